What follows belongs to an exercise in optimizing a design on an open flow for a short achievable clock period and few clock cycles; a production flow would make more cautious choices. At most, simulation tests tie the RTL to the original design; equivalence was not proved. The runs stand in the order in which they began. Some may have run side by side, so a run need not build on the results above it, and the first need not be the original design. The series may have gaps, and a smaller design here may also do less where the tests do not look. Only the layout flow was run in runs 3 and 4; the RTL was not checked for function there.

**flow/run.sh**
```bash
#!/bin/bash
# synth_recipe.tcl (not shown) runs the flow's synth.tcl, then flattens the netlist and writes it again
# the make line also repeats each setting of config.mk as NAME=value (left out here)
make -C /OpenROAD-flow-scripts/flow DESIGN_CONFIG=/design/flow/config.mk WORK_HOME=/design/flow/orfs CLKGATE_MAP_FILE= SYNTH_SCRIPT=/design/flow/synth_recipe.tcl finish
```
**flow/design.v**
```verilog
`timescale 1ns / 1ps
module RegFile (
    input         clk,
    input         rst,
    input  [4:0]  ra_a,
    input  [4:0]  ra_b,
    output [31:0] rd_a,
    output [31:0] rd_b,
    input         we_x,
    input  [4:0]  wa_x,
    input  [31:0] wd_x,
    input         we_w,
    input  [4:0]  wa_w,
    input  [31:0] wd_w
);
reg [31:0] r [0:31];
integer i;
always @(posedge clk) begin
    if (rst) begin
        for (i = 0; i < 32; i = i + 1) r[i] <= 32'b0;
    end else begin
        if (we_w) r[wa_w] <= wd_w;
        if (we_x) r[wa_x] <= wd_x;
    end
end
assign rd_a = r[ra_a];
assign rd_b = r[ra_b];
endmodule
`timescale 1ns / 1ps
module MultDiv #(
    parameter S  = 8,    
    parameter LS = 3     
) (
    input             clk,
    input             rst,
    input             start,     
    input      [31:0] a,         
    input      [31:0] b,         
    output            busy,
    output            done,      
    output     [31:0] hi,
    output     [31:0] lo
);
function [5:0] lzc;
    input [31:0] x;
    integer j;
    begin
        lzc = 6'd32;
        for (j = 0; j < 32; j = j + 1)
            if (x[j]) lzc = 6'd31 - j[5:0];
    end
endfunction
wire        sa = a[31];
wire        sb = b[31];
wire [31:0] ua = sa ? (32'd0 - a) : a;
wire [31:0] ub = sb ? (32'd0 - b) : b;
wire [5:0]  lza = lzc(ua);
wire [5:0]  lzb = lzc(ub);
wire        qzero = (lza > lzb);
wire [4:0]  k = lzb[4:0] - lza[4:0];             
wire [5-LS-1:0] ncm1 = k[4:LS];                  
wire [5:0]  steps = ({1'b0, ncm1} + 6'd1) << LS;  
wire [31:0] rem0 = (steps == 6'd32) ? 32'd0 : (ua >> steps);
wire [31:0] qd0  = ua << (6'd32 - steps);
reg         r_busy;
reg  [31:0] r_rem, r_qd, r_b;
reg  [5-LS-1:0] r_cnt;                           
reg         r_sq, r_sr;                          
reg  [31:0] rem [0:S];
reg  [31:0] qd  [0:S];
reg  [32:0] t;
reg  [33:0] d;
integer s;
always @(*) begin
    rem[0] = r_rem;
    qd[0]  = r_qd;
    for (s = 0; s < S; s = s + 1) begin
        t = {rem[s], qd[s][31]};
        d = {1'b0, t} - {2'b0, r_b};
        if (!d[33]) begin
            rem[s+1] = d[31:0];
            qd[s+1]  = {qd[s][30:0], 1'b1};
        end else begin
            rem[s+1] = t[31:0];
            qd[s+1]  = {qd[s][30:0], 1'b0};
        end
    end
end
wire last = r_busy && (r_cnt == 0);
assign busy = r_busy;
assign done = (start && qzero) || last;
assign hi   = r_busy ? (r_sr ? (32'd0 - rem[S]) : rem[S]) : a;
assign lo   = r_busy ? (r_sq ? (32'd0 - qd[S])  : qd[S])  : 32'd0;
always @(posedge clk) begin
    if (rst) begin
        r_busy <= 1'b0;
    end else if (r_busy) begin
        r_rem <= rem[S];
        r_qd  <= qd[S];
        r_cnt <= r_cnt - 1'b1;
        if (last) r_busy <= 1'b0;
    end else if (start && !qzero) begin
        r_busy <= 1'b1;
        r_rem  <= rem0;
        r_qd   <= qd0;
        r_b    <= ub;
        r_cnt  <= ncm1;
        r_sq   <= sa ^ sb;
        r_sr   <= sa;
    end
end
endmodule
`timescale 1ns / 1ps
module CPU (
    input         clk,
    input         reset,
    output [31:0] imem_addr,
    input  [31:0] imem_data,
    output [31:0] dmem_addr,
    output [31:0] dmem_wdata,
    output        dmem_we,
    input  [31:0] dmem_rdata
);
reg rst;
always @(posedge clk) rst <= reset;
reg  [31:0] pc_f;
reg  [31:0] ir, ir_pc;
reg         ir_v;
assign imem_addr = pc_f;
wire [5:0]  op   = ir[31:26];
wire [5:0]  fn   = ir[5:0];
wire [4:0]  ra   = ir[25:21];
wire [4:0]  rb   = ir[20:16];
wire [4:0]  rc   = ir[15:11];
wire [4:0]  sh   = ir[10:6];
wire [15:0] imm  = ir[15:0];
wire [31:0] sext = {{16{imm[15]}}, imm};
wire [31:0] zext = {16'b0, imm};
wire is_r    = (op == 6'h00);
wire f_add   = is_r && (fn == 6'h20);
wire f_sub   = is_r && (fn == 6'h22);
wire f_and   = is_r && (fn == 6'h24);
wire f_or    = is_r && (fn == 6'h25);
wire f_xor   = is_r && (fn == 6'h26);
wire f_slt   = is_r && (fn == 6'h2a);
wire f_sll   = is_r && (fn == 6'h00);
wire f_srl   = is_r && (fn == 6'h02);
wire f_sra   = is_r && (fn == 6'h03);
wire f_sllv  = is_r && (fn == 6'h04);
wire f_srlv  = is_r && (fn == 6'h06);
wire f_srav  = is_r && (fn == 6'h07);
wire f_jr    = is_r && (fn == 6'h08);
wire f_mult  = is_r && (fn == 6'h18);
wire f_div   = is_r && (fn == 6'h1a);
wire f_mfhi  = is_r && (fn == 6'h10);
wire f_mflo  = is_r && (fn == 6'h12);
wire o_j     = (op == 6'h02);
wire o_jal   = (op == 6'h03);
wire o_beq   = (op == 6'h04);
wire o_bne   = (op == 6'h05);
wire o_addi  = (op == 6'h08);
wire o_slti  = (op == 6'h0a);
wire o_andi  = (op == 6'h0c);
wire o_ori   = (op == 6'h0d);
wire o_xori  = (op == 6'h0e);
wire o_lui   = (op == 6'h0f);
wire o_lw    = (op == 6'h23);
wire o_sw    = (op == 6'h2b);
wire r_known = f_add | f_sub | f_and | f_or | f_xor | f_slt | f_sll | f_srl | f_sra |
               f_sllv | f_srlv | f_srav | f_jr | f_mult | f_div | f_mfhi | f_mflo;
wire i_alu   = o_addi | o_slti | o_andi | o_ori | o_xori | o_lui;
wire uses_a  = ~(o_j | o_jal | o_lui | f_sll | f_srl | f_sra | f_mfhi | f_mflo);
wire uses_b  = is_r | o_beq | o_bne | o_sw;
wire [31:0] rf_a, rf_b;
reg         ld_we;
reg  [4:0]  ld_rd;
reg  [31:0] ld_data;
wire [31:0] va = (ld_we && ld_rd == ra) ? ld_data : rf_a;
wire [31:0] vb = (ld_we && ld_rd == rb) ? ld_data : rf_b;
reg         m_we, m_ld;
reg  [4:0]  m_rd;
reg  [31:0] m_addr, m_wdata;
wire lu_stall = ir_v && m_ld && ((uses_a && m_rd == ra) || (uses_b && m_rd == rb));
wire dv_start, dv_busy, dv_done;
wire [31:0] dv_hi, dv_lo;
wire dv_stall = ir_v && f_div && !lu_stall && !dv_done;
wire x_fire   = ir_v && !lu_stall && !dv_stall;
assign dv_start = ir_v && f_div && !lu_stall && !dv_busy;
wire [31:0] opb   = is_r ? vb : ((o_xori | o_andi | o_ori) ? zext : sext);
wire [31:0] sum   = va + opb;
wire [31:0] diff  = va - opb;
wire        lt    = (va[31] != opb[31]) ? va[31] : diff[31];
wire        varsh = f_sllv | f_srlv | f_srav;
wire [4:0]  amt   = varsh ? va[4:0] : sh;
wire        big   = varsh && (|va[31:5]);
wire [31:0] shl   = big ? 32'd0 : (vb << amt);
wire [31:0] shr   = big ? 32'd0 : (vb >> amt);
wire [31:0] sar0  = $signed(vb) >>> amt;
wire [31:0] sar   = big ? {32{vb[31]}} : sar0;
reg  [31:0] hi, lo;
wire [31:0] pc4 = ir_pc + 32'd4;
reg  [31:0] res;
always @(*) begin
    res = 32'd0;
    case (1'b1)
        f_add | o_addi | o_xori: res = sum;
        f_sub:                   res = diff;
        f_and | o_andi:          res = va & opb;
        f_or  | o_ori:           res = va | opb;
        f_xor:                   res = va ^ vb;
        f_slt | o_slti:          res = {31'd0, lt};
        f_sll | f_sllv:          res = shl;
        f_srl | f_srlv:          res = shr;
        f_sra | f_srav:          res = sar;
        f_mfhi:                  res = hi;
        f_mflo:                  res = lo;
        o_lui:                   res = {imm, 16'd0};
        o_jal:                   res = pc4;
        default:                 res = 32'd0;
    endcase
end
wire       x_wen = r_known | i_alu | o_jal;
wire [4:0] x_wa  = o_jal ? 5'd31 : (is_r ? rc : rb);
wire        eq      = (va == vb);
wire        taken   = (o_beq && eq) || (o_bne && !eq);
wire [31:0] btarget = pc4 + {sext[29:0], 2'b00};
wire [31:0] jtarget = {pc4[31:28], ir[25:0], 2'b00};
wire [31:0] npc     = f_jr ? va : ((o_j | o_jal) ? jtarget : (taken ? btarget : pc4));
wire        redirect = x_fire && (npc != pc_f);
RegFile u_rf (
    .clk(clk), .rst(rst),
    .ra_a(ra), .ra_b(rb), .rd_a(rf_a), .rd_b(rf_b),
    .we_x(x_fire && x_wen), .wa_x(x_wa), .wd_x(res),
    .we_w(ld_we), .wa_w(ld_rd), .wd_w(ld_data)
);
MultDiv u_div (
    .clk(clk), .rst(rst), .start(dv_start), .a(va), .b(vb),
    .busy(dv_busy), .done(dv_done), .hi(dv_hi), .lo(dv_lo)
);
wire [63:0] prod = $signed(va) * $signed(vb);
always @(posedge clk) begin
    if (rst) begin
        hi <= 32'd0;
        lo <= 32'd0;
    end else if (x_fire && f_mult) begin
        hi <= prod[63:32];
        lo <= prod[31:0];
    end else if (x_fire && f_div) begin
        hi <= dv_hi;
        lo <= dv_lo;
    end
end
always @(posedge clk) begin
    if (rst) begin
        pc_f <= 32'd0;
        ir_v <= 1'b0;
    end else if (redirect) begin
        pc_f <= npc;
        ir_v <= 1'b0;
    end else if (!(ir_v && !x_fire)) begin
        pc_f  <= pc_f + 32'd4;
        ir    <= imem_data;
        ir_pc <= pc_f;
        ir_v  <= 1'b1;
    end
end
always @(posedge clk) begin
    m_we    <= !reset && !rst && x_fire && o_sw;
    m_ld    <= !rst && x_fire && o_lw;
    m_rd    <= rb;
    m_addr  <= sum;
    m_wdata <= vb;
end
assign dmem_addr  = m_addr;
assign dmem_wdata = m_wdata;
assign dmem_we    = m_we;
always @(posedge clk) begin
    ld_we   <= !rst && m_ld && !(x_fire && x_wen && x_wa == m_rd);
    ld_rd   <= m_rd;
    ld_data <= dmem_rdata;
end
endmodule
```
**flow/constraint.sdc**
```tcl
create_clock -name core_clock -period 100.0 [get_ports {clk}]
set_input_delay 20.0000 -clock core_clock [delete_from_list [all_inputs] [get_ports {clk}]]
set_output_delay 20.0000 -clock core_clock [all_outputs]
set_load 0.01 [all_outputs]
```
**flow/config.mk**
```make
export PLATFORM = sky130hd
export DESIGN_NAME = CPU
export DESIGN_NICKNAME = CPU
export VERILOG_FILES = /design/flow/design.v
export SDC_FILE = /design/flow/constraint.sdc
export NUM_CORES = 4
export LEC_CHECK = 0
export CAP_MARGIN = 20
export CORE_MARGIN = 2
export CORE_UTILIZATION = 40
export SLEW_MARGIN = 20
```
==> results of run 1 <==
==> final cells by class <==
cell class              count  area [um^2]
flip-flops and latches   1406        40100
inverters                1474         5530
clock buffers             233         4800
multi-input cells       10800        93100
repair buffers            607         5070
fillers                 33700       197000
diodes                     79          198
clock inverters            86          940
well taps                4730         5920
==> synth_stat cells (358+ instances only) <==
master / instances / area [um^2]
xnor2_1: 358 / 3140
nand3_1: 1163 / 5820
edfxtp_1: 1188 / 35700
inv_1: 1446 / 5430
clkbuf_1: 996 / 3740
nand2_1: 1462 / 5490
ha_1: 614 / 7680
a21oi_1: 589 / 2950
fa_1: 1094 / 21900
o21ai_0: 1523 / 7620
mux4_2: 641 / 14400
nor2_1: 877 / 3290
==> kinds of logic (layout without fill, tap and decap cells) <==
kind of cell / count (synthesis) / in the layout / synth area share (%)
AOI/OAI and AO/OA: 3220 / 3220 / 13.6
xor gates and xnor gates: 510 / 510 / 3.15
buffers and inverters: 2701 / 2400 / 7.27
adders and majority gates: 1708 / 1708 / 20.9
and+or+nand+nor: 4319 / 4319 / 13.9
other: 0 / 79 / 0
DFF: 1406 / 1406 / 28.2
muxes: 1005 / 1005 / 12.9
==> sequential cells by signal, indices dropped and copies added, names as in the netlist, 2 cells and up, named ones only <==
name / cells
hi: 32
ir: 32
ir_pc: 32
ld_data: 32
ld_rd: 5
lo: 32
m_addr: 32
m_rd: 5
m_wdata: 32
pc_f: 32
u_div.r_b: 32
u_div.r_cnt: 2
u_div.r_qd: 32
u_div.r_rem: 32
u_rf.r: 1024
==> path summary, 6_finish.rpt <==
check             slack (ns)          from  endpoint
hold / removal          0.44       m_rd[1]  ld_rd[1]
hold reg to reg         0.44       m_rd[1]  ld_rd[1]
setup / recovery       65.57  u_div.r_b[1]    hi[14]
setup reg to reg       65.57  u_div.r_b[1]    hi[14]
==> critical path: cells and delay by family (launching register included) <==
family                   cells  cell delay (ns)
XOR/XNOR                     1             0.16
AO/OA/AOI/OAI               73            21.69
AND/OR/NAND/NOR             23             5.16
flip-flops                   1             0.56
multiplexers                 4             1.05
adder cells (fa/ha/maj)      9             2.46
buffers and inverters       12             3.06
==> through the flow <==
stage / hold WS [ns] / setup slack (ns) / instance area (um^2)
floorplan: 0.396 / 72.39 / 142000
global placement: 0.430 / 66.92 / 150000
detailed placement: 0.431 / 66.56 / 150000
CTS: 0.442 / 66.39 / 155000
global route: 0.457 / 63.24 / 156000
finish: 0.441 / 65.57 / 156000
==> metal layers <==
layer | part of all wire (%) | vias up
met5 | 0.040 | -
met4 | 8.4 | 32
met3 | 11 | 2198
met2 | 44 | 8405
met1 | 36 | 61900
li1 | - | 51800
==> run summary, run 1 <==
Post-CTS Resized -> 0
Worst Skew -> 0.0727 ns
Maxcap violations -> 0
I/O pin count -> 163
Via density -> 6.42
DRT Wirelength -> 641 mm
CP Capture Type -> register
Seq/Total Area, Yosys -> 28.2%
Post-synth EDFFs -> 1188
Placed Cells -> 19000
Pin count of the biggest net entering global routing -> 112
Iter 0 DRT Violations -> 17100
Post-route ant nets -> 0
Root Driver -> clkbuf_16
Hold Vio Cnt, Final -> 0
GRT overflow -> 0
Num rows -> 218
Syn Area/Cell -> 9.53 um^2
Most frequent CP cell -> o21ai_0
Synth Warn # -> 5
Final setup TNS -> 0 ns
Setup CP Type -> reg2reg
Number of global-route vias before repair -> 120000
DR WL/cell -> 33.1 um
Die X -> 599 um
Final Wtd Congestion -> 1.07
Max transition margin -> 13.1%
Final count of pins violating max slew -> 0
Initial antenna violation count -> 59
Final nets -> 16200
Type of the most critical hold path -> reg2reg
Worst path slowest cell -> o41ai_1
Via count -> 124000
DRC violations left -> 0
First-pass DRT Iterations -> 8
Finished Layout Cells -> 19400
Gr usage total -> 35.2%
Clock sinks -> 1406
Layout cell share with drive strength beyond 1 -> 12.9%
Outcome -> no timing/DRC/antenna violations
Met2 Track Usage GR -> 54.3%
Syn Nets -> 16600
Vert. Die Dim -> 599 um
Yosys cell types -> 112
Worst Path Required -> 100.77 ns
Crit path largest cell delay -> 0.82 ns
Die footprint -> 359000 um^2
RSZ-0062 raised after global routing -> no
Port bufs -> 162
Yosys reg bits -> 1406
GR peak layer -> met2
Post-Syn Instances -> 14900
GR Util met3 -> 9.08%
Worst slew pin tran -> 1.29 ns
Fmax -> 0.0290 GHz
Hold depth -> 0
Grt met1 use -> 43.0%
Worst setup SP type -> register
Hpwl dp -> 445 mm
Commonest non-fill, non-tap cell in the layout -> o21ai_0
Final Core Density -> 44.1%
Crit-path max FO -> 75
Setup Fix Bufs, Post-CTS -> 0
Core Region -> 353000 um^2
Worst skew pair latency -> 0.93 ns
# hold bufs at CTS -> 0
Mapped cell area -> 142000 um^2
Min cycle time layout -> 34.43 ns
# H-tree levels -> 4
Leading cell types in the layout, fill and taps excluded -> o21ai_0, inv_1, nand2_1, edfxtp_1, nand3_1
Area Growth Syn to Fin -> 9.76%
CTS tree -> yes
Reg2Reg Depth -> 122
Prevailing post-synth register cell -> edfxtp_1
Num CTS Buffers -> 175
First-pass GRT wire length -> 901 mm
FFs w/ async S/R, synth -> 0%
CP arrival -> 35.20 ns
Initial Utilization -> 40.2%
Clock transition at the registers of the reported paths -> 0.07 ns
Final period util -> 34.4%
Final setup violation count -> 0
Max Root-Sink Buffers -> 4
Testbench counts, summed over its fixed seeds: cycles 83,279.
Power of run 1 is left out: the tool's default activity adds up to more than one toggle a clock period on the data nets, which glitch-free logic cannot reach.
==> inputs of run 2 (changes only) <==
--- a/flow/design.v
+++ b/flow/design.v
@@ -30,4 +30,4 @@
 module MultDiv #(
-    parameter S  = 8,    
-    parameter LS = 3     
+    parameter S  = 4,    
+    parameter LS = 2     
 ) (
@@ -40,4 +40,6 @@
     output            done,      
-    output     [31:0] hi,
-    output     [31:0] lo
+    output     [31:0] hi,        
+    output     [31:0] lo,
+    output            hi_neg,
+    output            lo_neg
 );
@@ -91,4 +93,6 @@
 assign done = (start && qzero) || last;
-assign hi   = r_busy ? (r_sr ? (32'd0 - rem[S]) : rem[S]) : a;
-assign lo   = r_busy ? (r_sq ? (32'd0 - qd[S])  : qd[S])  : 32'd0;
+assign hi     = r_busy ? rem[S] : a;
+assign lo     = r_busy ? qd[S]  : 32'd0;
+assign hi_neg = r_busy & r_sr;
+assign lo_neg = r_busy & r_sq;
 always @(posedge clk) begin
@@ -185,2 +189,3 @@
 wire [31:0] dv_hi, dv_lo;
+wire        dv_hi_neg, dv_lo_neg;
 wire dv_stall = ir_v && f_div && !lu_stall && !dv_done;
@@ -200,2 +205,5 @@
 reg  [31:0] hi, lo;
+reg         hi_n, lo_n;
+wire [31:0] hi_v = hi_n ? (32'd0 - hi) : hi;
+wire [31:0] lo_v = lo_n ? (32'd0 - lo) : lo;
 wire [31:0] pc4 = ir_pc + 32'd4;
@@ -214,4 +222,4 @@
         f_sra | f_srav:          res = sar;
-        f_mfhi:                  res = hi;
-        f_mflo:                  res = lo;
+        f_mfhi:                  res = hi_v;
+        f_mflo:                  res = lo_v;
         o_lui:                   res = {imm, 16'd0};
@@ -237,3 +245,4 @@
     .clk(clk), .rst(rst), .start(dv_start), .a(va), .b(vb),
-    .busy(dv_busy), .done(dv_done), .hi(dv_hi), .lo(dv_lo)
+    .busy(dv_busy), .done(dv_done), .hi(dv_hi), .lo(dv_lo),
+    .hi_neg(dv_hi_neg), .lo_neg(dv_lo_neg)
 );
@@ -242,12 +251,55 @@
     if (rst) begin
-        hi <= 32'd0;
-        lo <= 32'd0;
+        hi   <= 32'd0;
+        lo   <= 32'd0;
+        hi_n <= 1'b0;
+        lo_n <= 1'b0;
     end else if (x_fire && f_mult) begin
-        hi <= prod[63:32];
-        lo <= prod[31:0];
+        hi   <= prod[63:32];
+        lo   <= prod[31:0];
+        hi_n <= 1'b0;
+        lo_n <= 1'b0;
     end else if (x_fire && f_div) begin
-        hi <= dv_hi;
-        lo <= dv_lo;
+        hi   <= dv_hi;
+        lo   <= dv_lo;
+        hi_n <= dv_hi_neg;
+        lo_n <= dv_lo_neg;
     end
 end
+localparam BB    = 4;    
+localparam PD_J  = 1;    
+localparam PD_JR = 1;    
+localparam PD_BB = 1;    
+reg  [31:0] ras;
+wire [31:0] pcf4 = pc_f + 32'd4;
+wire [31:0] seq_next;
+generate if (BB > 0) begin : g_btb
+    reg  [31:0] bt_tgt [0:(1<<BB)-1];
+    reg  [31-BB-2:0] bt_tag [0:(1<<BB)-1];
+    reg  [(1<<BB)-1:0] bt_v;
+    wire [BB-1:0] fi = pc_f[BB+1:2];
+    wire [BB-1:0] xi = ir_pc[BB+1:2];
+    wire hit = bt_v[fi] && (bt_tag[fi] == pc_f[31:BB+2]);
+    assign seq_next = hit ? bt_tgt[fi] : pcf4;
+    always @(posedge clk) begin
+        if (rst) bt_v <= 0;
+        else if (redirect) begin
+            bt_v[xi]   <= 1'b1;
+            bt_tag[xi] <= ir_pc[31:BB+2];
+            bt_tgt[xi] <= npc;
+        end
+    end
+end else begin : g_nobtb
+    assign seq_next = pcf4;
+end endgenerate
+wire [5:0]  d_op  = imem_data[31:26];
+wire        d_jmp = PD_J && (d_op[5:1] == 5'b00001);
+wire        d_jr  = PD_JR && (d_op == 6'd0) && (imem_data[5:0] == 6'h08);
+wire        d_bb  = PD_BB && (d_op[5:1] == 5'b00010) && imem_data[15];
+wire [31:0] d_jt  = {pcf4[31:28], imem_data[25:0], 2'b00};
+wire [31:0] d_bt  = pcf4 + {{14{imem_data[15]}}, imem_data[15:0], 2'b00};
+wire [31:0] f_next = d_jmp ? d_jt : (d_jr ? ras : (d_bb ? d_bt : seq_next));
+always @(posedge clk) begin
+    if (rst) ras <= 32'd0;
+    else if (x_fire && o_jal) ras <= pc4;
+end
 always @(posedge clk) begin
@@ -260,3 +312,3 @@
     end else if (!(ir_v && !x_fire)) begin
-        pc_f  <= pc_f + 32'd4;
+        pc_f  <= f_next;
         ir    <= imem_data;
==> run summary, run 2 <==
Core Region -> 438000 um^2 (was 353000 um^2)
Syn Area/Cell -> 10.9 um^2 (was 9.53 um^2)
I/O pin count -> 163 (unchanged)
Reg2Reg Depth -> 56 (was 122)
Num rows -> 243 (was 218)
Mapped cell area -> 176000 um^2 (was 142000 um^2)
GR peak layer -> met2 (unchanged)
Post-route setup slack -> 76.25 ns (was 65.57 ns)
Worst setup SP type -> input pin (was register)
Crit path from -> imem_data[10] (was u_div.r_b[1])
Yosys reg bits -> 2389 (was 1406)
Most flops, register -> u_rf.r (unchanged)
Worst path slowest cell -> a2111oi_0 (was o41ai_1)
# hold bufs at CTS -> 0 (unchanged)
Critical R2R Launch -> u_div.r_b[1] (unchanged)
Gr usage total -> 31.6% (was 35.2%)
Hold Path Origin -> m_rd[4] (was m_rd[1])
GR Util met3 -> 8.74% (was 9.08%)
Synth Warn # -> 5 (unchanged)
Layout fillers -> 40500 (was 33700)
Initial Utilization -> 40.1% (was 40.2%)
Hpwl dp -> 486 mm (was 445 mm)
First-pass GRT wire length -> 1010 mm (was 901 mm)
Final Wtd Congestion -> 1.03 (was 1.07)
R2R setup slack -> 83.24 ns (was 65.57 ns)
Prevailing post-synth register cell -> edfxtp_1 (unchanged)
Max Root-Sink Buffers -> 4 (unchanged)
Hold Vio Cnt, Final -> 0 (unchanged)
Clock sinks -> 2389 (was 1406)
Met2 Track Usage GR -> 47.7% (was 54.3%)
Commonest non-fill, non-tap cell in the layout -> edfxtp_1 (was o21ai_0)
Synth area leader -> edfxtp_1 (unchanged)
Final setup TNS -> 0 ns (unchanged)
Register area -> 69100 um^2 (was 40100 um^2)
Post-synth EDFFs -> 2117 (was 1188)
Syn Nets -> 17800 (was 16600)
Largest family of logic cells by synthesized area -> adder cells (unchanged)
Area share of the largest cell type after synthesis -> 36.2% (was 25.2%)
Post-synthesis compound-gate area fraction -> 11.5% (was 13.6%)
CP arrival -> 24.62 ns (was 35.20 ns)
Final nets -> 17400 (was 16200)
Crit path largest cell delay -> 0.77 ns (was 0.82 ns)
Final instance area -> 194000 um^2 (was 156000 um^2)
Mux contribution to synthesized area -> 13.2% (was 12.9%)
Vert. Die Dim -> 667 um (was 599 um)
Worst r2r dst -> hi[31] (was hi[14])
Outcome -> no timing/DRC/antenna violations (unchanged)
Type of the most critical hold path -> reg2reg (unchanged)
Final Hold Slack -> 0.448 ns (was 0.441 ns)
Yosys cell types -> 115 (was 112)
Pin count of the biggest net entering global routing -> 104 (was 112)
Worst Skew -> 0.0906 ns (was 0.0727 ns)
CP cell instances -> clkdlybuf4s50_1, ha_1, or3_1, or3_1, a211oi_1, nor3_1, o31a_1, o31a_1, a31oi_1, a211o_1, o21ai_0, xor2_1, nor2_1, a2111oi_0, a221oi_1, nor3_1, a311o_1
Max transition margin -> 10.0% (was 13.1%)
Post-Place Worst Slack -> 75.52 ns (was 66.56 ns)
Root Driver -> clkbuf_16 (unchanged)
Post-synthesis simple-gate area fraction -> 11.0% (was 13.9%)
RSZ-0062 raised after global routing -> no (unchanged)
Worst Path Required -> 100.87 ns (was 100.77 ns)
Final period util -> 23.7% (was 34.4%)
Number of global-route vias before repair -> 134000 (was 120000)
Post-synthesis xor/xnor area fraction -> 2.52% (was 3.15%)
Adder-Cell Fraction of Synth Area -> 16.1% (was 20.9%)
Initial antenna violation count -> 61 (was 59)
Registers with the most flip-flops -> u_rf.r x1024, g_btb.bt_tgt x512, g_btb.bt_tag x416
Worst Hold Path EP -> ld_rd[4] (was ld_rd[1])
Final count of pins violating max slew -> 0 (unchanged)
Min cycle time layout -> 23.75 ns (was 34.43 ns)
Worst path buffer plus inverter count -> 1 (was 12)
GRT overflow -> 0 (unchanged)
DRT Wirelength -> 717 mm (was 641 mm)
Crit-path max FO -> 6 (was 75)
Area Growth Syn to Fin -> 10.1% (was 9.76%)
Top post-synthesis cells by area -> edfxtp_1, fa_1, mux4_2 (unchanged)
Fmax -> 0.0421 GHz (was 0.0290 GHz)
Leading cell types in the layout, fill and taps excluded -> edfxtp_1, o21ai_0, inv_1, nand2_1, nand3_1 (was o21ai_0, inv_1, nand2_1, edfxtp_1, nand3_1)
Post-Syn Instances -> 16100 (was 14900)
Num CTS Buffers -> 276 (was 175)
Via count -> 139000 (was 124000)
# H-tree levels -> 5 (was 4)
First-pass DRT Iterations -> 10 (was 8)
Iter 0 DRT Violations -> 19800 (was 17100)
Multi-input gate area -> 97200 um^2 (was 93100 um^2)
Most common cell in the netlist -> edfxtp_1 (was o21ai_0)
Post-CTS Resized -> 0 (unchanged)
Layout cell share with drive strength beyond 1 -> 13.8% (was 12.9%)
DRC violations left -> 0 (unchanged)
Worst skew pair latency -> 0.98 ns (was 0.93 ns)
Top post-synthesis cells by count -> edfxtp_1, o21ai_0, inv_1 (was o21ai_0, nand2_1, inv_1)
DR WL/cell -> 33.1 um (about the same)
Via density -> 6.39 (was 6.42)
Die footprint -> 445000 um^2 (was 359000 um^2)
Setup Fix Bufs, Post-CTS -> 0 (unchanged)
Maxcap violations -> 0 (unchanged)
FFs w/ async S/R, synth -> 0% (unchanged)
Clock transition at the registers of the reported paths -> 0.06 ns (was 0.07 ns)
Grt met1 use -> 40.6% (was 43.0%)
Post-route ant nets -> 0 (unchanged)
Die X -> 667 um (was 599 um)
Port bufs -> 162 (unchanged)
Max reg flops -> 1024 (unchanged)
Final setup violation count -> 0 (unchanged)
Setup CP Type -> in2reg (was reg2reg)
CP Capture Type -> register (unchanged)
Worst slew pin tran -> 1.34 ns (was 1.29 ns)
CTS tree -> yes (unchanged)
Seq/Total Area, Yosys -> 39.3% (was 28.2%)
Placed cell areas -> 184000 um^2 (was 150000 um^2)
Top Family by Delay on Critical Path -> compound AO/OA/AOI/OAI gates (unchanged)
Hold depth -> 0 (unchanged)
-- run 2: logic make-up (layout without fill, tap and decap cells) --
kind of cell,count (synthesis),after routing
AO/OA/AOI/OAI,3331,3331
XOR/XNOR,505,505
adder cells (fa/ha/maj),1612,1612
buffers and inverters,2799,2611
flip-flops,2389,2389
multiplexers,1237,1237
other,0,42
AND/OR/NAND/NOR,4215,4215
-- run 2: cell type report --
type,count,share of cell area [%]
Antenna cell,42,0.0543
Clock buffer,345,3.80
Clock inverter,146,0.828
Inverter,1431,2.78
Multi-Input combinational cell,10900,50.2
Sequential cell,2389,35.7
Tap cell,5757,3.72
Timing Repair Buffer,689,2.92
-- run 2: how the worst max path moves through the flow --
| stage | end | slack (ns) | cells after the start |
|---|---|---|---|
| floorplan | pc_f[29] | 76.86 | 16 |
| global placement | pc_f[29] | 75.16 | 15 |
| detailed placement | pc_f[29] | 75.52 | 17 |
| CTS | pc_f[29] | 76.49 | 17 |
| global route | pc_f[29] | 76.03 | 17 |
| finish | pc_f[29] | 76.25 | 17 |
-- run 2: routing by layer --
| layer | wire (um) | vias to the layer above |
|---|---|---|
| met2 | 313000 | 9430 |
| met1 | 264000 | 69700 |
| met3 | 88300 | 2122 |
| met4 | 51700 | 22 |
| met5 | 184 | - |
| li1 | - | 57300 |
-- run 2: through the flow --
step / util, % / instances
CTS: 44.1 / 21700
global route: 44.2 / 21700
detailed placement: 42.1 / 21200
floorplan: - / 16100
finish: 44.2 / 21700
global placement: 42.1 / 21200
Testbench counts for the RTL of run 2, summed over its fixed seeds: cycles 75,526.
Power of run 2 is left out for the same reason.
==> inputs of run 3 (changes only) <==
--- a/flow/design.v
+++ b/flow/design.v
@@ -30,4 +30,4 @@
 module MultDiv #(
-    parameter S  = 4,    
-    parameter LS = 2     
+    parameter S  = 8,    
+    parameter LS = 3     
 ) (
@@ -68,8 +68,10 @@
 reg  [31:0] r_rem, r_qd, r_b;
+reg  [32:0] r_b2;
+reg  [33:0] r_b3;
 reg  [5-LS-1:0] r_cnt;                           
 reg         r_sq, r_sr;                          
-reg  [31:0] rem [0:S];
-reg  [31:0] qd  [0:S];
-reg  [32:0] t;
-reg  [33:0] d;
+reg  [31:0] rem [0:S/2];
+reg  [31:0] qd  [0:S/2];
+reg  [33:0] t;
+reg  [34:0] d1, d2, d3;
 integer s;
@@ -78,11 +80,19 @@
     qd[0]  = r_qd;
-    for (s = 0; s < S; s = s + 1) begin
-        t = {rem[s], qd[s][31]};
-        d = {1'b0, t} - {2'b0, r_b};
-        if (!d[33]) begin
-            rem[s+1] = d[31:0];
-            qd[s+1]  = {qd[s][30:0], 1'b1};
+    for (s = 0; s < S/2; s = s + 1) begin
+        t  = {rem[s], qd[s][31:30]};
+        d1 = {1'b0, t} - {3'b0, r_b};
+        d2 = {1'b0, t} - {2'b0, r_b2};
+        d3 = {1'b0, t} - {1'b0, r_b3};
+        if (!d3[34]) begin
+            rem[s+1] = d3[31:0];
+            qd[s+1]  = {qd[s][29:0], 2'd3};
+        end else if (!d2[34]) begin
+            rem[s+1] = d2[31:0];
+            qd[s+1]  = {qd[s][29:0], 2'd2};
+        end else if (!d1[34]) begin
+            rem[s+1] = d1[31:0];
+            qd[s+1]  = {qd[s][29:0], 2'd1};
         end else begin
             rem[s+1] = t[31:0];
-            qd[s+1]  = {qd[s][30:0], 1'b0};
+            qd[s+1]  = {qd[s][29:0], 2'd0};
         end
@@ -93,4 +103,4 @@
 assign done = (start && qzero) || last;
-assign hi     = r_busy ? rem[S] : a;
-assign lo     = r_busy ? qd[S]  : 32'd0;
+assign hi     = r_busy ? rem[S/2] : a;
+assign lo     = r_busy ? qd[S/2]  : 32'd0;
 assign hi_neg = r_busy & r_sr;
@@ -101,4 +111,4 @@
     end else if (r_busy) begin
-        r_rem <= rem[S];
-        r_qd  <= qd[S];
+        r_rem <= rem[S/2];
+        r_qd  <= qd[S/2];
         r_cnt <= r_cnt - 1'b1;
@@ -110,2 +120,4 @@
         r_b    <= ub;
+        r_b2   <= {ub, 1'b0};
+        r_b3   <= {1'b0, ub, 1'b0} + {2'b0, ub};
         r_cnt  <= ncm1;
@@ -270,3 +282,3 @@
 localparam PD_JR = 1;    
-localparam PD_BB = 1;    
+localparam PD_BB = 0;    
 reg  [31:0] ras;
==> flow/flow/run.sh (new file) <==
#!/bin/bash
# Standard ORFS layout, with ORFS's own repair_timing (after CTS and after
# global routing) asked to keep a setup-slack margin, so that the cells on
# the paths to and from the ports get sized for speed. The SDC is unchanged.
set -euo pipefail
MARGIN=$(cat flow/margin.txt)
bash standard.sh SETUP_SLACK_MARGIN=$MARGIN finish > flow_standard.log 2>&1
==> flow/flow/margin.txt (new file) <==
79.5
==> flow/standard.sh (new file) <==
#!/bin/bash
# synth_recipe.tcl (not shown) runs the flow's synth.tcl, then flattens the netlist and writes it again
# the make line also repeats each setting of config.mk as NAME=value (left out here)
make -C /OpenROAD-flow-scripts/flow DESIGN_CONFIG=/design/flow/config.mk WORK_HOME=/design/flow/orfs CLKGATE_MAP_FILE= SYNTH_SCRIPT=/design/flow/synth_recipe.tcl "${@:-finish}"
--- a/flow/config.mk
+++ b/flow/config.mk
@@ -7,2 +7,3 @@
 export LEC_CHECK = 0
+export ABC_CLOCK_PERIOD_IN_PS = 15000
 export CAP_MARGIN = 20
removed: flow/run.sh
==> run summary, run 3 <==
Outcome -> no timing/DRC/antenna violations (unchanged)
Num rows -> 252 (was 243)
Maxcap violations -> 0 (unchanged)
Yosys cell types -> 102 (was 115)
Worst Hold Path EP -> ld_rd[0] (was ld_rd[4])
Reg2Reg Depth -> 66 (was 56)
Leading cell types in the layout, fill and taps excluded -> edfxtp_1, o21ai_0, nand2_1, inv_1, nand3_1 (was edfxtp_1, o21ai_0, inv_1, nand2_1, nand3_1)
Critical R2R Launch -> u_div.r_b3[0] (was u_div.r_b[1])
Setup CP Type -> reg2out (was in2reg)
Area Growth Syn to Fin -> 10.8% (was 10.1%)
Via density -> 6.45 (was 6.39)
Final setup TNS -> 0 ns (unchanged)
Registers with the most flip-flops -> u_rf.r x1024, g_btb.bt_tgt x512, g_btb.bt_tag x416 (unchanged)
Final count of pins violating max slew -> 0 (unchanged)
Area share of the largest cell type after synthesis -> 34.2% (was 36.2%)
Via count -> 155000 (was 139000)
Mapped cell area -> 188000 um^2 (was 176000 um^2)
GRT overflow -> 0 (unchanged)
Core Region -> 470000 um^2 (was 438000 um^2)
Final period util -> 21.6% (was 23.7%)
Initial Utilization -> 40.1% (about the same)
First-pass GRT wire length -> 1130 mm (was 1010 mm)
First-pass DRT Iterations -> 9 (was 10)
Layout fillers -> 43500 (was 40500)
Hold Vio Cnt, Final -> 0 (unchanged)
Most common cell in the netlist -> edfxtp_1 (unchanged)
# H-tree levels -> 5 (unchanged)
Crit path from -> pc_f[29] (was imem_data[10])
Pin count of the biggest net entering global routing -> 103 (was 104)
Num CTS Buffers -> 268 (was 276)
Prevailing post-synth register cell -> edfxtp_1 (unchanged)
Worst slew pin tran -> 1.26 ns (was 1.34 ns)
Crit-path max FO -> 2 (was 6)
CP Capture Type -> output pin (was register)
Post-synth EDFFs -> 2149 (was 2117)
Type of the most critical hold path -> reg2reg (unchanged)
Synth Warn # -> 5 (unchanged)
Commonest non-fill, non-tap cell in the layout -> edfxtp_1 (unchanged)
Final setup violation count -> 0 (unchanged)
Worst skew pair latency -> 1.02 ns (was 0.98 ns)
Top post-synthesis cells by area -> edfxtp_1, fa_1, mux4_2 (unchanged)
Min cycle time layout -> 21.63 ns (was 23.75 ns)
Max Root-Sink Buffers -> 4 (unchanged)
Seq/Total Area, Yosys -> 37.1% (was 39.3%)
Iter 0 DRT Violations -> 22100 (was 19800)
Final Wtd Congestion -> 1.07 (was 1.03)
Post-Syn Instances -> 17800 (was 16100)
Number of global-route vias before repair -> 151000 (was 134000)
CTS tree -> yes (unchanged)
Top Family by Delay on Critical Path -> flip-flops (was compound AO/OA/AOI/OAI gates)
Most flops, register -> u_rf.r (unchanged)
Die footprint -> 477000 um^2 (was 445000 um^2)
Multi-input gate area -> 109000 um^2 (was 97200 um^2)
Clock sinks -> 2421 (was 2389)
Die X -> 690 um (was 667 um)
Worst setup SP type -> register (was input pin)
Root Driver -> clkbuf_16 (unchanged)
Worst Path Required -> 80.00 ns (was 100.87 ns)
Crit path largest cell delay -> 0.35 ns (was 0.77 ns)
Layout cell share with drive strength beyond 1 -> 15.1% (was 13.8%)
Worst r2r dst -> u_div.r_rem[23] (was hi[31])
Final nets -> 19500 (was 17400)
Fmax -> 0.0462 GHz (was 0.0421 GHz)
Syn Nets -> 19700 (was 17800)
Vert. Die Dim -> 690 um (was 667 um)
Hpwl dp -> 556 mm (was 486 mm)
Gr usage total -> 33.1% (was 31.6%)
Post-route ant nets -> 0 (unchanged)
Worst path buffer plus inverter count -> 2 (was 1)
Initial antenna violation count -> 68 (was 61)
CP arrival -> 1.63 ns (was 24.62 ns)
Top post-synthesis cells by count -> edfxtp_1, o21ai_0, nand2_1 (was edfxtp_1, o21ai_0, inv_1)
Port bufs -> 162 (unchanged)
Max reg flops -> 1024 (unchanged)
R2R setup slack -> 80.25 ns (was 83.24 ns)
Yosys reg bits -> 2421 (was 2389)
Hold depth -> 0 (unchanged)
Syn Area/Cell -> 10.6 um^2 (was 10.9 um^2)
DR WL/cell -> 33.7 um (was 33.1 um)
Max transition margin -> 16.0% (was 10.0%)
Register area -> 70100 um^2 (was 69100 um^2)
Worst Skew -> 0.132 ns (was 0.0906 ns)
Clock transition at the registers of the reported paths -> 0.06 ns (about the same)
Synth area leader -> edfxtp_1 (unchanged)
CP cell instances -> buf_12, buf_6 (was clkdlybuf4s50_1, ha_1, or3_1, or3_1, a211oi_1, nor3_1, o31a_1, o31a_1, a31oi_1, a211o_1, o21ai_0, xor2_1, nor2_1, a2111oi_0, a221oi_1, nor3_1, a311o_1)
Worst path slowest cell -> dfxtp_4 (was a2111oi_0)
I/O pin count -> 163 (unchanged)
FFs w/ async S/R, synth -> 0% (unchanged)
Hold Path Origin -> m_rd[0] (was m_rd[4])
DRT Wirelength -> 810 mm (was 717 mm)
DRC violations left -> 0 (unchanged)
RSZ-0062 raised after global routing -> yes (was no)
# hold bufs at CTS -> 0 (unchanged)
## run 3: worst max path at each step
stage / to / slack [ns] / depth (start not counted)
6_report: imem_addr[29] / 78.37 / 2
5_1_grt: imem_addr[29] / 78.37 / 2
4_1_cts: imem_addr[29] / 78.35 / 2
3_5_place_dp: pc_f[31] / 77.45 / 8
3_3_place_gp: pc_f[25] / 77.40 / 8
2_1_floorplan: pc_f[25] / 78.50 / 8
## run 3: area by class of cell
class	count	area share, %
flip-flops and latches	2421	33.6
clock buffers	336	3.42
multi-input cells	12500	52.4
well taps	6223	3.73
inverters	1533	2.76
clock inverters	154	0.673
diodes	53	0.0635
repair buffers	831	3.32
## run 3: kinds of logic after synthesis
group | count (synthesis) | share of synthesized area, %
flops | 2421 | 37.1
mux | 1211 | 12.7
fa+ha+maj | 1886 | 16.9
simple gates | 4807 | 11.6
buf+inv | 2873 | 5.83
compound gates | 3900 | 12.6
xor+xnor | 687 | 3.19
## run 3: per-stage QoR
step / hold slack [ns] / cells / area, um^2 / worst slack [ns] / utilization (%)
global placement: 0.428 / 23400 / 199000 / 77.40 / 42.3
finish: 0.422 / 24000 / 209000 / 78.37 / 44.4
CTS: 0.412 / 24000 / 208000 / 78.35 / 44.3
global route: 0.437 / 24000 / 209000 / 78.37 / 44.4
floorplan: 0.346 / 17800 / 189000 / 78.50 / -
detailed placement: 0.424 / 23400 / 199000 / 77.45 / 42.3
## run 3: routing by layer
metal,global-route usage [%],up-vias,part of all wire [%]
li1,-,64000,-
met2,50.9,10200,44
met4,23.1,24,8.5
met3,8.14,2540,11
met5,0,-,0.023
met1,41.1,78100,36
## run 3: repair_timing
item / 4_1_cts / 5_1_grt
resized for setup: 653 / 89
gates cloned: 7 / 0
pin swaps: 59 / 29
setup endpoints to repair: 133 / 148
setup buffers: 48 / 16
Power of run 3 is left out for the same reason.
==> inputs of run 4 (changes only) <==
==> flow/design.v (replaced) <==
`timescale 1ns / 1ps
module ALU (
    input  [31:0] ir,
    input  [31:0] va,        
    input  [31:0] vb,        
    output reg [31:0] res,
    output        simple,    
    output [4:0]  wa,        
    output        uses_a,    
    output        uses_b,    
    output [31:0] sum
);
wire [5:0]  op   = ir[31:26];
wire [5:0]  fn   = ir[5:0];
wire [4:0]  sh   = ir[10:6];
wire [15:0] imm  = ir[15:0];
wire [31:0] sext = {{16{imm[15]}}, imm};
wire [31:0] zext = {16'b0, imm};
wire is_r    = (op == 6'h00);
wire f_add   = is_r && (fn == 6'h20);
wire f_sub   = is_r && (fn == 6'h22);
wire f_and   = is_r && (fn == 6'h24);
wire f_or    = is_r && (fn == 6'h25);
wire f_xor   = is_r && (fn == 6'h26);
wire f_slt   = is_r && (fn == 6'h2a);
wire f_sll   = is_r && (fn == 6'h00);
wire f_srl   = is_r && (fn == 6'h02);
wire f_sra   = is_r && (fn == 6'h03);
wire f_sllv  = is_r && (fn == 6'h04);
wire f_srlv  = is_r && (fn == 6'h06);
wire f_srav  = is_r && (fn == 6'h07);
wire f_mfhi  = is_r && (fn == 6'h10);
wire f_mflo  = is_r && (fn == 6'h12);
wire o_j     = (op == 6'h02);
wire o_jal   = (op == 6'h03);
wire o_beq   = (op == 6'h04);
wire o_bne   = (op == 6'h05);
wire o_addi  = (op == 6'h08);
wire o_slti  = (op == 6'h0a);
wire o_andi  = (op == 6'h0c);
wire o_ori   = (op == 6'h0d);
wire o_xori  = (op == 6'h0e);
wire o_lui   = (op == 6'h0f);
wire o_sw    = (op == 6'h2b);
assign simple = f_add | f_sub | f_and | f_or | f_xor | f_slt | f_sll | f_srl | f_sra |
                f_sllv | f_srlv | f_srav | o_addi | o_slti | o_andi | o_ori | o_xori | o_lui;
assign wa     = is_r ? ir[15:11] : ir[20:16];
assign uses_a = ~(o_j | o_jal | o_lui | f_sll | f_srl | f_sra | f_mfhi | f_mflo);
assign uses_b = is_r | o_beq | o_bne | o_sw;
wire [31:0] opb   = is_r ? vb : ((o_xori | o_andi | o_ori) ? zext : sext);
assign      sum   = va + opb;
wire [31:0] diff  = va - opb;
wire        lt    = (va[31] != opb[31]) ? va[31] : diff[31];
wire        varsh = f_sllv | f_srlv | f_srav;
wire [4:0]  amt   = varsh ? va[4:0] : sh;
wire        big   = varsh && (|va[31:5]);
wire [31:0] shl   = big ? 32'd0 : (vb << amt);
wire [31:0] shr   = big ? 32'd0 : (vb >> amt);
wire [31:0] sar0  = $signed(vb) >>> amt;
wire [31:0] sar   = big ? {32{vb[31]}} : sar0;
always @(*) begin
    res = 32'd0;
    case (1'b1)
        f_add | o_addi | o_xori: res = sum;
        f_sub:                   res = diff;
        f_and | o_andi:          res = va & opb;
        f_or  | o_ori:           res = va | opb;
        f_xor:                   res = va ^ vb;
        f_slt | o_slti:          res = {31'd0, lt};
        f_sll | f_sllv:          res = shl;
        f_srl | f_srlv:          res = shr;
        f_sra | f_srav:          res = sar;
        o_lui:                   res = {imm, 16'd0};
        default:                 res = 32'd0;
    endcase
end
endmodule
`timescale 1ns / 1ps
module RegFile (
    input         clk,
    input         rst,
    input  [4:0]  ra0,
    input  [4:0]  rb0,
    input  [4:0]  ra1,
    input  [4:0]  rb1,
    output [31:0] da0,
    output [31:0] db0,
    output [31:0] da1,
    output [31:0] db1,
    input         we_x0,
    input  [4:0]  wa_x0,
    input  [31:0] wd_x0,
    input         we_x1,
    input  [4:0]  wa_x1,
    input  [31:0] wd_x1,
    input         we_w,
    input  [4:0]  wa_w,
    input  [31:0] wd_w
);
reg [31:0] r [0:31];
integer i;
always @(posedge clk) begin
    if (rst) begin
        for (i = 0; i < 32; i = i + 1) r[i] <= 32'b0;
    end else begin
        if (we_w)  r[wa_w]  <= wd_w;
        if (we_x0) r[wa_x0] <= wd_x0;
        if (we_x1) r[wa_x1] <= wd_x1;
    end
end
assign da0 = r[ra0];
assign db0 = r[rb0];
assign da1 = r[ra1];
assign db1 = r[rb1];
endmodule
`timescale 1ns / 1ps
module MultDiv #(
    parameter S  = 8,    
    parameter LS = 3     
) (
    input             clk,
    input             rst,
    input             start,     
    input      [31:0] a,         
    input      [31:0] b,         
    output            busy,
    output            done,      
    output     [31:0] hi,        
    output     [31:0] lo,
    output            hi_neg,
    output            lo_neg
);
function [5:0] lzc;
    input [31:0] x;
    integer j;
    begin
        lzc = 6'd32;
        for (j = 0; j < 32; j = j + 1)
            if (x[j]) lzc = 6'd31 - j[5:0];
    end
endfunction
wire        sa = a[31];
wire        sb = b[31];
wire [31:0] ua = sa ? (32'd0 - a) : a;
wire [31:0] ub = sb ? (32'd0 - b) : b;
wire [5:0]  lza = lzc(ua);
wire [5:0]  lzb = lzc(ub);
wire        qzero = (lza > lzb);
wire [4:0]  k = lzb[4:0] - lza[4:0];             
wire [5-LS-1:0] ncm1 = k[4:LS];                  
wire [5:0]  steps = ({1'b0, ncm1} + 6'd1) << LS;  
wire [31:0] rem0 = (steps == 6'd32) ? 32'd0 : (ua >> steps);
wire [31:0] qd0  = ua << (6'd32 - steps);
reg         r_busy;
reg  [31:0] r_rem, r_qd, r_b;
reg  [32:0] r_b2;
reg  [33:0] r_b3;
reg  [5-LS-1:0] r_cnt;                           
reg         r_sq, r_sr;                          
reg  [31:0] rem [0:S/2];
reg  [31:0] qd  [0:S/2];
reg  [33:0] t;
reg  [34:0] d1, d2, d3;
integer s;
always @(*) begin
    rem[0] = r_rem;
    qd[0]  = r_qd;
    for (s = 0; s < S/2; s = s + 1) begin
        t  = {rem[s], qd[s][31:30]};
        d1 = {1'b0, t} - {3'b0, r_b};
        d2 = {1'b0, t} - {2'b0, r_b2};
        d3 = {1'b0, t} - {1'b0, r_b3};
        if (!d3[34]) begin
            rem[s+1] = d3[31:0];
            qd[s+1]  = {qd[s][29:0], 2'd3};
        end else if (!d2[34]) begin
            rem[s+1] = d2[31:0];
            qd[s+1]  = {qd[s][29:0], 2'd2};
        end else if (!d1[34]) begin
            rem[s+1] = d1[31:0];
            qd[s+1]  = {qd[s][29:0], 2'd1};
        end else begin
            rem[s+1] = t[31:0];
            qd[s+1]  = {qd[s][29:0], 2'd0};
        end
    end
end
wire last = r_busy && (r_cnt == 0);
assign busy = r_busy;
assign done = (start && qzero) || last;
assign hi     = r_busy ? rem[S/2] : a;
assign lo     = r_busy ? qd[S/2]  : 32'd0;
assign hi_neg = r_busy & r_sr;
assign lo_neg = r_busy & r_sq;
always @(posedge clk) begin
    if (rst) begin
        r_busy <= 1'b0;
    end else if (r_busy) begin
        r_rem <= rem[S/2];
        r_qd  <= qd[S/2];
        r_cnt <= r_cnt - 1'b1;
        if (last) r_busy <= 1'b0;
    end else if (start && !qzero) begin
        r_busy <= 1'b1;
        r_rem  <= rem0;
        r_qd   <= qd0;
        r_b    <= ub;
        r_b2   <= {ub, 1'b0};
        r_b3   <= {1'b0, ub, 1'b0} + {2'b0, ub};
        r_cnt  <= ncm1;
        r_sq   <= sa ^ sb;
        r_sr   <= sa;
    end
end
endmodule
`timescale 1ns / 1ps
module CPU (
    input         clk,
    input         reset,
    output [31:0] imem_addr,
    input  [31:0] imem_data,
    output [31:0] dmem_addr,
    output [31:0] dmem_wdata,
    output        dmem_we,
    input  [31:0] dmem_rdata
);
reg rst;
always @(posedge clk) rst <= reset;
reg  [31:0] pc_f;
reg  [31:0] ir0, ir0_pc, ir1, ir1_pc;
reg         ir0_v, ir1_v;
assign imem_addr = pc_f;
wire [5:0]  op   = ir0[31:26];
wire [5:0]  fn   = ir0[5:0];
wire [4:0]  ra   = ir0[25:21];
wire [4:0]  rb   = ir0[20:16];
wire [15:0] imm  = ir0[15:0];
wire [31:0] sext = {{16{imm[15]}}, imm};
wire is_r    = (op == 6'h00);
wire f_jr    = is_r && (fn == 6'h08);
wire f_mult  = is_r && (fn == 6'h18);
wire f_div   = is_r && (fn == 6'h1a);
wire f_mfhi  = is_r && (fn == 6'h10);
wire f_mflo  = is_r && (fn == 6'h12);
wire o_j     = (op == 6'h02);
wire o_jal   = (op == 6'h03);
wire o_beq   = (op == 6'h04);
wire o_bne   = (op == 6'h05);
wire o_lw    = (op == 6'h23);
wire o_sw    = (op == 6'h2b);
wire [31:0] rf_a0, rf_b0, rf_a1, rf_b1;
reg         ld_we;
reg  [4:0]  ld_rd;
reg  [31:0] ld_data;
wire [4:0]  ra1 = ir1[25:21];
wire [4:0]  rb1 = ir1[20:16];
wire [31:0] va  = (ld_we && ld_rd == ra)  ? ld_data : rf_a0;
wire [31:0] vb  = (ld_we && ld_rd == rb)  ? ld_data : rf_b0;
wire [31:0] va1r = (ld_we && ld_rd == ra1) ? ld_data : rf_a1;
wire [31:0] vb1r = (ld_we && ld_rd == rb1) ? ld_data : rf_b1;
wire        fw_a1, fw_b1;
wire [31:0] res0;
wire [31:0] va1 = fw_a1 ? res0 : va1r;
wire [31:0] vb1 = fw_b1 ? res0 : vb1r;
reg         m_we, m_ld;
reg  [4:0]  m_rd;
reg  [31:0] m_addr, m_wdata;
wire [31:0] res0_alu, sum;
wire        simple0, uses_a, uses_b;
wire [4:0]  wa0_alu;
ALU u_alu0 (
    .ir(ir0), .va(va), .vb(vb), .res(res0_alu), .simple(simple0), .wa(wa0_alu),
    .uses_a(uses_a), .uses_b(uses_b), .sum(sum)
);
wire lu_stall = ir0_v && m_ld && ((uses_a && m_rd == ra) || (uses_b && m_rd == rb));
wire dv_start, dv_busy, dv_done;
wire [31:0] dv_hi, dv_lo;
wire        dv_hi_neg, dv_lo_neg;
wire dv_stall = ir0_v && f_div && !lu_stall && !dv_done;
wire x_fire   = ir0_v && !lu_stall && !dv_stall;
assign dv_start = ir0_v && f_div && !lu_stall && !dv_busy;
reg  [31:0] hi, lo;
reg         hi_n, lo_n;
wire [31:0] hi_v = hi_n ? (32'd0 - hi) : hi;
wire [31:0] lo_v = lo_n ? (32'd0 - lo) : lo;
wire [31:0] pc4 = ir0_pc + 32'd4;
wire [63:0] prod = $signed(va) * $signed(vb);
assign res0 = f_mfhi ? hi_v : (f_mflo ? lo_v : (o_jal ? pc4 :
                   ((f_jr | f_mult | f_div) ? 32'd0 : res0_alu)));
wire        x_wen = simple0 | f_jr | f_mult | f_div | f_mfhi | f_mflo | o_jal;
wire [4:0]  x_wa  = o_jal ? 5'd31 : wa0_alu;
wire        eq      = (va == vb);
wire        taken   = (o_beq && eq) || (o_bne && !eq);
wire [31:0] btarget = pc4 + {sext[29:0], 2'b00};
wire [31:0] jtarget = {pc4[31:28], ir0[25:0], 2'b00};
wire [31:0] npc0    = f_jr ? va : ((o_j | o_jal) ? jtarget : (taken ? btarget : pc4));
wire [31:0] pred0   = ir1_v ? ir1_pc : pc_f;
wire        redir0  = x_fire && (npc0 != pred0);
wire [31:0] res1, sum1;
wire        simple1, uses_a1, uses_b1;
wire [4:0]  wa1;
ALU u_alu1 (
    .ir(ir1), .va(va1), .vb(vb1), .res(res1), .simple(simple1), .wa(wa1),
    .uses_a(uses_a1), .uses_b(uses_b1), .sum(sum1)
);
wire [5:0]  op1    = ir1[31:26];
wire [5:0]  fn1    = ir1[5:0];
wire        is_r1  = (op1 == 6'h00);
wire        f_jr1  = is_r1 && (fn1 == 6'h08);
wire        f_mfhi1 = is_r1 && (fn1 == 6'h10);
wire        f_mflo1 = is_r1 && (fn1 == 6'h12);
wire        o_j1   = (op1 == 6'h02);
wire        o_jal1 = (op1 == 6'h03);
wire        o_beq1 = (op1 == 6'h04);
wire        o_bne1 = (op1 == 6'h05);
wire        o_lw1  = (op1 == 6'h23);
wire        o_sw1  = (op1 == 6'h2b);
wire        mem0   = o_lw || o_sw;
wire        mem1   = o_lw1 || o_sw1;
wire        kind1  = simple1 | f_jr1 | f_mfhi1 | f_mflo1 | o_j1 | o_jal1 | o_beq1 | o_bne1 |
                     (mem1 && !mem0);
wire        x1_wen = simple1 | f_jr1 | f_mfhi1 | f_mflo1 | o_jal1;
wire [4:0]  x1_wa  = o_jal1 ? 5'd31 : wa1;
wire [31:0] pc1_4  = ir1_pc + 32'd4;
wire [31:0] hi1_v  = f_mult ? prod[63:32] : hi_v;
wire [31:0] lo1_v  = f_mult ? prod[31:0]  : lo_v;
wire [31:0] x1_res = f_mfhi1 ? hi1_v : (f_mflo1 ? lo1_v : (o_jal1 ? pc1_4 : (f_jr1 ? 32'd0 : res1)));
assign      fw_a1 = x_wen && (ra1 == x_wa);
assign      fw_b1 = x_wen && (rb1 == x_wa);
wire        dep1  = (o_lw && ((uses_a1 && ra1 == rb) || (uses_b1 && rb1 == rb) ||
                              ((x1_wen || o_lw1) && x1_wa == rb))) ||
                    ((f_mfhi1 || f_mflo1) && f_div);
wire        lu1   = m_ld && ((uses_a1 && m_rd == ra1) || (uses_b1 && m_rd == rb1));
wire        s1_go = ir1_v && kind1 && !dep1 && !lu1 && x_fire;
wire        s1_ok = s1_go && !redir0;           
wire        s1_we = s1_ok && x1_wen;
wire [31:0] sext1   = {{16{ir1[15]}}, ir1[15:0]};
wire        eq1     = (va1 == vb1);
wire        taken1  = (o_beq1 && eq1) || (o_bne1 && !eq1);
wire [31:0] btarget1 = pc1_4 + {sext1[29:0], 2'b00};
wire [31:0] jtarget1 = {pc1_4[31:28], ir1[25:0], 2'b00};
wire [31:0] npc1    = f_jr1 ? va1 : ((o_j1 | o_jal1) ? jtarget1 : (taken1 ? btarget1 : pc1_4));
wire        redir1  = s1_ok && (npc1 != pc_f);
wire        redirect = redir0 || redir1;
wire [31:0] npc     = redir0 ? npc0 : npc1;
wire        shift   = x_fire && !redir0 && ir1_v && !s1_go;
RegFile u_rf (
    .clk(clk), .rst(rst),
    .ra0(ra), .rb0(rb), .ra1(ra1), .rb1(rb1),
    .da0(rf_a0), .db0(rf_b0), .da1(rf_a1), .db1(rf_b1),
    .we_x0(x_fire && x_wen), .wa_x0(x_wa), .wd_x0(res0),
    .we_x1(s1_we), .wa_x1(x1_wa), .wd_x1(x1_res),
    .we_w(ld_we), .wa_w(ld_rd), .wd_w(ld_data)
);
MultDiv u_div (
    .clk(clk), .rst(rst), .start(dv_start), .a(va), .b(vb),
    .busy(dv_busy), .done(dv_done), .hi(dv_hi), .lo(dv_lo),
    .hi_neg(dv_hi_neg), .lo_neg(dv_lo_neg)
);
always @(posedge clk) begin
    if (rst) begin
        hi   <= 32'd0;
        lo   <= 32'd0;
        hi_n <= 1'b0;
        lo_n <= 1'b0;
    end else if (x_fire && f_mult) begin
        hi   <= prod[63:32];
        lo   <= prod[31:0];
        hi_n <= 1'b0;
        lo_n <= 1'b0;
    end else if (x_fire && f_div) begin
        hi   <= dv_hi;
        lo   <= dv_lo;
        hi_n <= dv_hi_neg;
        lo_n <= dv_lo_neg;
    end
end
localparam BB = 4;    
localparam CB = 8;    
reg  [31:0] ras;
wire [31:0] pcf4 = pc_f + 32'd4;
wire [31:0] pcf8 = pc_f + 32'd8;
reg  [17:0] bt_tgt [0:(1<<BB)-1];
reg  [5:0]  bt_tag [0:(1<<BB)-1];
reg  [(1<<BB)-1:0] bt_v;
wire [BB-1:0] bi0 = pc_f[BB+1:2];
wire [BB-1:0] bi1 = pcf4[BB+1:2];
wire        bhit0 = bt_v[bi0] && (bt_tag[bi0] == pc_f[BB+7:BB+2]);
wire        bhit1 = bt_v[bi1] && (bt_tag[bi1] == pcf4[BB+7:BB+2]);
wire [31:0] btgt0 = {pc_f[31:18], bt_tgt[bi0]};
wire [31:0] btgt1 = {pcf4[31:18], bt_tgt[bi1]};
wire [31:0] upd_pc = redir0 ? ir0_pc : ir1_pc;
wire [BB-1:0] bu = upd_pc[BB+1:2];
always @(posedge clk) begin
    if (rst) bt_v <= 0;
    else if (redirect) begin
        bt_v[bu]   <= 1'b1;
        bt_tag[bu] <= upd_pc[BB+7:BB+2];
        bt_tgt[bu] <= npc[17:0];
    end
end
localparam LB = 2;    
reg  [31:0] is_w   [0:(1<<CB)-1];
reg  [31-CB-2:0] is_tag [0:(1<<(CB-LB))-1];
reg  [(1<<CB)-1:0] is_v;
wire [CB-1:0] ci  = pcf4[CB+1:2];
wire [CB-LB-1:0] cl = pcf4[CB+1:LB+2];
wire        c_hit = is_v[ci] && (is_tag[cl] == pcf4[31:CB+2]);
wire [31:0] c_w   = is_w[ci];
wire [CB-1:0] cu  = ir0_pc[CB+1:2];
wire [CB-LB-1:0] cul = ir0_pc[CB+1:LB+2];
wire        c_same = (is_tag[cul] == ir0_pc[31:CB+2]);
integer q;
always @(posedge clk) begin
    if (rst) is_v <= 0;
    else if (ir0_v) begin
        if (c_same) begin
            is_v[cu] <= 1'b1;
        end else begin
            for (q = 0; q < (1<<LB); q = q + 1) is_v[{cul, q[LB-1:0]}] <= 1'b0;
            is_tag[cul] <= ir0_pc[31:CB+2];
            is_v[cu] <= 1'b1;
        end
        is_w[cu] <= ir0;
    end
end
wire [5:0]  c_op  = c_w[31:26];
wire        c_jmp = (c_op[5:1] == 5'b00001);
wire        c_jr  = (c_op == 6'd0) && (c_w[5:0] == 6'h08);
wire        c_bb  = (c_op[5:1] == 5'b00010) && c_w[15];
wire [31:0] c_jt  = {pcf8[31:28], c_w[25:0], 2'b00};
wire [31:0] c_bt  = pcf8 + {{14{c_w[15]}}, c_w[15:0], 2'b00};
wire [31:0] c_next = c_jmp ? c_jt : (c_jr ? ras : (c_bb ? c_bt : (bhit1 ? btgt1 : pcf8)));
wire [5:0]  d_op  = imem_data[31:26];
wire [7:0]  d_lo  = {1'b0, pcf4[8:2]} + {1'b0, imem_data[6:0]};
wire        d_jmp = (d_op[5:1] == 5'b00001);
wire        d_jr  = (d_op == 6'd0) && (imem_data[5:0] == 6'h08);
wire        d_bb  = (d_op[5:1] == 5'b00010) && (&imem_data[15:7]) && d_lo[7];
wire [31:0] d_jt  = {pcf4[31:28], imem_data[25:0], 2'b00};
wire [31:0] d_bt  = {pcf4[31:9], d_lo[6:0], pcf4[1:0]};
wire        d_tk  = d_jmp | d_jr | d_bb | bhit0;
wire [31:0] d_tgt = d_jmp ? d_jt : (d_jr ? ras : (d_bb ? d_bt : btgt0));
always @(posedge clk) begin
    if (rst) ras <= 32'd0;
    else if (s1_ok && o_jal1) ras <= pc1_4;
    else if (x_fire && o_jal) ras <= pc4;
end
always @(posedge clk) begin
    if (rst) begin
        pc_f  <= 32'd0;
        ir0_v <= 1'b0;
        ir1_v <= 1'b0;
    end else if (redirect) begin
        pc_f  <= npc;
        ir0_v <= 1'b0;
        ir1_v <= 1'b0;
    end else if (ir0_v && !x_fire) begin
    end else if (shift) begin
        ir0    <= ir1;
        ir0_pc <= ir1_pc;
        ir0_v  <= 1'b1;
        ir1    <= imem_data;
        ir1_pc <= pc_f;
        ir1_v  <= 1'b1;
        pc_f   <= d_tk ? d_tgt : pcf4;
    end else begin
        ir0    <= imem_data;
        ir0_pc <= pc_f;
        ir0_v  <= 1'b1;
        ir1    <= c_w;
        ir1_pc <= pcf4;
        ir1_v  <= c_hit && !d_tk;
        pc_f   <= d_tk ? d_tgt : (c_hit ? c_next : pcf4);
    end
end
always @(posedge clk) begin
    m_we    <= !reset && !rst && ((x_fire && o_sw) || (s1_ok && o_sw1));
    m_ld    <= !rst && ((x_fire && o_lw) || (s1_ok && o_lw1));
    m_rd    <= mem0 ? rb  : rb1;
    m_addr  <= mem0 ? sum : sum1;
    m_wdata <= mem0 ? vb  : vb1;
end
assign dmem_addr  = m_addr;
assign dmem_wdata = m_wdata;
assign dmem_we    = m_we;
always @(posedge clk) begin
    ld_we   <= !rst && m_ld && !(x_fire && x_wen && x_wa == m_rd) && !(s1_we && x1_wa == m_rd);
    ld_rd   <= m_rd;
    ld_data <= dmem_rdata;
end
endmodule
==> run summary, run 4 <==
Error -> ERROR: TCL interpreter returned an error: Source files actually used in the design:
Outcome -> did not finish (was no timing/DRC/antenna violations)
Last stage -> 1_2_yosys
Synth Warn # -> 6 (was 5)
==> inputs of run 5 (changes only) <==
--- a/flow/design.v
+++ b/flow/design.v
@@ -433,11 +433,17 @@
 wire [31:0] c_next = c_jmp ? c_jt : (c_jr ? ras : (c_bb ? c_bt : (bhit1 ? btgt1 : pcf8)));
+wire [CB-1:0] ti  = btgt0[CB+1:2];
+wire [CB-LB-1:0] tl = btgt0[CB+1:LB+2];
+wire        t_hit = is_v[ti] && (is_tag[tl] == btgt0[31:CB+2]);
+wire [31:0] t_w   = is_w[ti];
+wire [31:0] t_4   = btgt0 + 32'd4;
+wire [31:0] e_w    = bhit0 ? t_w   : c_w;
+wire [31:0] e_pc   = bhit0 ? btgt0 : pcf4;
+wire        e_hit  = bhit0 ? t_hit : c_hit;
+wire [31:0] e_next = bhit0 ? (t_hit ? t_4 : btgt0) : (c_hit ? c_next : pcf4);
 wire [5:0]  d_op  = imem_data[31:26];
-wire [7:0]  d_lo  = {1'b0, pcf4[8:2]} + {1'b0, imem_data[6:0]};
 wire        d_jmp = (d_op[5:1] == 5'b00001);
 wire        d_jr  = (d_op == 6'd0) && (imem_data[5:0] == 6'h08);
-wire        d_bb  = (d_op[5:1] == 5'b00010) && (&imem_data[15:7]) && d_lo[7];
 wire [31:0] d_jt  = {pcf4[31:28], imem_data[25:0], 2'b00};
-wire [31:0] d_bt  = {pcf4[31:9], d_lo[6:0], pcf4[1:0]};
-wire        d_tk  = d_jmp | d_jr | d_bb | bhit0;
-wire [31:0] d_tgt = d_jmp ? d_jt : (d_jr ? ras : (d_bb ? d_bt : btgt0));
+wire        d_tk  = d_jmp | d_jr | bhit0;
+wire [31:0] d_tgt = d_jmp ? d_jt : (d_jr ? ras : btgt0);
 always @(posedge clk) begin
@@ -469,6 +475,6 @@
         ir0_v  <= 1'b1;
-        ir1    <= c_w;
-        ir1_pc <= pcf4;
-        ir1_v  <= c_hit && !d_tk;
-        pc_f   <= d_tk ? d_tgt : (c_hit ? c_next : pcf4);
+        ir1    <= e_w;
+        ir1_pc <= e_pc;
+        ir1_v  <= e_hit && !d_jmp && !d_jr;
+        pc_f   <= (d_jmp | d_jr) ? d_tgt : e_next;
     end
--- a/flow/config.mk
+++ b/flow/config.mk
@@ -8,5 +8,7 @@
 export ABC_CLOCK_PERIOD_IN_PS = 15000
-export CAP_MARGIN = 20
+export CAP_MARGIN = 40
 export CORE_MARGIN = 2
-export CORE_UTILIZATION = 40
-export SLEW_MARGIN = 20
+export CORE_UTILIZATION = 30
+export PLACE_DENSITY = 0.35
+export SLEW_MARGIN = 40
+export SYNTH_MEMORY_MAX_BITS = 65536
==> run summary, run 5 <==
Post-route setup slack -> 77.72 ns
Registers with the most flip-flops -> is_w x8192, is_tag x1408, u_rf.r x1024
Vert. Die Dim -> 1.53 mm
GRT overflow -> 0
Max transition margin -> 25.7%
Initial antenna violation count -> 554
Mapped cell area -> 695000 um^2
Iter 0 DRT Violations -> 77000
Synth area leader -> edfxtp_1
DRC violations left -> 0
Yosys reg bits -> 11800
Pin count of the biggest net entering global routing -> 125
RSZ-0062 raised after global routing -> yes
First-pass DRT Iterations -> 13
Post-Place Worst Slack -> 73.40 ns
Worst slew pin tran -> 1.10 ns
Gr usage total -> 33.8%
Via count -> 525000
Initial Utilization -> 30.0%
Crit-path max FO -> 2
Die X -> 1.53 mm
Post-synth EDFFs -> 11300
Worst skew pair latency -> 1.67 ns
Type of the most critical hold path -> reg2reg
I/O pin count -> 163
Prevailing post-synth register cell -> edfxtp_1
Worst Path Required -> 80.00 ns
FFs w/ async S/R, synth -> 0%
DR WL/cell -> 48.7 um
Via density -> 6.30
Yosys cell types -> 124
Core Region -> 2310000 um^2
Worst path slowest cell -> dfxtp_4
Worst path buffer plus inverter count -> 1
Layout fillers -> 222000
Most flops, register -> is_w
# hold bufs at CTS -> 0
Outcome -> no timing/DRC/antenna violations (was did not finish)
Leading cell types in the layout, fill and taps excluded -> edfxtp_1, mux4_2, nand2_1, a21oi_1, buf_4
Placed Cells -> 79700
Max Root-Sink Buffers -> 6
Finished Layout Cells -> 83400
Final nets -> 52700
Number of global-route vias before repair -> 511000
CP arrival -> 2.28 ns
Setup CP Type -> reg2out
Most common cell in the netlist -> edfxtp_1
Fmax -> 0.0449 GHz
Register area -> 350000 um^2
Clock transition at the registers of the reported paths -> 0.06 ns
Hpwl dp -> 2740 mm
First-pass GRT wire length -> 5260 mm
Worst setup SP type -> register
Num rows -> 559
Num CTS Buffers -> 1494
Seq/Total Area, Yosys -> 50.3%
CTS tree -> yes
Multi-input gate area -> 334000 um^2
Final Hold Slack -> 0.489 ns
Post-route ant nets -> 0
Final Wtd Congestion -> 1.01
Area share of the largest cell type after synthesis -> 48.7%
Final count of pins violating max slew -> 0
Final setup TNS -> 0 ns
Maxcap violations -> 0
Top post-synthesis cells by count -> edfxtp_1, mux4_2, nand2_1
DRT Wirelength -> 4060 mm
Syn Nets -> 52100
Layout cell share with drive strength beyond 1 -> 28.1%
Post-Syn Instances -> 50000
CP Capture Type -> output pin
Commonest non-fill, non-tap cell in the layout -> edfxtp_1
Clock sinks -> 11800
Top Family by Delay on Critical Path -> flip-flops
Area Growth Syn to Fin -> 16.5%
Synth Warn # -> 6 (unchanged)
Max reg flops -> 8192
Hold Vio Cnt, Final -> 0
Crit path largest cell delay -> 0.56 ns
Min cycle time layout -> 22.28 ns
Final period util -> 22.3%
Die footprint -> 2330000 um^2
# H-tree levels -> 7
Top post-synthesis cells by area -> edfxtp_1, mux4_2, fa_1
Root Driver -> clkbuf_16
Port bufs -> 162
Final setup violation count -> 0
Worst Skew -> 0.167 ns
CP cell instances -> buf_6
Syn Area/Cell -> 13.9 um^2
-- run 5: final timing paths --
path	end	cells past startpoint	slack, ns	start
min	lo[8]	2	0.49	lo[8]
max reg2reg	u_rf.r[25][31]	65	80.28	register
max	imem_addr[30]	1	77.72	pc_f[30]
min reg2reg	lo[8]	2	0.49	lo[8]
-- run 5: cells by family (layout without fill, tap and decap cells) --
logic type | count (synthesis) | count (layout) | share of synthesized area [%]
AND/OR/NAND/NOR | 12100 | 12100 | 7.57
buffers and inverters | 5988 | 7728 | 3.35
other | 0 | 771 | 0
adder cells (fa/ha/maj) | 2056 | 2056 | 4.89
flip-flops | 11800 | 11800 | 50.3
multiplexers | 8453 | 8453 | 24.9
AO/OA/AOI/OAI | 8518 | 8519 | 7.67
XOR/XNOR | 1043 | 1043 | 1.31
-- run 5: metal layers --
metal	global-route usage, %	up-vias	wire, um
li1	-	200000	-
met1	43.6	286000	1600000
met2	51.8	32200	1810000
met3	8.61	7355	375000
met4	19.6	172	283000
met5	0	-	1480
-- run 5: what timing repair did --
item,CTS,global route
hold endpoints to repair,0,0
resized for setup,946,211
gates cloned,16,3
setup endpoints to repair,202,202
buffers inserted,124,30
pin swaps,116,107
-- run 5: metrics by stage --
step           util, %  instance area (um^2)
2_1_floorplan        -                695000
3_3_place_gp      32.3                748000
3_5_place_dp      32.6                754000
4_1_cts           34.8                805000
5_1_grt           35.0                809000
6_report          35.0                810000
-- run 5: area by class of cell --
cell class                 count  share of cell area [%]
clock buffer                1816                    4.82
tap                        30900                    4.77
timing repair buffer        3302                    3.75
antenna                      771                   0.238
inverter                    1736                   0.807
multi-input combinational  32200                    41.3
clock inverter               874                    1.12
sequential                 11800                    43.2
Testbench counts for the RTL of run 5, summed over its fixed seeds: cycles 56,400.
Power of run 5 is left out for the same reason.
==> inputs of run 6 (changes only) <==
==> flow/run.sh (new file) <==
#!/bin/bash
# synth_recipe.tcl (not shown) runs the flow's synth.tcl, then flattens the netlist and writes it again
# the make line also repeats each setting of config.mk as NAME=value (left out here)
make -C /OpenROAD-flow-scripts/flow DESIGN_CONFIG=/design/flow/config.mk WORK_HOME=/design/flow/orfs CLKGATE_MAP_FILE= SYNTH_SCRIPT=/design/flow/synth_recipe.tcl finish
--- a/flow/config.mk
+++ b/flow/config.mk
@@ -8,3 +8,3 @@
 export ABC_CLOCK_PERIOD_IN_PS = 15000
-export CAP_MARGIN = 40
+export CAP_MARGIN = 50
 export CORE_MARGIN = 2
@@ -12,3 +12,3 @@
 export PLACE_DENSITY = 0.35
-export SLEW_MARGIN = 40
+export SLEW_MARGIN = 50
 export SYNTH_MEMORY_MAX_BITS = 65536
removed: flow/flow/run.sh
removed: flow/flow/margin.txt
removed: flow/standard.sh
==> run summary, run 6 <==
Outcome -> no timing/DRC/antenna violations (unchanged)
Fmax -> 0.0384 GHz (was 0.0449 GHz)
Final period util -> 26.0% (was 22.3%)
RSZ-0062 raised after global routing -> no (was yes)
Post-CTS Resized -> 0 (was 946)
Yosys cell types -> 124 (unchanged)
DR WL/cell -> 48.8 um (was 48.7 um)
Most flops, register -> is_w (unchanged)
Clock transition at the registers of the reported paths -> 0.06 ns (about the same)
Crit-path max FO -> 20 (was 2)
Layout cell share with drive strength beyond 1 -> 27.8% (was 28.1%)
Final setup TNS -> 0 ns (unchanged)
Worst Hold Path EP -> lo[8] (unchanged)
Root Driver -> clkbuf_16 (unchanged)
Via count -> 525000 (about the same)
Max reg flops -> 8192 (unchanged)
Max transition margin -> 39.1% (was 25.7%)
Top post-synthesis cells by count -> edfxtp_1, mux4_2, nand2_1 (unchanged)
Iter 0 DRT Violations -> 76800 (was 77000)
Max Root-Sink Buffers -> 6 (unchanged)
Hpwl dp -> 2770 mm (was 2740 mm)
Leading cell types in the layout, fill and taps excluded -> edfxtp_1, mux4_2, nand2_1, a21oi_1, nor2_1 (was edfxtp_1, mux4_2, nand2_1, a21oi_1, buf_4)
Die X -> 1.53 mm (unchanged)
Post-Syn Instances -> 50000 (unchanged)
CTS tree -> yes (unchanged)
Final setup violation count -> 0 (unchanged)
Setup CP Type -> reg2reg (was reg2out)
Synth Warn # -> 6 (unchanged)
FFs w/ async S/R, synth -> 0% (unchanged)
Final Wtd Congestion -> 1.00 (was 1.01)
Worst skew pair latency -> 1.63 ns (was 1.67 ns)
Via density -> 6.29 (was 6.30)
Port bufs -> 162 (unchanged)
Area Growth Syn to Fin -> 16.9% (was 16.5%)
DRC violations left -> 0 (unchanged)
Worst Path Required -> 101.41 ns (was 80.00 ns)
Final count of pins violating max slew -> 0 (unchanged)
# hold bufs at CTS -> 0 (unchanged)
CP Capture Type -> register (was output pin)
Commonest non-fill, non-tap cell in the layout -> edfxtp_1 (unchanged)
Pin count of the biggest net entering global routing -> 115 (was 125)
Prevailing post-synth register cell -> edfxtp_1 (unchanged)
Initial Utilization -> 30.0% (unchanged)
GRT overflow -> 0 (unchanged)
Type of the most critical hold path -> reg2reg (unchanged)
Syn Nets -> 52100 (unchanged)
Initial antenna violation count -> 542 (was 554)
DRT Wirelength -> 4070 mm (was 4060 mm)
Worst setup SP type -> register (unchanged)
Hold depth -> 2 (unchanged)
Crit path largest cell delay -> 0.88 ns (was 0.56 ns)
Number of global-route vias before repair -> 511000 (about the same)
Worst Skew -> 0.177 ns (was 0.167 ns)
Worst slew pin tran -> 0.904 ns (was 1.10 ns)
Registers with the most flip-flops -> is_w x8192, is_tag x1408, u_rf.r x1024 (unchanged)
Hold Vio Cnt, Final -> 0 (unchanged)
Mapped cell area -> 695000 um^2 (unchanged)
Min cycle time layout -> 26.03 ns (was 22.28 ns)
CP arrival -> 27.43 ns (was 2.28 ns)
I/O pin count -> 163 (unchanged)
Synth area leader -> edfxtp_1 (unchanged)
Worst r2r dst -> hi[30] (was u_rf.r[25][31])
Reg2Reg Depth -> 90 (was 65)
R2R setup slack -> 73.97 ns (was 80.28 ns)
Hold Path Origin -> lo[8] (unchanged)
Area share of the largest cell type after synthesis -> 48.7% (unchanged)
Die footprint -> 2330000 um^2 (unchanged)
Maxcap violations -> 0 (unchanged)
Final Hold Slack -> 0.492 ns (was 0.489 ns)
Clock sinks -> 11800 (unchanged)
Yosys reg bits -> 11800 (unchanged)
Seq/Total Area, Yosys -> 50.3% (unchanged)
First-pass GRT wire length -> 5270 mm (was 5260 mm)
Worst path buffer plus inverter count -> 8 (was 1)
Top post-synthesis cells by area -> edfxtp_1, mux4_2, fa_1 (unchanged)
Critical R2R Launch -> u_div.r_b[1]
# H-tree levels -> 7 (unchanged)
First-pass DRT Iterations -> 9 (was 13)
Final nets -> 52600 (was 52700)
Top Family by Delay on Critical Path -> compound AO/OA/AOI/OAI gates (was flip-flops)
Vert. Die Dim -> 1.53 mm (unchanged)
Most frequent CP cell -> o21ai_0
Most common cell in the netlist -> edfxtp_1 (unchanged)
Core Region -> 2310000 um^2 (unchanged)
Post-synth EDFFs -> 11300 (unchanged)
Post-route ant nets -> 0 (unchanged)
Gr usage total -> 33.9% (was 33.8%)
Syn Area/Cell -> 13.9 um^2 (unchanged)
Num rows -> 559 (unchanged)
Worst path slowest cell -> or4b_2 (was dfxtp_4)
Setup Fix Bufs, Post-CTS -> 0 (was 124)
Num CTS Buffers -> 1498 (was 1494)
## run 6: cell counts after synthesis
No cell type changed its count.
## run 6: area by class of cell
cell class	count	area (um^2)
fill	222000	1500000
inverter	1736	6540
clock inverter	852	8110
timing repair buffer	3279	33000
antenna	775	1940
clock buffer	1868	39500
tap	30900	38600
sequential	11800	349000
multi-input combinational	32200	335000
## run 6: layer usage
metal	wire, um	global-route usage [%]
met1	1620000	44.5
met5	1680	0.0303
met3	366000	7.96
met2	1800000	51.7
met4	273000	19.1
## run 6: kinds of logic (layout without fill, tap and decap cells)
group           Yosys count  in the layout  synth area share (%)
mux                    8453           8453                  24.9
other cells               0            775                     0
buf+inv                5988           7735                  3.35
fa+ha+maj              2056           2056                  4.89
simple gates          12100          12100                  7.57
compound gates         8518           8518                  7.67
xor+xnor               1043           1043                  1.31
flops                 11800          11800                  50.3
## run 6: worst max-delay path by stage
stage	endpoint	from	cells past startpoint
after global placement	hi[30]	u_div.r_b[1]	90
after global routing	hi[30]	u_div.r_b[1]	90
after floorplan	pc_f[29]	imem_data[28]	12
after detailed placement	u_div.r_rem[6]	u_div.r_b[1]	90
final	hi[30]	u_div.r_b[1]	90
after CTS	hi[30]	u_div.r_b[1]	90
## run 6: tightest hold or removal path: stages (launching register included)
cell and delay (ns):
dfxtp_1 0.33, nand2_1 0.06, a21oi_1 0.05
## run 6: metrics by stage
step                      setup slack, ns  std cells  util (%)  cell area [um^2]
after floorplan                     77.59      50000         -            695000
after global placement              72.34      79500      32.3            748000
after detailed placement            73.81      79800      32.9            761000
after CTS                           73.53      82500      35.0            809000
after global routing                71.92      83100      35.1            812000
final                               73.97      83400      35.1            812000
Power of run 6 is left out for the same reason.

-- afterwards: timing with drivers on the ports --
How much do the figures lean on ideal ports? The routed layouts below were timed once more, with nothing changed but the port constraints. Step 1, drivers: a clkbuf_16 drives clk and a buf_2 each remaining input, both assumed. Step 2 times the ports against the registers' clock, not the clock port: input delays grow and output delays shrink by t, the midpoint of the rising clock arrivals with the driver on. a / b / c = ideal / step 1 / step 2; a / b = the first two.
run | shift t [ns] | setup slack, ns | clock arrival spread, ns | worst register clock-pin slew, ns | pins driven straight from the clock port
run 1 | 1.000 | 65.568 / 65.568 / 65.568 | 0.073 / 0.073 | 0.08 / 0.08 | 1
run 2 | 1.058 | 76.254 / 76.347 / 75.289 | 0.091 / 0.091 | 0.08 / 0.08 | 1
run 3 | 1.064 | 78.370 / 78.258 / 77.950 | 0.132 / 0.132 | 0.09 / 0.09 | 1
run 5 | 1.764 | 77.718 / 77.512 / 76.885 | 0.213 / 0.213 | 0.07 / 0.07 | 1
run 6 | 1.772 | 73.972 / 73.972 / 73.972 | 0.177 / 0.178 | 0.08 / 0.08 | 1
After both steps every run listed still meets setup and hold. The setup slack of run 2, which loses most, moves by +0.093 ns with the drivers and by -0.965 ns with both steps.
